What follows belongs to an exercise in optimizing a design on an open flow for small area; a production flow would make more cautious choices. In this exercise RTL edits were held to simulation tests only and were not proved equivalent to the original. Order is by start time. A run may have started before the one above it ended, and the first run may already hold edits. Not every run is shown, and edits may drop behaviour that the tests do not exercise.

===== design/flow/run.sh =====
#!/bin/bash
# synth_recipe.tcl (not shown) runs the flow's synth.tcl, then flattens the netlist and writes it again
# the make line also repeats each setting of config.mk as NAME=value (left out here)
make -C /OpenROAD-flow-scripts/flow DESIGN_CONFIG=/design/flow/config.mk WORK_HOME=/design/flow/orfs CLKGATE_MAP_FILE= SYNTH_SCRIPT=/design/flow/synth_recipe.tcl finish

===== design/flow/config.mk =====
export PLATFORM = sky130hd
export DESIGN_NAME = Full_datapath
export DESIGN_NICKNAME = Full_datapath
export VERILOG_FILES = /design/flow/design.v
export SDC_FILE = /design/flow/constraint.sdc
export NUM_CORES = 4
export LEC_CHECK = 0
export CAP_MARGIN = 20
export CORE_MARGIN = 2
export CORE_UTILIZATION = 30
export PLACE_DENSITY = 0.45
export SLEW_MARGIN = 20

===== design/flow/constraint.sdc =====
create_clock -name core_clock -period 15.0 [get_ports {clk}]
set_input_delay 3.0000 -clock core_clock [delete_from_list [all_inputs] [get_ports {clk}]]
set_output_delay 3.0000 -clock core_clock [all_outputs]
set_load 0.01 [all_outputs]

===== design/flow/design.v =====
`timescale 1ns / 1ps
module DFlipFlop (input clk, input rst, input D, output reg Q);
 always @ (posedge clk or posedge rst)
 if (rst) begin
 Q <= 1'b0;
 end else begin
 Q <= D;
 end
endmodule
module mux(input selector, input a, input b, output y);
assign y=selector?b:a;
endmodule
module multiplexer #(parameter n=32) (input [n-1:0]a ,input [n-1:0]b, input s, output [n-1:0]c );
  genvar i;
  generate
    for (i = 0; i < n; i = i + 1)
    begin : gen
             mux m (s,a[i],b[i],c[i]);
    end
  endgenerate
endmodule
module nbitreg # (parameter n=32) (input clk, input reset,input load, input [n-1:0] d, output [n-1:0] q);
wire [n-1:0] new_d;
genvar i;
generate
for (i=0;i<n;i=i+1)
begin : bits
DFlipFlop f(clk,reset,new_d[i],q[i]);
mux m (load,q[i],d [i],new_d[i]);
end
endgenerate
endmodule
module Full_Adder(a,b,cin, sum, cout);
input wire a, b, cin;
output wire sum, cout;
assign {cout,sum} = a+b+cin;
endmodule
module ripple#( parameter n=32)   (input [n-1:0] a, input [n-1:0] b, output [n-1:0] out);
genvar i;
wire [n:0]carry;
assign carry[0] = 1'b0;
generate
for (i=0; i<n; i=i+1)
begin : fa
Full_Adder inst( .a(a[i]), .b(b[i]), .cin(carry[i]), .sum(out[i]), .cout(carry[i+1]));
end
endgenerate
endmodule
module RegFile #(parameter n=32)(input clk, input rst,input [4:0] rr1, input [4:0]rr2, input [4:0]wr, input [n-1:0] wd,
 input regwrite, output [n-1:0] rd1, output [n-1:0] rd2 );
    reg [31:0]load;
    wire [n-1:0]q[31:0];
    genvar i;
    generate
    for (i=0;i<32;i=i+1)
    begin : regs
        nbitreg  #(.n(n)) registers(clk,rst, load[i],wd,q[i]);
    end
    endgenerate
    assign rd1 = q[rr1];
    assign rd2 = q[rr2];
    integer j;
    always@(*)begin
        for(j = 0; j<32; j = j+1)
            load[j] = regwrite && (wr != 0) && (j == wr);
    end
endmodule
module mux4x1(input [31:0] a, input [31:0] b, input [31:0] c, input [31:0] d, input [1:0] s, output reg [31:0] y);
always @(*)
case (s)
 2'b00: y = a;
 2'b01: y = b;
 2'b10: y = c;
 default: y = d;
endcase
endmodule
module RFMux(input [31:0] sum, input [31:0] PCsum, input [31:0] muxout, input jump, input auipc, output [31:0] out);
assign out = jump ? PCsum : (auipc ? sum : muxout);
endmodule
module rv32_ImmGen (input [31:0] IR, output reg [31:0] Imm);
always @(*) begin
	case (IR[6:2])
		5'b00100 : Imm = { {21{IR[31]}}, IR[30:25], IR[24:21], IR[20] };           
		5'b01000 : Imm = { {21{IR[31]}}, IR[30:25], IR[11:8], IR[7] };             
		5'b01101 : Imm = { IR[31], IR[30:20], IR[19:12], 12'b0 };                  
		5'b00101 : Imm = { IR[31], IR[30:20], IR[19:12], 12'b0 };                  
		5'b11011 : Imm = { {12{IR[31]}}, IR[19:12], IR[20], IR[30:25], IR[24:21], 1'b0 };  
		5'b11001 : Imm = { {21{IR[31]}}, IR[30:25], IR[24:21], IR[20] };           
		5'b11000 : Imm = { {20{IR[31]}}, IR[7], IR[30:25], IR[11:8], 1'b0};        
		default  : Imm = { {21{IR[31]}}, IR[30:25], IR[24:21], IR[20] };           
	endcase
end
endmodule
module ALUcontrolunit(input [3:0] inst, input [1:0] ALUOp, input ALUSrc, output reg [3:0] ALUsel);
always @(*) begin
 if (ALUOp == 2'b00) ALUsel = 4'b0000;
 else if (ALUOp == 2'b01) ALUsel = 4'b0001;
 else case (inst[2:0])
  3'b000: ALUsel = (inst[3] && !ALUSrc) ? 4'b0001 : 4'b0000;  
  3'b001: ALUsel = 4'b1001;                                   
  3'b010: ALUsel = 4'b1101;                                   
  3'b011: ALUsel = 4'b1111;                                   
  3'b100: ALUsel = 4'b0111;                                   
  3'b101: ALUsel = inst[3] ? 4'b1010 : 4'b1000;               
  3'b110: ALUsel = 4'b0100;                                   
  default: ALUsel = 4'b0101;                                  
 endcase
end
endmodule
module branchControl(input cf, input zf, input sf, input vf, input branch, input jump, input isjalr,
 input [2:0] funct3, output reg [1:0] sel);
reg taken;
always @(*) begin
 case (funct3)
  3'b000: taken = zf;           
  3'b001: taken = ~zf;          
  3'b100: taken = (sf != vf);   
  3'b101: taken = (sf == vf);   
  3'b110: taken = ~cf;          
  3'b111: taken = cf;           
  default: taken = 1'b0;
 endcase
 if (jump) sel = isjalr ? 2'b11 : 2'b01;
 else if (branch && taken) sel = 2'b01;
 else sel = 2'b00;
end
endmodule
`timescale 1ns / 1ps
module shifter( input [31:0]a,  input [4:0] shamt, input [1:0] sh_type, output reg [31:0] r);
 always@ (*)
 begin  
 case (sh_type)
2'b00: r = a >> shamt;  
2'b01: r = a << shamt;  
2'b10: r = $signed(a) >>> shamt;  
default: r = a;
 endcase
end
endmodule
module prv32_ALU(
	input   wire [31:0] a, b,
	input   wire [4:0]  shamt,
	output  reg  [31:0] r,
	output  wire        cf, zf, vf, sf,
	input   wire [3:0]  alufn
);
    wire [31:0] add,  op_b;
    wire cfa, cfs;
    assign op_b = (~b);
    assign {cf, add} = alufn[0] ? (a + op_b + 1'b1) : (a + b);
    assign zf = (add == 0);
    assign sf = add[31];
    assign vf = (a[31] ^ (op_b[31]) ^ add[31] ^ cf);
    wire[31:0] sh;
    shifter shifter0(.a(a), .shamt(shamt), .sh_type(alufn[1:0]),  .r(sh));
    always @ * begin
        r = 0;
        (* parallel_case *)
        case (alufn)
            4'b00_00 : r = add;
            4'b00_01 : r = add;
            4'b00_11 : r = b;
            4'b01_00:  r = a | b;
            4'b01_01:  r = a & b;
            4'b01_11:  r = a ^ b;
            4'b10_00:  r=sh;  
            4'b10_01:  r=sh;  
            4'b10_10:  r=sh;  
            4'b11_01:  r = {31'b0,(sf != vf)}; 
            4'b11_11:  r = {31'b0,(~cf)};  
            default: r = 0;          	
        endcase
    end
endmodule
`timescale 1ns / 1ps
module PC(input [31:0] PCsum, input [31:0] sum, input [31:0] ALUresult, input[1:0] branchcontrolsignal, output reg [31:0] PCin);
always@(*)
begin
case(branchcontrolsignal)
2'b00:    PCin= PCsum;
2'b01:    PCin= sum; 
2'b11:    PCin= ALUresult;
default: PCin= PCsum;
endcase
end
endmodule
module controlunit(input [31:0] instruction, output reg[9:0] out );
always@(*)
begin
if (instruction[6:2] == 5'b01100) 
begin  out=10'b0000010001;
end
else if (instruction[6:2] == 5'b00100) 
begin  out=10'b0000010011;
end
else if (instruction[6:2]==5'b00000) 
begin  out=10'b0001100011;
end
else if (instruction[6:2]==5'b01000) 
begin  out=10'b0000000110;
end
else if (instruction[6:2]==5'b11000) 
begin  out=10'b0010001000;
end
else if (instruction[6:2]==5'b11011) 
begin  out=10'b1010000011;   
end
else if (instruction[6:2]==5'b11001) 
begin  out=10'b1010010011;   
end
else if (instruction[6:2]==5'b00101) 
begin  out=10'b0100000011;
end
else out=10'd0;
end
endmodule
`timescale 1ns / 1ps
module forwarding_unit(input[4:0] rs1, input [4:0]rs2, input[4:0] memrd,input [4:0] wbrd, input regwritemem,
 input regwritewb, output reg [1:0] forwardA, output reg [1:0] forwardB);
always@ (*)
begin 
if ((memrd!=0) && (memrd==rs1) && (regwritemem==1))
    forwardA=2'b10;
    else if ((regwritewb==1) && (wbrd!=0) &&(wbrd==rs1))
                forwardA=2'b01; 
                    else forwardA=2'b00;
if ((regwritemem==1) && (memrd!=0) && (memrd==rs2))
                        forwardB=2'b10;   
else if( (regwritewb==1) && (wbrd!=0) &&(wbrd==rs2))
             forwardB=2'b01; 
           else 
             forwardB=2'b00; 
end
endmodule
`timescale 1ns / 1ps
module Full_datapath( input clk, input rst,
 output [11:0] mem_addr, output [2:0] mem_func, output mem_re, output mem_we,
 output [31:0] mem_wdata, input [31:0] mem_rdata,
 output wb_we, output [4:0] wb_rd, output [31:0] wb_data);
wire [31:0] inst;
wire [4:0] readreg1, readreg2, writereg;
wire  branch, memRead, memtoReg;
wire  [1:0] ALUOp;
wire   memWrite, ALUSrc, regWrite;
wire [31:0] PCsum ;
wire [31:0] PCin ;
wire [31:0] PC;
wire [31:0] ALUresult;
wire zero;
wire [31:0] data_out,data_out_1;
wire jalr, AUIPC;
wire [31:0] gen_out;
wire [31:0]sum;
wire [31:0] muxout1;
wire [3:0] ALUsel;
wire [31:0] muxout2;
wire [31:0] readdata1, readdata2;
wire [31:0] IF_ID_PC, IF_ID_Inst;
wire [31:0] outIF_ID_PC, outIF_ID_Inst;
wire stall;
wire [11:0] mem_in;
wire sclk;
wire [3:0] EX_MEM_Func_out; 
wire cf_out,zf_out,vf_out,sf_out;
wire [4:0] EX_MEM_RS2;
wire EX_MEM_AUIPC_out;
wire EX_MEM_Jalr_out;
wire EX_MEM_IsJalr_out;
wire branch1;
wire [31:0] EX_MEM_BranchAddOut;
wire [31:0] EX_MEM_ALU_out;
wire [31:0] EX_MEM_RegR2;
wire [4:0] EX_MEM_Ctrl;
wire [4:0] EX_MEM_Rd;
wire EX_MEM_Zero;
wire [1:0] forwardA;
wire [1:0] forwardB;
wire [31:0] aluinput1;
wire [31:0] aluinput2;
wire [1:0] ALUop1;
wire ALUSrc1;
wire [31:0] ID_EX_PC, ID_EX_RegR1, ID_EX_RegR2, ID_EX_Imm;
wire [9:0] ID_EX_Ctrl;
wire [3:0] ID_EX_Func;
wire [4:0] ID_EX_Rs1, ID_EX_Rs2;
wire [4:0] ID_EX_lastInst;
wire [4:0] out_ID_EX_lastInst;
wire [31:0] ID_EX_PC_out, ID_EX_RegR1_out, ID_EX_RegR2_out, ID_EX_Imm_out;
wire [9:0] ID_EX_Ctrl_out;
wire [3:0] ID_EX_Func_out;
wire [4:0] ID_EX_Rs1_out, ID_EX_Rs2_out;
wire [4:0] ID_EX_shamt;
wire [4:0] ID_EX_shamt_out;
wire [31:0] MEM_WB_sum; 
wire [31:0] MEM_WB_PCsum; 
wire  MEM_WB_AUIPC;
wire  MEM_WB_JALR; 
wire [31:0] EX_MEM_in;
wire [4:0] MEM_WB_Rd;
wire memread1, memwrite1;
wire flush;
nbitreg #(1) clk1 (clk, rst, 1'b1, ~sclk, sclk);
wire [2:0] func;
assign mem_in = (sclk) ? EX_MEM_ALU_out[11:0] : PC[11:0];
assign func = (sclk) ?EX_MEM_Func_out[2:0] : 3'b010 ;
assign mem_addr = mem_in;
assign mem_func = func;
assign mem_re = memread1;
assign mem_we = memwrite1;
assign mem_wdata = EX_MEM_in;
assign data_out = mem_rdata;
assign IF_ID_PC=PC;
assign IF_ID_Inst=(sclk) ? 32'b0000000_00000_00000_000_00000_0110011 : data_out;
wire [1:0] branchcontrolsignal;
PC PCmux(PCsum, EX_MEM_BranchAddOut, EX_MEM_ALU_out, branchcontrolsignal,  PCin);
nbitreg #(32) Pcc (clk, rst, sclk ,PCin,PC);
ripple adderr(32'd4, PC, PCsum);
wire [31:0] out_IF_ID_PCsum;
wire [31:0] rfin;
assign flush = (branchcontrolsignal != 2'b00);
wire[95:0] IF_IDin= (flush) ? 32'b0000000_00000_00000_000_00000_0110011 :
 {IF_ID_PC, IF_ID_Inst, PCsum};  
 nbitreg #(96) IF_ID (clk,rst,1'b1,
 {IF_IDin},
 {outIF_ID_PC, outIF_ID_Inst, out_IF_ID_PCsum}
  );    
RFMux rfmuxx ( MEM_WB_sum, MEM_WB_PCsum,muxout2, MEM_WB_JALR, MEM_WB_AUIPC, rfin);
RegFile RF(clk, rst, readreg1, readreg2,writereg ,rfin, MEM_WB_Ctrl[0] , readdata1, readdata2 );
rv32_ImmGen imminstr ( outIF_ID_Inst, gen_out  );
controlunit CUI (outIF_ID_Inst , {jalr, AUIPC, branch, memRead, memtoReg,  ALUOp,   memWrite, ALUSrc, regWrite} );
assign ID_EX_Ctrl={jalr, AUIPC, branch, memRead, memtoReg,  ALUOp,   memWrite, ALUSrc, regWrite};
assign ID_EX_PC=outIF_ID_PC;
assign ID_EX_Rs1=readreg1;
assign ID_EX_Rs2=readreg2;
assign ID_EX_RegR1=readdata1;
assign ID_EX_RegR2=readdata2;
assign ID_EX_Imm=gen_out;
assign ID_EX_Func={outIF_ID_Inst[30], outIF_ID_Inst[14:12]};
assign ID_EX_lastInst=outIF_ID_Inst[11:7];  
assign ID_EX_shamt = outIF_ID_Inst[24:20];
wire [31:0] ID_EX_PCsum; 
wire[193:0] ID_EXin= (flush) ? 32'b0000000_00000_00000_000_00000_0110011 :
 {ID_EX_Ctrl,ID_EX_PC,ID_EX_RegR1,ID_EX_RegR2,
    ID_EX_Imm, ID_EX_Func,ID_EX_Rs1,ID_EX_Rs2,ID_EX_lastInst,ID_EX_shamt,out_IF_ID_PCsum};  
 nbitreg #(194) ID_EX (clk,rst,1'b1,
 {ID_EXin},
{ID_EX_Ctrl_out,ID_EX_PC_out,ID_EX_RegR1_out,ID_EX_RegR2_out,
    ID_EX_Imm_out, ID_EX_Func_out,ID_EX_Rs1_out,ID_EX_Rs2_out, out_ID_EX_lastInst,
    ID_EX_shamt_out, ID_EX_PCsum});
assign ALUop1=ID_EX_Ctrl_out[4:3];
assign ALUSrc1=ID_EX_Ctrl_out[1];  
wire cf,zf,vf,sf;
wire [4:0] alu_shamt = ALUSrc1 ? ID_EX_shamt_out : aluinput2[4:0];
ripple  add2(ID_EX_Imm_out,ID_EX_PC_out, sum); 
multiplexer muxx1(aluinput2, ID_EX_Imm_out, ALUSrc1,muxout1);
ALUcontrolunit acu(ID_EX_Func_out, ALUop1, ALUSrc1, ALUsel);
prv32_ALU aluu1(aluinput1,muxout1,alu_shamt, ALUresult,cf,zf,vf,sf, ALUsel );
forwarding_unit f1(ID_EX_Rs1_out, ID_EX_Rs2_out, EX_MEM_Rd, MEM_WB_Rd, 
  EX_MEM_Ctrl[0], MEM_WB_Ctrl[0], forwardA,  forwardB);
mux4x1 m1 (ID_EX_RegR1_out, rfin, EX_MEM_ALU_out,32'd0, forwardA, aluinput1);
mux4x1 m2 (ID_EX_RegR2_out, rfin, EX_MEM_ALU_out,32'd0, forwardB, aluinput2);
wire EX_MEM_Jalr = ID_EX_Ctrl_out[9];
wire EX_MEM_AUIPC = ID_EX_Ctrl_out[8];
wire EX_MEM_IsJalr = ID_EX_Ctrl_out[9] & ID_EX_Ctrl_out[4];
wire [4:0]control_new= {ID_EX_Ctrl_out[7:5], ID_EX_Ctrl_out[2], ID_EX_Ctrl_out[0]};
wire [31:0] EX_MEM_PCsum; 
wire[185:0] EX_MEMin= (flush) ? 32'b0000000_00000_00000_000_00000_0110011 :
 {control_new, sum, ALUresult,ID_EX_RegR2_out,out_ID_EX_lastInst,
 ID_EX_Func_out,cf,zf,vf,sf,ID_EX_Rs2_out,EX_MEM_Jalr,EX_MEM_AUIPC, EX_MEM_IsJalr, ID_EX_PCsum,aluinput2};  
 nbitreg #(186) EX_MEM (clk,rst,1'b1,
 {EX_MEMin},
 {EX_MEM_Ctrl, EX_MEM_BranchAddOut,
 EX_MEM_ALU_out, EX_MEM_RegR2, EX_MEM_Rd,EX_MEM_Func_out,cf_out,zf_out,vf_out,sf_out,
 EX_MEM_RS2,EX_MEM_Jalr_out,EX_MEM_AUIPC_out,EX_MEM_IsJalr_out,EX_MEM_PCsum,EX_MEM_in} );
assign branch1= EX_MEM_Ctrl[4];
assign memread1=EX_MEM_Ctrl[3];
assign memwrite1=EX_MEM_Ctrl[1];
branchControl bc(cf_out,zf_out,sf_out,vf_out, branch1,EX_MEM_Jalr_out, EX_MEM_IsJalr_out,
 EX_MEM_Func_out[2:0], branchcontrolsignal);
wire [31:0] MEM_WB_Mem_out, MEM_WB_ALU_out;
wire [1:0] MEM_WB_Ctrl;
 nbitreg #(137) MEM_WB (clk,rst,1'b1,
 {{EX_MEM_Ctrl[2], EX_MEM_Ctrl[0]}, data_out, EX_MEM_ALU_out,EX_MEM_Rd,
 EX_MEM_BranchAddOut,EX_MEM_PCsum,EX_MEM_AUIPC_out,EX_MEM_Jalr_out },
 {MEM_WB_Ctrl,MEM_WB_Mem_out, MEM_WB_ALU_out,
 MEM_WB_Rd, MEM_WB_sum,MEM_WB_PCsum,MEM_WB_AUIPC, MEM_WB_JALR} ); 
assign readreg1=outIF_ID_Inst[19:15];
assign readreg2=outIF_ID_Inst[24:20];
assign writereg= MEM_WB_Rd;
multiplexer muxx3( MEM_WB_ALU_out,MEM_WB_Mem_out , MEM_WB_Ctrl[1],muxout2);
assign wb_we = MEM_WB_Ctrl[0] && (MEM_WB_Rd != 5'd0);
assign wb_rd = MEM_WB_Rd;
assign wb_data = rfin;
endmodule

==> impl_metrics.yaml, run 1 <==
timing:
  finalHoldViolations: 0
  max_freq_mhz: 68.7
  setup_viol: 0
  post-route-worst-setup-slack_ns: 0.441
  worstMarginPinSlew_ns: 1.27
  rsz0062_at_grt: "false"
  drv_slew: 0
  fin_crit_sh: 0.971
  max_slew_margin: 0.151
  clock_skew_ns: 0.0694
  holdWs_ns: 0.338
  min_period_ns: 14.56
layout:
  mostFrequentLayoutCells: "dfrtp_1, nor2_1, a21oi_1, o21ai_0, nand2_1"
  fin_nets: 8390
  area_delta_synth_final_pct: 15.1
  final_common_cell: "dfrtp_1"
  layout-drive-gt1-share: 0.102
  register_area_mm2: 0.0406
  multi_input_area_mm2: 0.0366
  n_fill_cell: 26800
placed_design:
  hpwl_um: 261000
  io_buffer_count: 120
  place.gp.congestion: 0.973
  place_ws_ns: -0.513
detailed_routing:
  post_drt_via_cell_ratio: 6.10
  route.vias.total: 72600
  wl_per_cell_um: 35.6
  ant_nets: 0
  drtIter0Drc: 10500
  wl_um: 424000
  drc: 0
  firstDrtPassIters: 8
critical_path:
  cpMaxStageDelayCell: "fa_2"
  end_kind: "flop"
  cp-start-kind: "flop"
  cp_common_cell: "fa_1"
  rr_endpoint: "EX_MEM.bits[180].f.Q"
  crit_type: "reg -> reg"
  rrSetupSlack_ns: 0.44
  slowest_delay_ns: 0.50
  critical_path.max_fanout: 2
  cp.required_ns: 15.70
  worstPathArrival_ns: 15.26
  startpoint: "ID_EX.bits[56].f.Q"
  crit_end: "EX_MEM.bits[180].f.Q"
  r2r_start: "ID_EX.bits[56].f.Q"
  r2r_cells: 35
hold_path:
  min_path_type: "reg -> reg"
  min_delay_path_depth: 0
synth:
  synth_ff_type: "dfrtp_1"
  synth.avg_cell_area_um2: 9.49
  ys_seq_area_frac: 0.506
  synth-xor-area-share: 0.00448
  synth_fa_ha_area_frac: 0.0275
  synth_area_mm2: 0.0802
  synth.area.top_cells: "dfrtp_1, a21oi_1, o21ai_0"
  synth_mux_area_frac: 0.0380
  async_flop_share: 1.00
  synth_compound_gate_area_share: 0.237
  synth_top_family_by_area: "compound AO/OA/AOI/OAI gates"
  synth_top_area_frac: 0.506
  synth_area_leader_cell: "dfrtp_1"
  syn_inst: 8455
  synth_edf_count: 0
  synth_simple_gate_area_frac: 0.135
  ys_ff_latch: 1623
  netlist-cell-type-count: 90
  ys_warn_count: 11
run_status:
  outcome: "complete, no violations"
global_routing:
  antenna_found_initial: 22
  grt_pass1_vias: 69600
  grt.overflow.total: 0
  grt_start_max_net_pins: 170
  grt_pass1_wl_um: 583000
  grt.total_usage: 0.305
clock_tree:
  numCtsBuffers: 187
  cts_setup_buffers: 0
  clock_latency_ns: 0.89
  root_buffer: "clkbuf_16"
  cts.clk_slew.worst_paths_ns: 0.06
  ctsLongestPathBuffers: 3
  tritoncts: "built"
  clock_sinks: 1623
  htreeDepth: 4
floorplan:
  dieArea_mm2: 0.272
  dieHeight_um: 521
  ios: 121
  coreArea_mm2: 0.266
  rows: 189
  die_x_um: 521
  start_util: 0.302
run:
  maxCapViolCount: 0
[flip-flops by register name, indices dropped and copies added (netlist names)]
name and cells:
RF.regs.registers.bits.f.Q 1024, clk1.bits.f.Q 1, EX_MEM.bits.f.Q 147, IF_ID.bits.f.Q 94, ID_EX.bits.f.Q 188, Pcc.bits.f.Q 32, MEM_WB.bits.f.Q 137
[layout make-up]
cell class / instances / share of cell area
antenna: 9 / 0.000244
clock buffer: 280 / 0.0605
clock inverter: 71 / 0.0102
inverter: 201 / 0.00823
multi-input combinational: 5798 / 0.396
sequential: 1623 / 0.440
tap: 3533 / 0.0479
timing repair buffer: 388 / 0.0367
[critical path: cells and delay by family, from the launching register on]
| kind | cells | cell delay [ns] |
|---|---|---|
| xor+xnor | 2 | 0.32 |
| fa+ha+maj | 31 | 13.58 |
| buf+inv | 1 | 0.08 |
| flops | 1 | 0.36 |
| simple gates | 1 | 0.05 |
[cell usage after synthesis, types with 23 or more instances]
| cell | instances |
|---|---|
| nor3_1 | 111 |
| a22oi_1 | 400 |
| nand3_1 | 136 |
| nand2_1 | 701 |
| a31oi_1 | 25 |
| nor2_1 | 905 |
| a221oi_1 | 300 |
| fa_1 | 32 |
| inv_1 | 198 |
| and2_1 | 226 |
| buf_2 | 31 |
| nand2b_1 | 29 |
| o21bai_1 | 38 |
| a21oi_1 | 793 |
| a221o_1 | 24 |
| a22o_1 | 297 |
| ha_1 | 125 |
| nor4_1 | 31 |
| o22ai_1 | 31 |
| buf_1 | 49 |
| clkbuf_1 | 678 |
| dfrtp_1 | 1623 |
| a211oi_1 | 36 |
| nand4_1 | 131 |
| a21o_1 | 23 |
| and3_1 | 55 |
| mux2i_1 | 230 |
| o21ai_0 | 715 |
| o211ai_1 | 44 |
| mux2_2 | 59 |
| xnor2_1 | 23 |
| buf_4 | 71 |
[timing repair]
item | 4_1_cts | 5_1_grt
hold buffers | 0 | 0
setup endpoints to repair | 2 | 1
pin swaps | 3 | 3
resized for setup | 5 | 8
[cell families after synthesis]
kind of cell,count (synthesis)
xor+xnor,41
mux,294
simple gates,2408
buf+inv,1034
fa+ha+maj,157
flops,1623
compound gates,2898
[worst min path at each step]
stage / startpoint / to / slack, ns
final: EX_MEM.bits[45].f.Q / MEM_WB.bits[15].f.Q / 0.34
after global routing: EX_MEM.bits[39].f.Q / MEM_WB.bits[9].f.Q / 0.35
after CTS: EX_MEM.bits[38].f.Q / MEM_WB.bits[8].f.Q / 0.34
after detailed placement: EX_MEM.bits[42].f.Q / MEM_WB.bits[12].f.Q / 0.33
after global placement: EX_MEM.bits[51].f.Q / MEM_WB.bits[21].f.Q / 0.33
after floorplan: EX_MEM.bits[40].f.Q / MEM_WB.bits[10].f.Q / 0.33
[per-layer routing]
metal,GRT usage,part of all wire,vias to the layer above
met5,0.00386,0.00036,-
met4,0.155,0.063,13
met3,0.0809,0.10,1298
met2,0.438,0.41,4824
met1,0.420,0.42,36600
li1,-,-,29900
[stage by stage]
stage	utilization	instances	TNS (ns)	area, um^2
final	0.348	11900	0	92300
after global routing	0.348	11900	0	92300
after CTS	0.347	11900	0	92200
after detailed placement	0.323	11500	-0.760	85700
after global placement	0.322	11500	-0.761	85600
after floorplan	-	8455	-	80200
Power of run 1 is not shown: the default activity estimate is doubtful for this run.
==> inputs of run 2 (changes only) <==
==> design/flow/design.v (replaced) <==
`timescale 1ns / 1ps
module Full_datapath( input clk, input rst,
 output [11:0] mem_addr, output [2:0] mem_func, output mem_re, output mem_we,
 output [31:0] mem_wdata, input [31:0] mem_rdata,
 output wb_we, output [4:0] wb_rd, output [31:0] wb_data);
reg        ph;
reg        rdr;
reg        pl;       
reg        wbwe;
reg [31:0] pc;       
reg [31:2] ir1;      
reg [31:2] ir;       
reg [4:0]  wrd;
reg [31:0] r;        
reg [31:1] vld;      
always @(posedge clk or posedge rst)
 if (rst) begin
  ph <= 1'b0; rdr <= 1'b1; pl <= 1'b0; wbwe <= 1'b0; pc <= 32'd0; vld <= 31'd0;
 end else begin
  ph <= ~ph;
  pl <= rdr & ph;
  wbwe <= ph & wen;
  if (ph) begin
   rdr <= taken;
   pc <= pc_next;
   if (wen) vld[ir[11:7]] <= 1'b1;
  end
 end
always @(posedge clk) begin
 ir1 <= mem_rdata[31:2];
 if (ph) ir <= ir1;
 wrd <= ir[11:7];
 r <= ph ? res : rp;
end
wire [4:0] op = ir[6:2];
wire [2:0] f3 = ir[14:12];
wire is_op   = op == 5'b01100;
wire is_opi  = op == 5'b00100;
wire is_ld   = op == 5'b00000;
wire is_st   = op == 5'b01000;
wire is_br   = op == 5'b11000;
wire is_jal  = op == 5'b11011;
wire is_jalr = op == 5'b11001;
wire is_aui  = op == 5'b00101;
wire ok = ph & ~rdr;
wire [4:0] ra = ph ? ir[19:15] : ir[24:20];
wire [30:0] rs;
genvar g, k;
generate for (g = 1; g < 32; g = g + 1) begin : x
 reg [31:0] q;
 always @(posedge clk) if (wen && ir[11:7] == g) q <= res;
 assign rs[g-1] = ra == g && vld[g];
end endgenerate
wire [31:0] rp;
generate for (k = 0; k < 32; k = k + 1) begin : rdb
 wire [30:0] col;
 for (g = 1; g < 32; g = g + 1) begin : c
  assign col[g-1] = x[g].q[k];
 end
 rdbit m(col, rs, rp[k]);
end endgenerate
wire [31:0] imm_i = {{21{ir[31]}}, ir[30:20]};
wire [31:0] imm_s = {{21{ir[31]}}, ir[30:25], ir[11:7]};
wire [31:0] imm_b = {{20{ir[31]}}, ir[7], ir[30:25], ir[11:8], 1'b0};
wire [31:0] imm_j = {{12{ir[31]}}, ir[19:12], ir[20], ir[30:21], 1'b0};
wire [31:0] imm_u = {ir[31:12], 12'b0};
wire alu_f = is_op | is_opi | is_jalr;    
wire [31:0] a = rp;
wire [31:0] b = (is_op | is_br) ? r : (is_st ? imm_s : imm_i);
wire sub = is_br | (alu_f & (f3 == 3'b010 || f3 == 3'b011 || (f3 == 3'b000 && ir[30] && is_op)));
wire [31:0] alu;
wire cf, zf, lt;
alu_unit alu0(.a(a), .b(b), .sub(sub), .alu_f(alu_f), .f3(f3), .i30(ir[30]), .y(alu), .cf(cf), .zf(zf), .lt(lt));
reg cond;
always @*
 case (f3)
  3'b000: cond = zf;
  3'b001: cond = ~zf;
  3'b100: cond = lt;
  3'b101: cond = ~lt;
  3'b110: cond = ~cf;
  3'b111: cond = cf;
  default: cond = 1'b0;
 endcase
wire taken = ok & (is_jal | is_jalr | (is_br & cond));
wire [31:0] pc4 = pc + 32'd4;
wire [31:0] tgt = pc + (is_aui ? imm_u : (is_jal ? imm_j : imm_b));
wire [31:0] pc_next = taken ? (is_jalr ? alu : tgt) : (rdr ? pc : pc4);
wire [31:0] res = (is_jal | is_jalr) ? pc4 : is_aui ? tgt : is_ld ? mem_rdata : alu;
wire wen = ok & (is_op | is_opi | is_ld | is_jal | is_jalr | is_aui) & (ir[11:7] != 5'd0);
assign mem_addr = ph ? alu[11:0] : (rdr ? pc[11:0] : pc4[11:0]);
assign mem_func = ph ? f3 : 3'b010;
assign mem_re = ph ? ok & is_ld : pl;
assign mem_we = ok & is_st;
assign mem_wdata = r;
assign wb_we = wbwe;
assign wb_rd = wrd;
assign wb_data = r;
endmodule
module aoi222(input a1, input a2, input b1, input b2, input c1, input c2, output y);
assign y = ~((a1 & a2) | (b1 & b2) | (c1 & c2));
endmodule
module rdbit(input [30:0] d, input [30:0] s, output y);
wire [10:0] n;
genvar k;
generate for (k = 0; k < 10; k = k + 1) begin : g
 aoi222 c(d[3*k], s[3*k], d[3*k+1], s[3*k+1], d[3*k+2], s[3*k+2], n[k]);
end endgenerate
assign n[10] = ~(d[30] & s[30]);
assign y = ~&n;
endmodule
module alu_unit(input [31:0] a, input [31:0] b, input sub, input alu_f, input [2:0] f3, input i30,
 output reg [31:0] y, output cf, output zf, output lt);
wire [32:0] sum = {1'b0, a} + {1'b0, b ^ {32{sub}}} + {32'd0, sub};
assign cf = sum[32];
assign zf = sum[31:0] == 32'd0;
wire vf = a[31] ^ ~b[31] ^ sum[31] ^ cf;
assign lt = sum[31] ^ vf;
wire sl = f3 == 3'b001;
wire [31:0] sh_in, sh_l;
wire [31:0] sh_r = $signed({i30 & ~sl & a[31], sl ? sh_in : a}) >>> b[4:0];
genvar g;
generate for (g = 0; g < 32; g = g + 1) begin : rev
 assign sh_in[g] = a[31 - g];
 assign sh_l[g] = sh_r[31 - g];
end endgenerate
always @* begin
 if (!alu_f) y = sum[31:0];
 else case (f3)
  3'b000: y = sum[31:0];
  3'b001: y = sh_l;
  3'b010: y = {31'd0, lt};
  3'b011: y = {31'd0, ~cf};
  3'b100: y = a ^ b;
  3'b101: y = sh_r;
  3'b110: y = a | b;
  default: y = a & b;
 endcase
end
endmodule
--- a/design/flow/config.mk
+++ b/design/flow/config.mk
@@ -10,3 +10,5 @@
 export CORE_UTILIZATION = 30
 export PLACE_DENSITY = 0.45
 export SLEW_MARGIN = 20
+export SYNTH_HIERARCHICAL = 1
+export SYNTH_MINIMUM_KEEP_SIZE = 0
==> run 2 against run 1 <==
Still clean on timing, DRC and antenna; via count is 50% lower; worst hold slack better by 0.060 ns; first-iteration DRC count is 55% lower; synthesized area is 35% lower; flip-flop and latch count is 467 lower; core utilization is 0.50 points higher; design area is 34% lower; count of clock-buffer cells in the layout is 111 lower; clock skew is 0.017 ns lower; routed wire length is 54% lower; synthesized cell count is 56% lower; largest cell class unchanged.
==> impl_metrics.yaml, run 2 <==
timing:
  max_slew_margin: 0.262
  rsz0062_at_grt: "false"
  max_freq_mhz: 86.5
  setup_viol: 0
  finalHoldViolations: 0
  fin_crit_sh: 0.771
  min_period_ns: 11.56
  worstMarginPinSlew_ns: 1.09
  tns_ns: 0
  clock_skew_ns: 0.0522
  drv_slew: 0
layout:
  fin_nets: 4117
  final_common_cell: "edfxtp_1"
  n_fill_cell: 16900
  layout-drive-gt1-share: 0.122
  mostFrequentLayoutCells: "edfxtp_1, a222oi_1, nand2_1, nor2_1, a21oi_1"
  final_core_util: 0.353
  regMostFlops: "x.q"
  area_delta_synth_final_pct: 17.0
  top_regs: "x.q: 992 flops, pc: 32 flops, r: 32 flops"
  largest_register_ffs: 992
synth:
  synth_edf_count: 1022
  synth_common_cells: "edfxtp_1, a222oi_1, nand2_1, nor2_1, a21oi_1"
  netlist-cell-type-count: 101
  yosysMostFrequentCell: "edfxtp_1"
  async_flop_share: 0.0580
  ys_warn_count: 8
  synth_area_mm2: 0.0523
  ys_ff_latch: 1156
  synth.avg_cell_area_um2: 13.9
  synth_top_area_frac: 0.587
  synth.area.top_cells: "edfxtp_1, a222oi_1, ha_1"
  synth_area_leader_cell: "edfxtp_1"
  syn_inst: 3749
  synth_ff_type: "edfxtp_1"
  ys_seq_area_frac: 0.645
clock_tree:
  tritoncts: "built"
  postCtsHoldBufs: 0
  cts.clk_slew.worst_paths_ns: 0.06
  clock_sinks: 1156
  ctsLongestPathBuffers: 3
  root_buffer: "clkbuf_16"
  cts_resized: 0
  htreeDepth: 4
  clock_latency_ns: 0.79
  cts_setup_buffers: 0
  numCtsBuffers: 133
placed_design:
  place.gp.congestion: 0.937
  io_buffer_count: 120
  hpwl_um: 130000
global_routing:
  grt_pass1_vias: 35500
  antenna_found_initial: 11
  grt_pass1_wl_um: 275000
  grt_start_max_net_pins: 60
  grt.total_usage: 0.214
  grt.overflow.total: 0
critical_path:
  rrSetupSlack_ns: 5.47
  critical_path.max_fanout: 59
  cp.required_ns: 12.00
  crit_type: "reg -> out"
  cp-start-kind: "flop"
  end_kind: "output port"
  worstPathArrival_ns: 8.56
detailed_routing:
  drc: 0
  route.vias.total: 36400
  dr_wl_met3_um: 12000
  routed.top_layer: "met4"
  wl_per_cell_um: 30.6
  drtIter0Drc: 4661
  ant_nets: 0
  post_drt_via_cell_ratio: 5.71
  firstDrtPassIters: 9
  drt-met1-wl_um: 85600
  met2_length_um: 88400
  wl_um: 195000
floorplan:
  ios: 121
  start_util: 0.301
  die_x_um: 421
  dieArea_mm2: 0.178
  rows: 153
  coreArea_mm2: 0.173
  dieHeight_um: 421
run:
  maxCapViolCount: 0
hold_path:
  min_path_type: "reg -> reg"
run_status:
  outcome: "complete, no violations"
[run 2: changes by cell type in the layout (fill, tap and decap cells not counted), moves of 84 or more]
cell / previous run / this run
o21ai_0: 713 / 124
buf_4: 255 / 108
and2_1: 223 / 22
edfxtp_1: 0 / 1022
nor2_1: 827 / 175
a222oi_1: 12 / 322
mux2i_1: 203 / 93
a22oi_1: 400 / 16
a221oi_1: 300 / 17
nand2_1: 690 / 256
dfrtp_1: 1619 / 65
a22o_1: 297 / 10
inv_1: 197 / 113
a21oi_1: 788 / 147
[run 2: worst paths after layout]
kind                          from          end  depth (start not counted)
max in group asynchronous      rst           ph                          3
setup / recovery                ph  mem_addr[0]                         23
min in group asynchronous      rst       pc[22]                          2
hold / removal             ir1[22]       ir[22]                          0
setup reg to reg                ph       pc[22]                         28
hold reg to reg            ir1[22]       ir[22]                          0
[run 2: critical path: stages, from the launching register on]
cell and delay (ns):
dfrtp_4 0.91, inv_1 0.20, buf_4 0.29, nand2_1 0.13
o32ai_1 0.10, buf_4 0.19, and3_2 0.47, a222oi_1 0.45
nand4_1 0.24, a2111o_1 0.61, mux2i_2 0.37, inv_1 0.10
fa_1 0.41, a21o_1 0.20, a22oi_1 0.42, a211oi_1 0.19
nand3b_1 0.24, a221o_1 0.41, a221o_1 0.41, xnor2_1 0.19
a31oi_1 0.10, a21oi_1 0.27, mux2_2 0.25, clkdlybuf4s50_1 0.55
[run 2: per-layer routing]
metal | GRT usage | vias to the layer above
met5 | 0 | -
li1 | - | 15800
met1 | 0.298 | 18900
met2 | 0.331 | 1529
met4 | 0.0962 | 0
met3 | 0.0291 | 274
[run 2: kinds of logic after synthesis]
| kind of cell | Yosys count | share of synthesized area |
|---|---|---|
| DFF | 1156 | 0.645 |
| xor gates and xnor gates | 132 | 0.0221 |
| adders and majority gates | 140 | 0.0338 |
| AOI/OAI and AO/OA | 1029 | 0.155 |
| and+or+nand+nor | 834 | 0.0785 |
| muxes | 165 | 0.0413 |
| buffers and inverters | 293 | 0.0241 |
[run 2: layout make-up]
cell class              count  area [um^2]  area share
multi-input cells        2300        17600       0.288
flip-flops and latches   1156        33700       0.551
clock inverters            68          853      0.0140
clock buffers             169         3500      0.0573
inverters                 121          454     0.00743
well taps                2325         2910      0.0476
diodes                      7         17.5    0.000286
repair buffers            231         2070      0.0339
[run 2: Yosys stat by module (local to each module, per instance)]
module | cells inside | area [um^2] | times used | flops+latches
Full_datapath | 2310 | 41100 | 1 | 1156
rdbit | 4 | 27.5 | 32 | 0
aoi222 | 1 | 10.0 | 320 | 0
alu_unit | 991 | 7120 | 1 | 0
[run 2: through the flow]
stage	instances	hold WS [ns]	area (um^2)	setup WS (ns)
3_5_place_dp	6133	0.389	56800	4.18
2_1_floorplan	3749	0.346	52300	5.97
3_3_place_gp	6130	0.386	56700	4.27
6_report	6377	0.398	61200	3.44
4_1_cts	6370	0.398	61100	3.30
5_1_grt	6370	0.405	61100	3.01
Power of run 2 is not shown: the default activity estimate is doubtful for this run.
==> inputs of run 3 (changes only) <==
--- a/design/flow/config.mk
+++ b/design/flow/config.mk
@@ -7,8 +7,8 @@
 export LEC_CHECK = 0
 export CAP_MARGIN = 20
 export CORE_MARGIN = 2
-export CORE_UTILIZATION = 30
-export PLACE_DENSITY = 0.45
+export CORE_UTILIZATION = 55
+export PLACE_DENSITY = 0.65
 export SLEW_MARGIN = 20
 export SYNTH_HIERARCHICAL = 1
 export SYNTH_MINIMUM_KEEP_SIZE = 0
==> run 3 against run 2 <==
Still clean; final cell count shrank 17%; worst setup slack lost 0.80 ns; flip-flop and latch count is the same.
==> impl_metrics.yaml, run 3 <==
detailed_routing:
  firstDrtPassIters: 10
  ant_nets: 0
  drc: 0
  route.vias.total: 37600
  drtIter0Drc: 6962
  wl_um: 183000
  post_drt_via_cell_ratio: 7.12
  wl_per_cell_um: 34.6
synth:
  synth.area.top_cells: "edfxtp_1, a222oi_1, ha_1"
  synth_ff_type: "edfxtp_1"
  yosysMostFrequentCell: "edfxtp_1"
  ys_seq_area_frac: 0.645
  syn_inst: 3749
  ys_warn_count: 8
  synth_area_leader_cell: "edfxtp_1"
  synth_edf_count: 1022
  ys_ff_latch: 1156
  netlist-cell-type-count: 101
  async_flop_share: 0.0580
  synth_common_cells: "edfxtp_1, a222oi_1, nand2_1, nor2_1, a21oi_1"
  synth.avg_cell_area_um2: 13.9
  synth_top_area_frac: 0.587
  synth_area_mm2: 0.0523
clock_tree:
  root_buffer: "clkbuf_16"
  cts_resized: 0
  numCtsBuffers: 112
  clock_sinks: 1156
  cts_setup_buffers: 0
  tritoncts: "built"
  ctsLongestPathBuffers: 3
  clock_latency_ns: 0.72
  postCtsHoldBufs: 0
  htreeDepth: 3
  cts.clk_slew.worst_paths_ns: 0.06
run_status:
  outcome: "complete, no violations"
timing:
  finalHoldViolations: 0
  clock_skew_ns: 0.0379
  rsz0062_at_grt: "false"
  setup_viol: 0
  min_period_ns: 12.37
  max_freq_mhz: 80.9
  drv_slew: 0
  tns_ns: 0
  worstMarginPinSlew_ns: 1.21
  max_slew_margin: 0.186
  fin_crit_sh: 0.824
floorplan:
  start_util: 0.553
  coreArea_mm2: 0.0946
  dieArea_mm2: 0.0975
  die_x_um: 312
  ios: 121
  rows: 113
  dieHeight_um: 312
layout:
  regMostFlops: "x.q"
  fin_cells: 5281
  layout-drive-gt1-share: 0.111
  top_regs: "x.q: 992 flops, pc: 32 flops, r: 32 flops"
  largest_register_ffs: 992
  area_delta_synth_final_pct: 12.9
  fin_nets: 4094
  final_common_cell: "edfxtp_1"
  mostFrequentLayoutCells: "edfxtp_1, a222oi_1, nand2_1, nor2_1, a21oi_1"
global_routing:
  grt.total_usage: 0.368
  antenna_found_initial: 8
  grt.overflow.total: 0
  grt_pass1_wl_um: 258000
  grt_start_max_net_pins: 65
  grt_pass1_vias: 35700
critical_path:
  crit_type: "reg -> out"
  cp-start-kind: "flop"
  rrSetupSlack_ns: 4.68
  worstPathArrival_ns: 9.37
  critical_path.max_fanout: 64
  cp.required_ns: 12.00
  end_kind: "output port"
placed_design:
  hpwl_um: 118000
  place.gp.congestion: 1.05
  dp.cells: 5067
  io_buffer_count: 120
hold_path:
  min_path_type: "reg -> reg"
run:
  maxCapViolCount: 0
-- run 3: cell count changes in the layout (fill, tap and decap cells not counted), sizes merged, moves of 2 or more --
cell,change
buf,-2
clkinvlp,+2
clkbuf,-25
clkinv,-5
diode,-3
bufinv,-2
-- run 3: worst paths after layout --
check | end | cells after the start | startpoint
max in group asynchronous | ph | 3 | rst
worst min register to register | ir[6] | 0 | ir1[6]
worst min-delay path | ir[6] | 0 | ir1[6]
min in group asynchronous | wbwe | 2 | rst
worst max register to register | pc[20] | 26 | ph
worst max-delay path | mem_addr[0] | 18 | ph
-- run 3: through the flow --
step | setup slack (ns) | hold WS [ns] | util | instance area, um^2
after floorplan | 5.97 | 0.346 | - | 52300
after global placement | 3.83 | 0.386 | 0.585 | 55300
after detailed placement | 3.74 | 0.389 | 0.585 | 55300
after CTS | 2.98 | 0.403 | 0.622 | 58900
after global routing | 2.54 | 0.404 | 0.624 | 59000
final | 2.63 | 0.404 | 0.624 | 59000
-- run 3: Yosys stat by module, one instance, submodules excluded --
module / area [um^2] / times used / flops+latches
rdbit: 27.5 / 32 / 0
alu_unit: 7120 / 1 / 0
Full_datapath: 41100 / 1 / 1156
aoi222: 10.0 / 320 / 0
-- run 3: cell families after synthesis --
| logic type | synth area share |
|---|---|
| XOR/XNOR | 0.0221 |
| flip-flops | 0.645 |
| AND/OR/NAND/NOR | 0.0785 |
| adder cells (fa/ha/maj) | 0.0338 |
| AO/OA/AOI/OAI | 0.155 |
| buffers and inverters | 0.0241 |
| multiplexers | 0.0413 |
-- run 3: worst max-delay path: stages, from the launching register on --
cell,delay (ns)
dfrtp_4,0.92
inv_1,0.64
o32ai_1,1.06
and3_2,1.03
a222oi_1,0.17
nand4_1,0.23
a2111o_1,0.39
ha_1,0.39
a21o_1,0.21
a22oi_1,0.52
a211oi_1,0.15
nand3b_1,0.23
a221o_1,0.45
a221o_1,0.44
xnor2_1,0.19
a31oi_1,0.14
a21oi_1,0.63
mux2_2,0.29
clkdlybuf4s50_1,0.54
-- run 3: layout make-up --
cell class              count  area [um^2]
repair buffers            229         2130
diodes                      4         10.0
multi-input cells        2300        17600
inverters                 121          454
clock inverters            62          576
well taps                1265         1580
flip-flops and latches   1156        33700
clock buffers             144         2940
fillers                  7043        35600
-- run 3: per-layer routing --
| layer | wire length [um] | vias to the layer above | track usage |
|---|---|---|---|
| li1 | - | 15700 | - |
| met1 | 72000 | 19000 | 0.534 |
| met2 | 79500 | 2583 | 0.534 |
| met3 | 23900 | 357 | 0.0979 |
| met4 | 7380 | 6 | 0.140 |
| met5 | 53 | - | 0 |
Power of run 3 is not shown: the default activity estimate is doubtful for this run.
==> inputs of run 4 (changes only) <==
==> design/flow/design.v (replaced) <==
`timescale 1ns / 1ps
module Full_datapath( input clk, input rst,
 output [11:0] mem_addr, output [2:0] mem_func, output mem_re, output mem_we,
 output [31:0] mem_wdata, input [31:0] mem_rdata,
 output wb_we, output [4:0] wb_rd, output [31:0] wb_data);
reg        ph;
reg        rdr;
reg        pl;
reg        wbwe;
reg [31:0] pc;       
reg [31:2] ir1;      
reg [31:2] ir;       
reg [4:0]  wrd;
reg [31:0] r;        
reg [31:1] vld;      
wire [4:0] op = ir[6:2];
wire [2:0] f3 = ir[14:12];
wire [4:0] rd = ir[11:7];
wire is_op   = op == 5'b01100;
wire is_opi  = op == 5'b00100;
wire is_ld   = op == 5'b00000;
wire is_st   = op == 5'b01000;
wire is_br   = op == 5'b11000;
wire is_jal  = op == 5'b11011;
wire is_jalr = op == 5'b11001;
wire is_aui  = op == 5'b00101;
wire jump    = is_jal | is_jalr;
wire ok      = ph & ~rdr;
wire wen     = ok & (is_op | is_opi | is_ld | jump | is_aui) & (rd != 5'd0);
wire [31:0] w;        
wire [4:0] ra = ph ? ir[19:15] : ir[24:20];
wire [31:1] wsel;
wire [30:0] rsel;
genvar g, k;
generate for (g = 1; g < 32; g = g + 1) begin : x
 reg [31:0] q;
 assign wsel[g] = wen && rd == g;
 assign rsel[g-1] = ra == g && vld[g];
 always @(posedge clk) if (wsel[g]) q <= w;
end endgenerate
wire [31:0] rp;
generate for (k = 0; k < 32; k = k + 1) begin : rdb
 wire [30:0] col;
 for (g = 1; g < 32; g = g + 1) begin : c
  assign col[g-1] = x[g].q[k];
 end
 rdbit m(col, rsel, rp[k]);
end endgenerate
wire use_r = is_op | is_br;
wire alu_f = is_op | is_opi | is_jalr;    
wire sub = is_br | (alu_f & (f3 == 3'b010 || f3 == 3'b011 || (f3 == 3'b000 && ir[30] && is_op)));
wire [31:0] imm = {{21{ir[31]}}, ir[30:25], is_st ? ir[11:7] : ir[24:20]};
wire [31:0] bx;       
generate for (k = 0; k < 32; k = k + 1) begin : bs
 mxx m(imm[k], r[k], use_r, sub, bx[k]);
end endgenerate
wire [31:0] sum;
wire [16:0] cl;
wire [32:16] c0, c1;
wire [31:16] s0, s1;
assign cl[0] = sub;
assign c0[16] = 1'b0;
assign c1[16] = 1'b1;
generate for (k = 0; k < 16; k = k + 1) begin : al
 fa m(rp[k], bx[k], cl[k], sum[k], cl[k+1]);
end
for (k = 16; k < 32; k = k + 1) begin : ah
 fa m0(rp[k], bx[k], c0[k], s0[k], c0[k+1]);
 fa m1(rp[k], bx[k], c1[k], s1[k], c1[k+1]);
 mx2 m(s0[k], s1[k], cl[16], sum[k]);
end endgenerate
wire cf;
mx2 mc(c0[32], c1[32], cl[16], cf);
wire zf = sum == 32'd0;
wire lt = rp[31] ^ bx[31] ^ cf;
wire sl = f3 == 3'b001;
wire fill = ir[30] & ~sl & rp[31];
wire [31:0] s_0, s_1, s_2, s_3, s_4, s_5;
generate for (k = 0; k < 32; k = k + 1) begin : sh
 mx2i m0(rp[k], rp[31-k], sl, s_0[k]);
 mx2i m1(s_0[k], (k + 1 < 32) ? s_0[(k + 1) % 32] : ~fill, bx[0], s_1[k]);
 mx2i m2(s_1[k], (k + 2 < 32) ? s_1[(k + 2) % 32] : fill, bx[1], s_2[k]);
 mx2i m3(s_2[k], (k + 4 < 32) ? s_2[(k + 4) % 32] : ~fill, bx[2], s_3[k]);
 mx2i m4(s_3[k], (k + 8 < 32) ? s_3[(k + 8) % 32] : fill, bx[3], s_4[k]);
 mx2i m5(s_4[k], (k + 16 < 32) ? s_4[(k + 16) % 32] : ~fill, bx[4], s_5[k]);
end endgenerate
wire s_sum = ~alu_f | f3 == 3'b000;
wire s_shr = alu_f & f3 == 3'b101;
wire s_shl = alu_f & sl;
wire k_xo  = alu_f & (f3 == 3'b100 || f3 == 3'b110);
wire k_ao  = alu_f & (f3 == 3'b110 || f3 == 3'b111);
wire s_lt  = alu_f & f3 == 3'b010;
wire s_ltu = alu_f & f3 == 3'b011;
wire [31:0] alu, alu_l;
generate for (k = 0; k < 32; k = k + 1) begin : ao
 alubit m(sum[k], s_sum, s_5[k], s_shr, s_5[31-k], s_shl, rp[k], bx[k], k_xo, k_ao, alu_l[k]);
end endgenerate
assign alu = {alu_l[31:1], alu_l[0] | (s_lt & lt) | (s_ltu & ~cf)};
reg cond;
always @*
 case (f3)
  3'b000: cond = zf;
  3'b001: cond = ~zf;
  3'b100: cond = lt;
  3'b101: cond = ~lt;
  3'b110: cond = ~cf;
  3'b111: cond = cf;
  default: cond = 1'b0;
 endcase
wire taken = ok & (jump | (is_br & cond));
wire [31:0] pinc;
wire [32:2] ci;
assign ci[2] = ~rdr;
assign pinc[1:0] = pc[1:0];
generate for (k = 2; k < 32; k = k + 1) begin : inc
 ha m(pc[k], ci[k], pinc[k], ci[k+1]);
end endgenerate
wire [31:0] timm;
assign timm[0] = 1'b0;
assign timm[4:1] = is_aui ? 4'd0 : is_jal ? ir[24:21] : ir[11:8];
assign timm[10:5] = is_aui ? 6'd0 : ir[30:25];
assign timm[11] = is_aui ? 1'b0 : is_jal ? ir[20] : ir[7];
assign timm[19:12] = (is_aui | is_jal) ? ir[19:12] : {8{ir[31]}};
assign timm[31:20] = is_aui ? ir[31:20] : {12{ir[31]}};
wire [31:0] tgt;
wire [32:1] ct;
assign tgt[0] = pc[0];
assign ct[1] = 1'b0;
generate for (k = 1; k < 32; k = k + 1) begin : ta
 fa m(pc[k], timm[k], ct[k], tgt[k], ct[k+1]);
end endgenerate
wire p_hold = ~ph;
wire p_inc  = ph & ~taken;
wire p_tgt  = taken & ~is_jalr;
wire p_alu  = taken & is_jalr;
wire [31:0] pc_next;
generate for (k = 0; k < 32; k = k + 1) begin : pn
 ao4 m(pc[k], p_hold, pinc[k], p_inc, tgt[k], p_tgt, alu[k], p_alu, pc_next[k]);
end endgenerate
wire w_j   = ph & jump;
wire w_au  = ph & is_aui;
wire w_ld  = ph & is_ld;
wire w_alu = ph & ~(jump | is_aui | is_ld);
generate for (k = 0; k < 32; k = k + 1) begin : wm
 ao5 m(pinc[k], w_j, tgt[k], w_au, mem_rdata[k], w_ld, alu[k], w_alu, rp[k], ~ph, w[k]);
end endgenerate
always @(posedge clk or posedge rst)
 if (rst) begin
  ph <= 1'b0; rdr <= 1'b1; pl <= 1'b0; wbwe <= 1'b0; pc <= 32'd0; vld <= 31'd0;
 end else begin
  ph <= ~ph;
  pl <= rdr & ph;
  wbwe <= wen;
  rdr <= ph ? taken : rdr;
  pc <= pc_next;
  vld <= vld | wsel;
 end
always @(posedge clk) begin
 ir1 <= mem_rdata[31:2];
 if (ph) ir <= ir1;
 wrd <= rd;
 r <= w;
end
generate for (k = 0; k < 12; k = k + 1) begin : ma
 mx2 m(pinc[k], alu[k], ph, mem_addr[k]);
end endgenerate
assign mem_func = ph ? f3 : 3'b010;
assign mem_re = ph ? ok & is_ld : pl;
assign mem_we = ok & is_st;
assign mem_wdata = r;
assign wb_we = wbwe;
assign wb_rd = wrd;
assign wb_data = r;
endmodule
module fa(input a, input b, input ci, output s, output co);
assign {co, s} = a + b + ci;
endmodule
module ha(input a, input b, output s, output co);
assign {co, s} = a + b;
endmodule
module mx2(input a0, input a1, input s, output y);
assign y = s ? a1 : a0;
endmodule
module mx2i(input a0, input a1, input s, output y);
assign y = ~(s ? a1 : a0);
endmodule
module mxx(input a0, input a1, input s, input x, output y);
assign y = (s ? a1 : a0) ^ x;
endmodule
module aoi222(input a1, input a2, input b1, input b2, input c1, input c2, output y);
assign y = ~((a1 & a2) | (b1 & b2) | (c1 & c2));
endmodule
module aoi22(input a1, input a2, input b1, input b2, output y);
assign y = ~((a1 & a2) | (b1 & b2));
endmodule
module ao4(input a1, input a2, input b1, input b2, input c1, input c2, input d1, input d2, output y);
assign y = (a1 & a2) | (b1 & b2) | (c1 & c2) | (d1 & d2);
endmodule
module ao5(input a1, input a2, input b1, input b2, input c1, input c2, input d1, input d2,
 input e1, input e2, output y);
assign y = (a1 & a2) | (b1 & b2) | (c1 & c2) | (d1 & d2) | (e1 & e2);
endmodule
module alubit(input sum, input s_sum, input shr, input s_shr, input shl, input s_shl,
 input a, input b, input k_xo, input k_ao, output y);
assign y = (sum & s_sum) | (shr & s_shr) | (shl & s_shl) | ((a ^ b) & k_xo) | (a & b & k_ao);
endmodule
module lgc(input a, input b, input k_xo, input k_ao, output y);
wire x = a ^ b;
assign y = ~((x & k_xo) | (a & b & k_ao));
endmodule
module rdbit(input [30:0] d, input [30:0] s, output y);
wire [10:0] n;
genvar k;
generate for (k = 0; k < 10; k = k + 1) begin : g
 aoi222 c(d[3*k], s[3*k], d[3*k+1], s[3*k+1], d[3*k+2], s[3*k+2], n[k]);
end endgenerate
assign n[10] = ~(d[30] & s[30]);
assign y = ~&n;
endmodule
--- a/design/flow/config.mk
+++ b/design/flow/config.mk
@@ -8,6 +8,7 @@
 export CAP_MARGIN = 20
 export CORE_MARGIN = 2
 export CORE_UTILIZATION = 55
+export CTS_BUF_LIST = sky130_fd_sc_hd__clkbuf_8
 export PLACE_DENSITY = 0.65
 export SLEW_MARGIN = 20
 export SYNTH_HIERARCHICAL = 1
==> run 4 against run 3 <==
Synthesized cell count down 29%; design area down 7.5%; die area down 9.5%; core utilization up 1.7 points; count of clock-buffer cells in the layout up 47; highest routed layer unchanged.
==> impl_metrics.yaml, run 4 <==
layout:
  largest_register_ffs: 992
  multi_input_area_mm2: 0.0135
  layout-drive-gt1-share: 0.161
  top_regs: "x.q: 992 flops, pc: 32 flops, r: 32 flops"
  final_core_util: 0.641
  mostFrequentLayoutCells: "edfxtp_1, a222oi_1, mux2i_1, clkbuf_8, buf_4"
  final_common_cell: "edfxtp_1"
  n_fill_cell: 6032
  area_delta_synth_final_pct: 15.4
  fin_nets: 3234
  register_area_mm2: 0.0337
  regMostFlops: "x.q"
timing:
  setup_viol: 0
  max_slew_margin: 0.264
  max_freq_mhz: 68.0
  tns_ns: 0
  fin_crit_sh: 0.980
  clock_skew_ns: 0.0512
  worstMarginPinSlew_ns: 1.10
  finalHoldViolations: 0
  drv_slew: 0
  rsz0062_at_grt: "false"
  min_period_ns: 14.70
  holdWs_ns: 0.401
detailed_routing:
  firstDrtPassIters: 13
  wl_per_cell_um: 35.0
  post_drt_via_cell_ratio: 7.06
  drc: 0
  drtIter0Drc: 5728
  route.vias.total: 30800
  wl_um: 153000
  ant_nets: 0
synth:
  ys_warn_count: 7
  netlist-cell-type-count: 61
  synth_ff_type: "edfxtp_1"
  ys_seq_area_frac: 0.713
  synth_area_mm2: 0.0473
  yosysMostFrequentCell: "edfxtp_1"
  synth_edf_count: 1022
  synth_area_leader_cell: "edfxtp_1"
  synth.area.top_cells: "edfxtp_1, a222oi_1, mux2i_1"
  syn_inst: 2664
  synth_top_area_frac: 0.649
  synth.avg_cell_area_um2: 17.7
  synth_common_cells: "edfxtp_1, a222oi_1, mux2i_1, nand2_1, a22oi_1"
  ys_ff_latch: 1156
  async_flop_share: 0.0580
critical_path:
  cp-start-kind: "flop"
  cp.required_ns: 12.00
  startpoint: "ir[24]"
  critPathBufInv: 2
  slowest_delay_ns: 0.65
  cp_common_cell: "fa_1"
  r2r_start: "ir[4]"
  critical_path.max_fanout: 17
  end_kind: "output port"
  worstPathArrival_ns: 11.70
  crit_type: "reg -> out"
  cpMaxStageDelayCell: "a2111o_2"
  cp_top_family: "adder cells"
clock_tree:
  ctsLongestPathBuffers: 3
  numCtsBuffers: 179
  htreeDepth: 4
  postCtsHoldBufs: 0
  tritoncts: "built"
  root_buffer: "clkbuf_8"
  cts.clk_slew.worst_paths_ns: 0.06
  clock_latency_ns: 0.86
  clock_sinks: 1156
hold_path:
  min_path_type: "reg -> reg"
  hp-start: "ir1[3]"
run:
  maxCapViolCount: 0
placed_design:
  place.gp.congestion: 0.942
  hpwl_um: 97200
  io_buffer_count: 120
global_routing:
  grt_pass1_wl_um: 215000
  grt.total_usage: 0.341
  grt_start_max_net_pins: 68
  grt.overflow.total: 0
  antenna_found_initial: 8
  grt_pass1_vias: 30000
floorplan:
  start_util: 0.555
  die_x_um: 297
  dieArea_mm2: 0.0883
  rows: 107
  coreArea_mm2: 0.0851
  ios: 121
  dieHeight_um: 297
run_status:
  outcome: "complete, no violations"
-- run 4: metal layers --
metal,vias up,track usage,routed length [um]
li1,12500,-,-
met1,15600,0.459,56900
met2,2282,0.515,69300
met3,375,0.0719,16700
met4,2,0.203,9690
met5,-,0,16
-- run 4: final timing paths --
check,to,slack [ns],depth (start not counted)
setup / recovery,mem_addr[0],0.30,29
hold / removal,ir[3],0.40,0
setup reg to reg,x[17].q[31],0.47,38
hold reg to reg,ir[3],0.40,0
max in group asynchronous,ph,11.86,4
min in group asynchronous,pc[2],2.52,3
-- run 4: per-stage QoR --
stage | instance area, um^2 | setup slack, ns | std cells
after floorplan | 47300 | 0.455 | 2665
after global placement | 50800 | 0.464 | 4006
after detailed placement | 50900 | 0.254 | 4007
after CTS | 54300 | 0.134 | 4336
after global routing | 54500 | 0.0170 | 4352
final | 54600 | 0.301 | 4357
-- run 4: cell families after synthesis --
logic type | count (synthesis) | share of synthesized area
other cells | 2 | 0.000159
fa+ha+maj | 142 | 0.0501
flops | 1156 | 0.713
mux | 263 | 0.0589
buf+inv | 80 | 0.00980
compound gates | 620 | 0.122
xor+xnor | 37 | 0.00686
simple gates | 364 | 0.0387
-- run 4: area by class of cell --
cell class / instances / area share
diodes: 6 / 0.000275
clock buffers: 191 / 0.0482
clock inverters: 138 / 0.0149
inverters: 16 / 0.00115
multi-input cells: 1429 / 0.247
flip-flops and latches: 1156 / 0.618
well taps: 1144 / 0.0262
repair buffers: 277 / 0.0444
-- run 4: timing repair --
action / CTS / global route
endpoints found under the setup margin: 0 / 65
gates resized for setup: 0 / 23
buffers inserted: 0 / 14
endpoints found under the hold margin: 0 / 0
-- run 4: worst register-to-register path: cells and delay by family, from the launching register on --
family                   cells  cell delay, ns
adder cells (fa/ha/maj)     31           12.42
AND/OR/NAND/NOR              4            0.72
flip-flops                   1            0.45
buffers and inverters        1            0.26
multiplexers                 1            0.22
AO/OA/AOI/OAI                1            0.18
-- run 4: modules after synthesis, one instance, submodules excluded --
| module | copies in the design | cells inside | area (um^2) |
|---|---|---|---|
| mx2 | 29 | 1 | 15.0 |
| Full_datapath | 1 | 1502 | 35900 |
| aoi222 | 320 | 1 | 10.0 |
| mxx | 32 | 2 | 18.8 |
| mx2i | 192 | 1 | 10.0 |
| ao4 | 32 | 3 | 18.8 |
| ao5 | 32 | 3 | 21.3 |
| rdbit | 32 | 4 | 27.5 |
| fa | 79 | 1 | 20.0 |
| alubit | 32 | 4 | 33.8 |
| ha | 30 | 1 | 12.5 |
Power of run 4 is not shown: the default activity estimate is doubtful for this run.
==> inputs of run 5 (changes only) <==
--- a/design/flow/config.mk
+++ b/design/flow/config.mk
@@ -8,7 +8,7 @@
 export CAP_MARGIN = 20
 export CORE_MARGIN = 2
 export CORE_UTILIZATION = 55
-export CTS_BUF_LIST = sky130_fd_sc_hd__clkbuf_8
+export CTS_BUF_LIST = sky130_fd_sc_hd__clkbuf_4
 export PLACE_DENSITY = 0.65
 export SLEW_MARGIN = 20
 export SYNTH_HIERARCHICAL = 1
==> run 5 against run 4 <==
Non-clock buffer count grew 12; largest cell class unchanged; count of clock-buffer cells in the layout grew 257; via count grew 3.1%; synthesized cell count is the same; still clean; register-to-register slack is essentially flat; flip-flop and latch count is the same.
==> impl_metrics.yaml, run 5 <==
critical_path:
  worstPathArrival_ns: 11.81
  end_kind: "output port"
  cp-start-kind: "flop"
  rrSetupSlack_ns: 0.47
  critical_path.max_fanout: 5
  crit_type: "reg -> out"
  cp_common_cell: "fa_1"
  slowest_delay_ns: 0.59
  cp.required_ns: 12.00
  cpMaxStageDelayCell: "a2111o_2"
placed_design:
  place.gp.congestion: 0.942
  hpwl_um: 97200
  io_buffer_count: 120
  dp.cells: 4007
detailed_routing:
  ant_nets: 0
  route.vias.total: 31700
  firstDrtPassIters: 15
  post_drt_via_cell_ratio: 6.98
  wl_per_cell_um: 33.9
  drtIter0Drc: 5832
  drc: 0
  wl_um: 154000
layout:
  largest_register_ffs: 992
  fin_cells: 4540
  top_regs: "x.q: 992 flops, pc: 32 flops, r: 32 flops"
  mostFrequentLayoutCells: "edfxtp_1, clkbuf_4, a222oi_1, mux2i_1, buf_4"
  regMostFlops: "x.q"
  final_common_cell: "edfxtp_1"
  fin_nets: 3374
  n_fill_cell: 6102
  layout-drive-gt1-share: 0.230
  area_delta_synth_final_pct: 16.3
floorplan:
  start_util: 0.555
  coreArea_mm2: 0.0851
  ios: 121
  rows: 107
  dieArea_mm2: 0.0883
  die_x_um: 297
  dieHeight_um: 297
synth:
  synth_common_cells: "edfxtp_1, a222oi_1, mux2i_1, nand2_1, a22oi_1"
  synth_ff_type: "edfxtp_1"
  ys_warn_count: 7
  synth_edf_count: 1022
  netlist-cell-type-count: 61
  ys_seq_area_frac: 0.713
  synth_area_mm2: 0.0473
  syn_inst: 2664
  synth_top_area_frac: 0.649
  yosysMostFrequentCell: "edfxtp_1"
  synth.avg_cell_area_um2: 17.7
  synth.area.top_cells: "edfxtp_1, a222oi_1, mux2i_1"
  synth_area_leader_cell: "edfxtp_1"
  async_flop_share: 0.0580
  ys_ff_latch: 1156
global_routing:
  grt_start_max_net_pins: 68
  antenna_found_initial: 12
  grt.total_usage: 0.345
  grt_pass1_wl_um: 218000
  grt_pass1_vias: 31100
  grt.overflow.total: 0
clock_tree:
  clock_sinks: 1156
  tritoncts: "built"
  root_buffer: "clkbuf_4"
  cts.clk_slew.worst_paths_ns: 0.06
  clock_latency_ns: 1.25
  ctsLongestPathBuffers: 4
  numCtsBuffers: 307
  htreeDepth: 5
hold_path:
  min_path_type: "reg -> reg"
timing:
  min_period_ns: 14.81
  max_freq_mhz: 67.5
  fin_crit_sh: 0.987
  worstMarginPinSlew_ns: 1.10
  setup_viol: 0
  drv_slew: 0
  clock_skew_ns: 0.155
  max_slew_margin: 0.264
  finalHoldViolations: 0
run_status:
  outcome: "complete, no violations"
run:
  maxCapViolCount: 0
run 5: changes by cell type in the layout (fill, tap and decap cells not counted), sizes merged:
cell,previous run,this run
clkbuf,191,449
inv,81,19
clkinv,64,41
buf,157,168
bufinv,7,4
diode,6,9
clkinvlp,2,1
run 5: cell families (layout without fill, tap and decap cells):
family,count (synthesis),in the layout,share of synthesized area
simple gates,364,364,0.0387
flops,1156,1156,0.713
fa+ha+maj,142,142,0.0501
other cells,2,12,0.000159
buf+inv,80,802,0.00980
xor+xnor,37,37,0.00686
compound gates,620,620,0.122
mux,263,263,0.0589
run 5: modules after synthesis, one instance, submodules excluded:
module,times used,cells
rdbit,32,4
ao5,32,3
alubit,32,4
fa,79,1
ha,30,1
ao4,32,3
aoi222,320,1
mx2,29,1
Full_datapath,1,1502
mx2i,192,1
mxx,32,2
run 5: cell type report:
| type | count | area [um^2] | share of cell area |
|---|---|---|---|
| Tap cell | 1144 | 1430 | 0.0260 |
| Sequential cell | 1156 | 33700 | 0.613 |
| Clock buffer | 448 | 3360 | 0.0612 |
| Multi-Input combinational cell | 1429 | 13500 | 0.246 |
| Inverter | 16 | 62.6 | 0.00114 |
| Timing Repair Buffer | 289 | 2530 | 0.0461 |
| Clock inverter | 49 | 298 | 0.00542 |
| Antenna cell | 9 | 22.5 | 0.000410 |
run 5: path summary, 6_finish.rpt:
kind / from / end / cells past startpoint
max: ir[24] / mem_addr[0] / 28
min: ir1[3] / ir[3] / 0
max reg2reg: ir[4] / x[8].q[31] / 38
min reg2reg: ir1[3] / ir[3] / 0
max in group asynchronous: rst / vld[31] / 4
min in group asynchronous: rst / pl / 3
run 5: per-layer routing:
layer,global-route usage,share of wire,vias up
li1,-,-,12900
met1,0.456,0.36,15900
met2,0.519,0.46,2451
met3,0.0846,0.12,450
met4,0.210,0.063,6
met5,0,0.00026,-
run 5: worst max-delay path, delay by kind of cell (launching register included):
| kind | cells | cell delay [ns] |
|---|---|---|
| multiplexers | 2 | 0.58 |
| flip-flops | 1 | 0.49 |
| XOR/XNOR | 1 | 0.15 |
| AO/OA/AOI/OAI | 4 | 1.55 |
| adder cells (fa/ha/maj) | 16 | 6.35 |
| AND/OR/NAND/NOR | 3 | 0.77 |
| buffers and inverters | 2 | 0.66 |
run 5: what timing repair did:
action | in CTS | in global routing
endpoints found under the setup margin | 1 | 65
pin swaps | 6 | 12
buffers inserted | 8 | 17
resized for setup | 10 | 39
hold buffers | 0 | 0
run 5: through the flow:
step	util	worst slack [ns]	TNS, ns	hold WS (ns)	area [um^2]
finish	0.645	0.194	0	0.312	55000
global route	0.645	-0.00357	-0.00587	0.304	54900
CTS	0.641	0.00275	0	0.300	54600
detailed placement	0.597	0.254	0	0.389	50900
global placement	0.597	0.464	0	0.386	50800
floorplan	-	0.455	0	0.346	47300
Power of run 5 is not shown: the default activity estimate is doubtful for this run.
==> inputs of run 6 (changes only) <==
--- a/design/flow/design.v
+++ b/design/flow/design.v
@@ -21,9 +21,9 @@
 wire is_ld   = op == 5'b00000;
 wire is_st   = op == 5'b01000;
 wire is_br   = op == 5'b11000;
-wire is_jal  = op == 5'b11011;
 wire is_jalr = op == 5'b11001;
-wire is_aui  = op == 5'b00101;
+reg  is_aui;    
+reg  is_jal;
 wire jump    = is_jal | is_jalr;
 wire ok      = ph & ~rdr;
 wire wen     = ok & (is_op | is_opi | is_ld | jump | is_aui) & (rd != 5'd0);
@@ -157,12 +157,16 @@
  end
 always @(posedge clk) begin
  ir1 <= mem_rdata[31:2];
- if (ph) ir <= ir1;
+ if (ph) begin
+  ir <= ir1;
+  is_aui <= ir1[6:2] == 5'b00101;
+  is_jal <= ir1[6:2] == 5'b11011;
+ end
  wrd <= rd;
  r <= w;
 end
 generate for (k = 0; k < 12; k = k + 1) begin : ma
- mx2 m(pinc[k], alu[k], ph, mem_addr[k]);
+ mx2 m(pinc[k], sum[k], ph, mem_addr[k]);
 end endgenerate
 assign mem_func = ph ? f3 : 3'b010;
 assign mem_re = ph ? ok & is_ld : pl;
--- a/design/flow/config.mk
+++ b/design/flow/config.mk
@@ -8,7 +8,9 @@
 export CAP_MARGIN = 20
 export CORE_MARGIN = 2
 export CORE_UTILIZATION = 55
-export CTS_BUF_LIST = sky130_fd_sc_hd__clkbuf_4
+export CTS_BUF_LIST = sky130_fd_sc_hd__clkbuf_8
+export CTS_CLUSTER_DIAMETER = 60
+export CTS_CLUSTER_SIZE = 14
 export PLACE_DENSITY = 0.65
 export SLEW_MARGIN = 20
 export SYNTH_HIERARCHICAL = 1
==> run 6 against run 5 <==
Still clean on timing, DRC and antenna; synthesized area is 0.19% lower; maximum frequency is 1.8% higher; via count is 4.9% lower; worst setup slack better by 0.27 ns; core utilization is 2.7 points lower; worst hold slack better by 0.096 ns; critical path type is now reg -> reg; critical endpoint is now x[16].q[31]; highest routed layer is now met4.
==> impl_metrics.yaml, run 6 <==
run_status:
  outcome: "complete, no violations"
placed_design:
  io_buffer_count: 120
  place.gp.congestion: 0.922
  hpwl_um: 98200
timing:
  rsz0062_at_grt: "false"
  max_slew_margin: 0.180
  fin_crit_sh: 0.969
  drv_slew: 0
  worstMarginPinSlew_ns: 1.23
  tns_ns: 0
  clock_skew_ns: 0.0814
  min_period_ns: 14.54
  max_freq_mhz: 68.8
  finalHoldViolations: 0
  setup_viol: 0
layout:
  mostFrequentLayoutCells: "edfxtp_1, a222oi_1, mux2i_1, nand2_1, a22oi_1"
  n_fill_cell: 6167
  final_core_util: 0.618
  regMostFlops: "x.q"
  fin_nets: 3126
  largest_register_ffs: 992
  final_common_cell: "edfxtp_1"
  register_area_mm2: 0.0338
  top_regs: "x.q: 992 flops, pc: 32 flops, r: 32 flops"
  multi_input_area_mm2: 0.0133
  area_delta_synth_final_pct: 11.5
  layout-drive-gt1-share: 0.127
critical_path:
  critical_path.max_fanout: 32
  end_kind: "flop"
  cp.required_ns: 15.25
  crit_type: "reg -> reg"
  cp-start-kind: "flop"
  slowest_delay_ns: 0.59
  cp_top_family: "adder cells"
  cp_common_cell: "fa_1"
  worstPathArrival_ns: 14.79
  cpMaxStageDelayCell: "nand2_1"
  critPathBufInv: 0
synth:
  async_flop_share: 0.0579
  syn_inst: 2653
  ys_warn_count: 7
  yosysMostFrequentCell: "edfxtp_1"
  synth.avg_cell_area_um2: 17.8
  synth_edf_count: 1024
  synth_top_area_frac: 0.652
  synth.area.top_cells: "edfxtp_1, a222oi_1, mux2i_1"
  ys_seq_area_frac: 0.716
  synth_ff_type: "edfxtp_1"
  synth_area_mm2: 0.0472
  synth_common_cells: "edfxtp_1, a222oi_1, mux2i_1, nand2_1, a22oi_1"
  ys_ff_latch: 1158
  synth_area_leader_cell: "edfxtp_1"
  netlist-cell-type-count: 60
global_routing:
  antenna_found_initial: 3
  grt.total_usage: 0.349
  grt_start_max_net_pins: 68
  grt_pass1_vias: 29500
  grt_pass1_wl_um: 218000
  grt.overflow.total: 0
clock_tree:
  cts_resized: 0
  clock_latency_ns: 0.79
  htreeDepth: 3
  clock_sinks: 1158
  cts.clk_slew.worst_paths_ns: 0.09
  cts_setup_buffers: 0
  tritoncts: "built"
  numCtsBuffers: 100
  root_buffer: "clkbuf_8"
  postCtsHoldBufs: 0
  ctsLongestPathBuffers: 3
detailed_routing:
  wl_per_cell_um: 37.6
  route.vias.total: 30200
  post_drt_via_cell_ratio: 7.26
  drc: 0
  wl_um: 156000
  ant_nets: 0
  firstDrtPassIters: 13
  drtIter0Drc: 5545
floorplan:
  ios: 121
  dieArea_mm2: 0.0881
  die_x_um: 297
  rows: 107
  start_util: 0.555
  dieHeight_um: 297
  coreArea_mm2: 0.0850
hold_path:
  min_path_type: "reg -> reg"
run:
  maxCapViolCount: 0
## run 6: cell count changes after synthesis, moves of 5 or more
cell and delta:
buf_2 -7, or2_2 +15, nand2_1 +29, or2_1 +12, a31o_2 -15, nor3_1 -9
or3_1 +5, a41o_1 -9, o21ai_0 +7, a21o_1 -18
## run 6: layer usage
metal  routed length [um]  vias to the layer above  track usage
met3                19500                      382       0.0794
met2                72300                     2321        0.541
met4                 8920                        0        0.187
met1                55500                    15300        0.461
met5                    0                        -            0
li1                     -                    12100            -
## run 6: cell families (layout without fill, tap and decap cells)
kind of cell | count (synthesis) | after routing | synth area share
AOI/OAI and AO/OA | 577 | 577 | 0.115
xor gates and xnor gates | 35 | 35 | 0.00650
adders and majority gates | 141 | 141 | 0.0500
buffers and inverters | 62 | 417 | 0.00822
DFF | 1158 | 1158 | 0.716
muxes | 265 | 265 | 0.0595
other | 2 | 4 | 0.000159
and+or+nand+nor | 413 | 413 | 0.0449
## run 6: area by class of cell
class / instances / share of cell area
repair buffers: 246 / 0.0417
well taps: 1144 / 0.0272
flip-flops and latches: 1158 / 0.642
multi-input cells: 1434 / 0.253
diodes: 1 / 0.0000476
clock buffers: 104 / 0.0272
inverters: 11 / 0.000785
clock inverters: 56 / 0.00724
## run 6: final timing paths
path | start | to | slack [ns] | depth (start not counted)
hold / removal | ir1[25] | ir[25] | 0.41 | 0
setup reg to reg | ir[21] | x[16].q[31] | 0.46 | 35
max in group asynchronous | rst | rdr | 11.79 | 4
hold reg to reg | ir1[25] | ir[25] | 0.41 | 0
min in group asynchronous | rst | ph | 2.57 | 3
setup / recovery | ir[21] | x[16].q[31] | 0.46 | 35
## run 6: modules after synthesis, one instance, submodules excluded
module         flip-flops and latches  times used  cells
Full_datapath                    1158           1   1491
alubit                              0          32      4
ao4                                 0          32      3
ao5                                 0          32      3
aoi222                              0         320      1
fa                                  0          79      1
ha                                  0          30      1
mx2                                 0          29      1
mx2i                                0         192      1
mxx                                 0          32      2
rdbit                               0          32      4
## run 6: per-stage QoR
step                      area, um^2  cells  hold slack [ns]  setup slack [ns]
after global placement         50700   3992            0.386             0.874
final                          52600   4154            0.409             0.462
after CTS                      52500   4152            0.408             0.561
after floorplan                47200   2654            0.386             0.399
after detailed placement       50700   3992            0.389             0.627
after global routing           52600   4154            0.414             0.180
## run 6: worst register-to-register path, delay by kind of cell (launching register included)
family	cells	cell delay (ns)
AO/OA/AOI/OAI	1	0.20
adder cells (fa/ha/maj)	31	12.40
flip-flops	1	0.50
multiplexers	1	0.22
AND/OR/NAND/NOR	2	0.68
Power of run 6 is not shown: the default activity estimate is doubtful for this run.
==> inputs of run 7 (changes only) <==
--- a/design/flow/config.mk
+++ b/design/flow/config.mk
@@ -8,9 +8,9 @@
 export CAP_MARGIN = 20
 export CORE_MARGIN = 2
 export CORE_UTILIZATION = 55
-export CTS_BUF_LIST = sky130_fd_sc_hd__clkbuf_8
+export CTS_BUF_LIST = sky130_fd_sc_hd__clkbuf_16
 export CTS_CLUSTER_DIAMETER = 60
-export CTS_CLUSTER_SIZE = 14
+export CTS_CLUSTER_SIZE = 20
 export PLACE_DENSITY = 0.65
 export SLEW_MARGIN = 20
 export SYNTH_HIERARCHICAL = 1
==> run 7 against run 6 <==
Still clean on timing, DRC and antenna; final cell count decreased by 0.12%; sequential share of layout area down 1.3 points; maximum frequency rose by 0.44%; non-clock buffer count is the same; via count about the same; worst setup slack gained 0.064 ns; clock skew down 0.034 ns; core utilization increased by 1.3 points; synthesized cell count did not move; first-iteration DRC count increased by 9.1%; global-route usage rose by 0.077 points; largest cell class unchanged.
==> impl_metrics.yaml, run 7 <==
critical_path:
  crit_type: "reg -> reg"
  cp.required_ns: 15.18
  critical_path.max_fanout: 32
  cp_top_family: "adder cells"
  worstPathArrival_ns: 14.66
  slowest_delay_ns: 0.56
  critPathBufInv: 0
  rr_endpoint: "x[21].q[31]"
  rrSetupSlack_ns: 0.53
  cp-start-kind: "flop"
  cp_common_cell: "fa_1"
  cpMaxStageDelayCell: "nand2_1"
  r2r_cells: 35
  end_kind: "flop"
  cp_num_cells: 35
  r2r_start: "ir[8]"
synth:
  synth.avg_cell_area_um2: 17.8
  synth_edf_count: 1024
  ys_ff_latch: 1158
  synth_ff_type: "edfxtp_1"
  synth_top_area_frac: 0.652
  yosysMostFrequentCell: "edfxtp_1"
  synth_area_leader_cell: "edfxtp_1"
  syn_inst: 2653
  synth_area_mm2: 0.0472
  async_flop_share: 0.0579
  synth.area.top_cells: "edfxtp_1, a222oi_1, mux2i_1"
  ys_warn_count: 7
  synth_common_cells: "edfxtp_1, a222oi_1, mux2i_1, nand2_1, a22oi_1"
  netlist-cell-type-count: 60
  ys_seq_area_frac: 0.716
global_routing:
  grt_pass1_wl_um: 218000
  antenna_found_initial: 2
  grt.total_usage: 0.350
  grt.overflow.total: 0
  grt_pass1_vias: 29500
  grt_start_max_net_pins: 68
timing:
  drv_slew: 0
  clock_skew_ns: 0.0473
  max_slew_margin: 0.233
  min_period_ns: 14.47
  holdWs_ns: 0.405
  setup_viol: 0
  max_freq_mhz: 69.1
  finalHoldViolations: 0
  rsz0062_at_grt: "false"
  fin_crit_sh: 0.965
  tns_ns: 0
  worstMarginPinSlew_ns: 1.15
placed_design:
  hpwl_um: 98200
  io_buffer_count: 120
  place.gp.congestion: 0.922
clock_tree:
  numCtsBuffers: 86
  clock_latency_ns: 0.69
  clock_sinks: 1158
  postCtsHoldBufs: 0
  cts.clk_slew.worst_paths_ns: 0.07
  ctsLongestPathBuffers: 3
  cts_setup_buffers: 0
  root_buffer: "clkbuf_16"
  cts_resized: 0
  htreeDepth: 3
  tritoncts: "built"
detailed_routing:
  drtIter0Drc: 6049
  ant_nets: 0
  wl_um: 157000
  wl_per_cell_um: 37.7
  firstDrtPassIters: 14
  post_drt_via_cell_ratio: 7.27
  route.vias.total: 30200
  drc: 0
floorplan:
  die_x_um: 297
  rows: 107
  coreArea_mm2: 0.0850
  start_util: 0.555
  dieHeight_um: 297
  ios: 121
  dieArea_mm2: 0.0881
layout:
  mostFrequentLayoutCells: "edfxtp_1, a222oi_1, mux2i_1, nand2_1, a22oi_1"
  final_common_cell: "edfxtp_1"
  regMostFlops: "x.q"
  largest_register_ffs: 992
  layout-drive-gt1-share: 0.132
  top_regs: "x.q: 992 flops, pc: 32 flops, r: 32 flops"
  area_delta_synth_final_pct: 13.8
  fin_nets: 3112
hold_path:
  min_path_type: "reg -> reg"
  min_to: "ir[25]"
  hp-start: "ir1[25]"
  min_delay_path_depth: 0
run:
  maxCapViolCount: 0
run_status:
  outcome: "complete, no violations"
[run 7: cell counts after synthesis]
No cell type changed its count.
[run 7: worst max path at each step]
stage                      start           to  slack (ns)
after floorplan               ph        pc[0]        0.40
after global routing       ir[8]  x[15].q[31]        0.20
after global placement    ir[21]  x[28].q[31]        0.87
after detailed placement   ir[8]  x[30].q[31]        0.63
after CTS                  ir[8]  x[24].q[31]        0.59
final                      ir[8]  x[21].q[31]        0.53
[run 7: cell families (layout without fill, tap and decap cells)]
kind of cell,count (synthesis),in the layout,share of synthesized area
AO/OA/AOI/OAI,577,577,0.115
adder cells (fa/ha/maj),141,141,0.0500
AND/OR/NAND/NOR,413,413,0.0449
multiplexers,265,265,0.0595
other,2,7,0.000159
flip-flops,1158,1158,0.716
buffers and inverters,62,409,0.00822
XOR/XNOR,35,35,0.00650
[run 7: layout make-up]
class / instances / area (um^2)
clock inverters: 66 / 742
fillers: 6015 / 31300
clock buffers: 86 / 2150
inverters: 11 / 41.3
flip-flops and latches: 1158 / 33800
repair buffers: 246 / 2190
well taps: 1144 / 1430
multi-input cells: 1434 / 13300
diodes: 4 / 10.0
[run 7: per-layer routing]
layer | wire [um] | vias up | GRT usage
li1 | - | 12200 | -
met1 | 56200 | 15300 | 0.464
met2 | 71800 | 2302 | 0.538
met3 | 19000 | 396 | 0.0795
met4 | 9540 | 2 | 0.195
met5 | 8 | - | 0
[run 7: metrics by stage]
step	setup slack (ns)	std cells	area [um^2]	util
final	0.526	4149	53700	0.631
after detailed placement	0.627	3992	50700	0.596
after global routing	0.198	4145	53700	0.631
after floorplan	0.399	2654	47200	-
after global placement	0.874	3992	50700	0.596
after CTS	0.586	4144	53600	0.630
[run 7: modules after synthesis, one instance, submodules excluded, excerpt]
module | cell area (um^2) | flip-flops and latches | times used
Full_datapath | 35800 | 1158 | 1
ao4 | 18.8 | 0 | 32
ao5 | 21.3 | 0 | 32
ha | 12.5 | 0 | 30
mx2 | 15.0 | 0 | 29
mx2i | 10.0 | 0 | 192
mxx | 18.8 | 0 | 32
rdbit | 27.5 | 0 | 32
Power of run 7 is not shown: the default activity estimate is doubtful for this run.
==> inputs of run 8 (changes only) <==
==> design/flow/flow/run.sh (new file) <==
#!/bin/bash
# The standard layout, with single-drive buffers on the ports and
# power recovery (downsizing of gates off the critical paths) after
# global routing. Synthesis is the standard one, unchanged.
set -euo pipefail
bash standard.sh synth > synth.log 2>&1
bash standard.sh 'BUFFER_PORTS_ARGS=-buffer_cell sky130_fd_sc_hd__buf_1' RECOVER_POWER=100 finish > layout.log 2>&1
==> design/flow/standard.sh (new file) <==
#!/bin/bash
# synth_recipe.tcl (not shown) runs the flow's synth.tcl, then flattens the netlist and writes it again
# the make line also repeats each setting of config.mk as NAME=value (left out here)
make -C /OpenROAD-flow-scripts/flow DESIGN_CONFIG=/design/flow/config.mk WORK_HOME=/design/flow/orfs CLKGATE_MAP_FILE= SYNTH_SCRIPT=/design/flow/synth_recipe.tcl "${@:-finish}"
--- a/design/flow/config.mk
+++ b/design/flow/config.mk
@@ -8,9 +8,9 @@
 export CAP_MARGIN = 20
 export CORE_MARGIN = 2
 export CORE_UTILIZATION = 55
-export CTS_BUF_LIST = sky130_fd_sc_hd__clkbuf_16
+export CTS_BUF_LIST = sky130_fd_sc_hd__clkbuf_8
 export CTS_CLUSTER_DIAMETER = 60
-export CTS_CLUSTER_SIZE = 20
+export CTS_CLUSTER_SIZE = 14
 export PLACE_DENSITY = 0.65
 export SLEW_MARGIN = 20
 export SYNTH_HIERARCHICAL = 1
removed: design/flow/run.sh
==> run 8 against run 7 <==
The layout now fails its checks (max-capacitance violations, max-slew violations); clock skew rose by 0.015 ns; core utilization fell by 2.9 points; sequential share of layout area rose by 3.0 points; maximum frequency rose by 0.12%; critical path depth did not move; design area fell by 4.5%; routed wire length rose by 0.57%; first-iteration DRC count rose by 2.8%; flip-flop and latch count did not move; critical path type unchanged; largest cell class unchanged.
==> impl_metrics.yaml, run 8 <==
clock_tree:
  postCtsHoldBufs: 0
  cts_resized: 0
  root_buffer: "clkbuf_8"
  ctsLongestPathBuffers: 3
  numCtsBuffers: 99
  cts_setup_buffers: 0
  clock_latency_ns: 0.79
  cts.clk_slew.worst_paths_ns: 0.09
  tritoncts: "built"
  clock_sinks: 1158
  htreeDepth: 3
placed_design:
  post_dp_cell_area_mm2: 0.0499
  hpwl_um: 97300
  io_buffer_count: 120
  place.gp.congestion: 0.922
synth:
  ys_ff_latch: 1158
  yosysMostFrequentCell: "edfxtp_1"
  synth.avg_cell_area_um2: 17.8
  synth.area.top_cells: "edfxtp_1, a222oi_1, mux2i_1"
  synth_ff_type: "edfxtp_1"
  synth_top_area_frac: 0.652
  synth_common_cells: "edfxtp_1, a222oi_1, mux2i_1, nand2_1, a22oi_1"
  synth_edf_count: 1024
  ys_seq_area_frac: 0.716
  synth_area_mm2: 0.0472
  ys_warn_count: 7
  netlist-cell-type-count: 60
  syn_inst: 2653
  async_flop_share: 0.0579
  synth_area_leader_cell: "edfxtp_1"
critical_path:
  end_kind: "flop"
  cpMaxStageDelayCell: "nand2_1"
  critical_path.max_fanout: 32
  worstPathArrival_ns: 14.75
  slowest_delay_ns: 0.57
  crit_type: "reg -> reg"
  cp-start-kind: "flop"
  cp_top_family: "adder cells"
  cp.required_ns: 15.30
  critPathBufInv: 0
  cp_common_cell: "fa_1"
detailed_routing:
  drc: 0
  firstDrtPassIters: 14
  wl_per_cell_um: 38.0
  wl_um: 157000
  ant_nets: 0
  drtIter0Drc: 6220
  route.vias.total: 30200
  post_drt_via_cell_ratio: 7.28
floorplan:
  ios: 121
  die_x_um: 297
  dieArea_mm2: 0.0881
  start_util: 0.555
  dieHeight_um: 297
  coreArea_mm2: 0.0850
  rows: 107
layout:
  layout-drive-gt1-share: 0.0881
  area_delta_synth_final_pct: 8.63
  final_common_cell: "edfxtp_1"
  mostFrequentLayoutCells: "edfxtp_1, a222oi_1, mux2i_1, nand2_1, a22oi_1"
  finalInstanceArea_mm2: 0.0512
  register_area_mm2: 0.0338
  largest_register_ffs: 992
  fin_nets: 3126
  multi_input_area_mm2: 0.0131
  n_fill_cell: 6347
  top_regs: "x.q: 992 flops, pc: 32 flops, r: 32 flops"
  regMostFlops: "x.q"
timing:
  clock_skew_ns: 0.0622
  rsz0062_at_grt: "false"
  finalHoldViolations: 0
  holdWs_ns: 0.407
  worstMarginPinSlew_ns: 4.23
  min_period_ns: 14.46
  drv_slew: 1572
  max_freq_mhz: 69.2
  setup_viol: 0
  tns_ns: 0
  fin_crit_sh: 0.964
  max_slew_margin: -1.82
global_routing:
  grt_pass1_wl_um: 218000
  grt_pass1_vias: 29500
  antenna_found_initial: 3
  grt_start_max_net_pins: 70
  grt.overflow.total: 0
  grt.total_usage: 0.351
run_status:
  outcome: "finished with violations"
  check-failures: "max-capacitance violations, max-slew violations"
hold_path:
  min_path_type: "reg -> reg"
run:
  maxCapViolCount: 45
==> run 8: cell counts after synthesis <==
Identical to the previous run, type by type.
==> run 8: kinds of logic (layout without fill, tap and decap cells) <==
logic type / count (synthesis) / count (layout) / synth area share
mux: 265 / 265 / 0.0595
compound gates: 577 / 577 / 0.115
buf+inv: 62 / 405 / 0.00822
xor+xnor: 35 / 35 / 0.00650
flops: 1158 / 1158 / 0.716
other cells: 2 / 4 / 0.000159
simple gates: 413 / 413 / 0.0449
fa+ha+maj: 141 / 141 / 0.0500
==> run 8: area by class of cell <==
class                      instances  share of cell area
antenna                            1           0.0000488
clock buffer                     103              0.0277
clock inverter                    44             0.00527
inverter                          11            0.000806
multi-input combinational       1434               0.255
sequential                      1158               0.659
tap                             1144              0.0279
timing repair buffer             247              0.0240
==> run 8: path summary, 6_finish.rpt <==
kind / from / end / slack (ns) / cells past startpoint
setup / recovery: ir[8] / x[23].q[31] / 0.54 / 35
hold / removal: ir1[14] / ir[14] / 0.41 / 0
setup reg to reg: ir[8] / x[23].q[31] / 0.54 / 35
hold reg to reg: ir1[14] / ir[14] / 0.41 / 0
max in group asynchronous: rst / pc[26] / 8.79 / 3
min in group asynchronous: rst / pc[1] / 3.85 / 3
==> run 8: Yosys stat by module (local to each module, per instance), excerpt <==
module,flip-flops and latches,copies in the design,cells
alubit,0,32,4
ha,0,30,1
ao4,0,32,3
fa,0,79,1
mx2i,0,192,1
mxx,0,32,2
==> run 8: worst reg2reg max path: cells and delay by family, from the launching register on <==
family,cells,cell delay [ns]
AO/OA/AOI/OAI,1,0.18
AND/OR/NAND/NOR,2,0.66
flip-flops,1,0.51
multiplexers,1,0.25
adder cells (fa/ha/maj),31,12.36
==> run 8: per-layer routing <==
| metal | track usage | wire length [um] | vias up |
|---|---|---|---|
| li1 | - | - | 12100 |
| met1 | 0.456 | 54500 | 15200 |
| met2 | 0.545 | 72100 | 2391 |
| met3 | 0.0828 | 20300 | 452 |
| met4 | 0.205 | 10600 | 0 |
| met5 | 0 | 0 | - |
==> run 8: through the flow <==
stage | setup WS [ns] | std cells | utilization
floorplan | 0.399 | 2654 | -
global placement | 0.806 | 3993 | 0.587
detailed placement | 0.656 | 3994 | 0.587
CTS | 0.635 | 4141 | 0.607
global route | 0.160 | 4142 | 0.603
finish | 0.543 | 4142 | 0.603
Power of run 8 is not shown: the default activity estimate is doubtful for this run.
==> inputs of run 9 (changes only) <==
==> design/flow/flow/run.sh (replaced) <==
#!/bin/bash
# The standard layout, with single-drive buffers (buf_1) on the ports.
# Synthesis is the standard one, unchanged.
set -euo pipefail
bash standard.sh synth > synth.log 2>&1
bash standard.sh 'BUFFER_PORTS_ARGS=-buffer_cell sky130_fd_sc_hd__buf_1' finish > layout.log 2>&1
==> run 9 against run 8 <==
Now clean on timing, DRC and antenna; worst setup slack better by 0.026 ns; flip-flop and latch count stayed put; maximum frequency is 0.18% higher; design area is 0.79% higher; register-to-register slack better by 0.03 ns; routed wire length hardly changed; via count is 0.99% higher; global-route usage stayed put; synthesized area stayed put; worst hold slack hardly changed; sequential share of layout area is 0.51 points lower; synthesized cell count stayed put; largest cell class unchanged.
==> impl_metrics.yaml, run 9 <==
synth:
  synth_common_cells: "edfxtp_1, a222oi_1, mux2i_1, nand2_1, a22oi_1"
  ys_warn_count: 7
  synth_area_mm2: 0.0472
  synth_ff_type: "edfxtp_1"
  synth.avg_cell_area_um2: 17.8
  ys_ff_latch: 1158
  synth_edf_count: 1024
  synth_area_leader_cell: "edfxtp_1"
  syn_inst: 2653
  synth.area.top_cells: "edfxtp_1, a222oi_1, mux2i_1"
  yosysMostFrequentCell: "edfxtp_1"
  synth_top_area_frac: 0.652
  async_flop_share: 0.0579
  netlist-cell-type-count: 60
  ys_seq_area_frac: 0.716
critical_path:
  r2r_start: "ir[8]"
  slowest_delay_ns: 0.57
  cp-start-kind: "flop"
  critical_path.max_fanout: 32
  r2r_cells: 35
  rrSetupSlack_ns: 0.57
  cp_common_cell: "fa_1"
  end_kind: "flop"
  cp.required_ns: 15.31
  cpMaxStageDelayCell: "nand2_1"
  rr_endpoint: "x[21].q[31]"
  crit_type: "reg -> reg"
  worstPathArrival_ns: 14.74
global_routing:
  grt.overflow.total: 0
  grt_pass1_wl_um: 218000
  grt.total_usage: 0.351
  antenna_found_initial: 3
  grt_pass1_vias: 29500
  grt_start_max_net_pins: 70
floorplan:
  die_x_um: 297
  dieArea_mm2: 0.0881
  start_util: 0.555
  rows: 107
  ios: 121
  dieHeight_um: 297
  coreArea_mm2: 0.0850
timing:
  min_period_ns: 14.43
  tns_ns: 0
  drv_slew: 0
  rsz0062_at_grt: "false"
  worstMarginPinSlew_ns: 1.19
  max_freq_mhz: 69.3
  fin_crit_sh: 0.962
  max_slew_margin: 0.205
  clock_skew_ns: 0.0591
  finalHoldViolations: 0
  setup_viol: 0
hold_path:
  min_delay_path_depth: 0
  hp-start: "ir1[11]"
  min_path_type: "reg -> reg"
  min_to: "ir[11]"
layout:
  layout-drive-gt1-share: 0.124
  top_regs: "x.q: 992 flops, pc: 32 flops, r: 32 flops"
  multi_input_area_mm2: 0.0133
  n_fill_cell: 6240
  regMostFlops: "x.q"
  final_common_cell: "edfxtp_1"
  register_area_mm2: 0.0338
  mostFrequentLayoutCells: "edfxtp_1, a222oi_1, mux2i_1, nand2_1, a22oi_1"
  area_delta_synth_final_pct: 9.49
  fin_nets: 3126
  largest_register_ffs: 992
clock_tree:
  clock_sinks: 1158
  ctsLongestPathBuffers: 3
  numCtsBuffers: 99
  cts.clk_slew.worst_paths_ns: 0.10
  clock_latency_ns: 0.79
  root_buffer: "clkbuf_8"
  cts_setup_buffers: 0
  cts_resized: 0
  postCtsHoldBufs: 0
  htreeDepth: 3
  tritoncts: "built"
detailed_routing:
  post_drt_via_cell_ratio: 7.35
  firstDrtPassIters: 13
  wl_um: 157000
  ant_nets: 0
  drc: 0
  drtIter0Drc: 6220
  wl_per_cell_um: 38.0
  route.vias.total: 30500
run:
  maxCapViolCount: 0
placed_design:
  io_buffer_count: 120
  hpwl_um: 97300
  place.gp.congestion: 0.922
run_status:
  outcome: "complete, no violations"
-- run 9: changes by cell type in the layout (fill, tap and decap cells not counted), moves of 7 or more --
cell	previous run	this run
mux2_4	4	29
nor4_2	0	8
nand2_1	169	153
clkbuf_1	54	0
nor4_1	18	10
buf_1	113	120
mux2_1	25	0
buf_4	80	126
nand2_2	2	18
-- run 9: Yosys stat by module, one instance, submodules excluded --
| module | cell area, um^2 | flip-flops and latches |
|---|---|---|
| Full_datapath | 35800 | 1158 |
| ao4 | 18.8 | 0 |
| ao5 | 21.3 | 0 |
| aoi222 | 10.0 | 0 |
| mxx | 18.8 | 0 |
| mx2i | 10.0 | 0 |
| rdbit | 27.5 | 0 |
| ha | 12.5 | 0 |
| fa | 20.0 | 0 |
| mx2 | 15.0 | 0 |
| alubit | 33.8 | 0 |
-- run 9: per-stage QoR --
stage	cells	setup WS (ns)	hold slack, ns	util	cell area, um^2
2_1_floorplan	2654	0.399	0.386	-	47200
3_3_place_gp	3993	0.806	0.387	0.587	49900
3_5_place_dp	3994	0.656	0.389	0.587	49900
4_1_cts	4141	0.635	0.408	0.607	51600
5_1_grt	4142	0.163	0.415	0.607	51600
6_report	4144	0.569	0.408	0.607	51600
-- run 9: cell families (layout without fill, tap and decap cells) --
family	count (synthesis)	count (layout)	share of synthesized area
buf+inv	62	405	0.00822
xor+xnor	35	35	0.00650
simple gates	413	413	0.0449
mux	265	265	0.0595
fa+ha+maj	141	141	0.0500
flops	1158	1158	0.716
other cells	2	6	0.000159
compound gates	577	577	0.115
-- run 9: worst max path at each step --
stage / startpoint / to / slack [ns] / cells after the start
after floorplan: ph / pc[0] / 0.40 / 32
after global placement: ir[21] / x[28].q[31] / 0.81 / 35
after detailed placement: ir[8] / x[26].q[31] / 0.66 / 35
after CTS: ir[8] / x[6].q[31] / 0.64 / 35
after global routing: ir[8] / x[6].q[31] / 0.16 / 35
final: ir[8] / x[21].q[31] / 0.57 / 35
-- run 9: critical path, delay by kind of cell (launching register included) --
kind,cells,cell delay [ns]
compound gates,1,0.18
fa+ha+maj,31,12.32
flops,1,0.51
mux,1,0.25
simple gates,2,0.66
-- run 9: cell type report --
| type | instances | area share |
|---|---|---|
| Clock buffer | 103 | 0.0275 |
| Sequential cell | 1158 | 0.654 |
| Inverter | 11 | 0.000800 |
| Tap cell | 1144 | 0.0277 |
| Timing Repair Buffer | 247 | 0.0273 |
| Antenna cell | 3 | 0.000145 |
| Multi-Input combinational cell | 1434 | 0.257 |
| Clock inverter | 44 | 0.00523 |
-- run 9: per-layer routing --
layer  track usage  up-vias  part of all wire
li1              -    12100                 -
met1         0.456    15400              0.34
met2         0.545     2491              0.46
met3        0.0828      473              0.13
met4         0.205        0             0.067
met5             0        -                 0
Power of run 9 is not shown: the default activity estimate is doubtful for this run.
==> inputs of run 10 (changes only) <==
==> design/flow/run.sh (new file) <==
#!/bin/bash
# synth_recipe.tcl (not shown) runs the flow's synth.tcl, then flattens the netlist and writes it again
# the make line also repeats each setting of config.mk as NAME=value (left out here)
make -C /OpenROAD-flow-scripts/flow DESIGN_CONFIG=/design/flow/config.mk WORK_HOME=/design/flow/orfs CLKGATE_MAP_FILE= SYNTH_SCRIPT=/design/flow/synth_recipe.tcl finish
--- a/design/flow/config.mk
+++ b/design/flow/config.mk
@@ -7,11 +7,11 @@
 export LEC_CHECK = 0
 export CAP_MARGIN = 20
 export CORE_MARGIN = 2
-export CORE_UTILIZATION = 55
+export CORE_UTILIZATION = 70
 export CTS_BUF_LIST = sky130_fd_sc_hd__clkbuf_8
 export CTS_CLUSTER_DIAMETER = 60
 export CTS_CLUSTER_SIZE = 14
-export PLACE_DENSITY = 0.65
+export PLACE_DENSITY = 0.8
 export SLEW_MARGIN = 20
 export SYNTH_HIERARCHICAL = 1
 export SYNTH_MINIMUM_KEEP_SIZE = 0
removed: design/flow/flow/run.sh
removed: design/flow/standard.sh
==> run 10 against run 9 <==
Synthesized cell count unchanged; global-route usage up 9.6 points; still clean; first-iteration DRC count up 26%; die area down 21%; non-clock buffer count down 1; critical endpoint is now x[5].q[31]; critical path depth unchanged; worst setup slack worse by 0.068 ns; count of clock-buffer cells in the layout down 5; maximum frequency down 0.47%; synthesized area unchanged.
==> impl_metrics.yaml, run 10 <==
clock_tree:
  tritoncts: "built"
  cts.clk_slew.worst_paths_ns: 0.10
  cts_setup_buffers: 0
  ctsLongestPathBuffers: 3
  numCtsBuffers: 96
  clock_sinks: 1158
  root_buffer: "clkbuf_8"
  postCtsHoldBufs: 0
  clock_latency_ns: 0.77
  cts_resized: 0
  htreeDepth: 3
critical_path:
  cp-start-kind: "flop"
  crit_type: "reg -> reg"
  rrSetupSlack_ns: 0.50
  slowest_delay_ns: 0.60
  end_kind: "flop"
  cp_common_cell: "fa_1"
  critical_path.max_fanout: 32
  cp.required_ns: 15.25
  cpMaxStageDelayCell: "nand2_1"
  worstPathArrival_ns: 14.75
placed_design:
  place_ws_ns: 0.713
  place.gp.congestion: 0.993
  hpwl_um: 94700
  io_buffer_count: 120
synth:
  synth.area.top_cells: "edfxtp_1, a222oi_1, mux2i_1"
  synth_mux_area_frac: 0.0595
  ys_warn_count: 7
  syn_inst: 2653
  synth_edf_count: 1024
  synth_top_family_by_area: "compound AO/OA/AOI/OAI gates"
  synth_compound_gate_area_share: 0.115
  synth_fa_ha_area_frac: 0.0500
  synth_area_mm2: 0.0472
  synth_area_leader_cell: "edfxtp_1"
  synth_common_cells: "edfxtp_1, a222oi_1, mux2i_1, nand2_1, a22oi_1"
  synth-xor-area-share: 0.00650
  ys_ff_latch: 1158
  synth_ff_type: "edfxtp_1"
  synth_top_area_frac: 0.652
  async_flop_share: 0.0579
  synth.avg_cell_area_um2: 17.8
  yosysMostFrequentCell: "edfxtp_1"
  ys_seq_area_frac: 0.716
  netlist-cell-type-count: 60
  synth_simple_gate_area_frac: 0.0449
layout:
  fin_nets: 3122
  area_delta_synth_final_pct: 10.3
  largest_register_ffs: 992
  layout-drive-gt1-share: 0.123
  final_common_cell: "edfxtp_1"
  top_regs: "x.q: 992 flops, pc: 32 flops, r: 32 flops"
  regMostFlops: "x.q"
  mostFrequentLayoutCells: "edfxtp_1, a222oi_1, mux2i_1, nand2_1, a22oi_1"
  n_fill_cell: 3610
timing:
  fin_crit_sh: 0.967
  clock_skew_ns: 0.0383
  post-route-worst-setup-slack_ns: 0.501
  max_slew_margin: 0.202
  max_freq_mhz: 69.0
  tns_ns: 0
  drv_slew: 0
  rsz0062_at_grt: "false"
  worstMarginPinSlew_ns: 1.19
  min_period_ns: 14.50
  setup_viol: 0
  finalHoldViolations: 0
floorplan:
  ios: 121
  dieHeight_um: 264
  dieArea_mm2: 0.0695
  coreArea_mm2: 0.0669
  die_x_um: 264
  start_util: 0.705
  rows: 95
detailed_routing:
  post_drt_via_cell_ratio: 8.17
  drc: 0
  drtIter0Drc: 7826
  route.vias.total: 31500
  wl_um: 155000
  wl_per_cell_um: 40.3
  firstDrtPassIters: 14
  ant_nets: 0
hold_path:
  min_path_type: "reg -> reg"
global_routing:
  grt_pass1_wl_um: 218000
  antenna_found_initial: 5
  grt.overflow.total: 0
  grt_pass1_vias: 30600
  grt_start_max_net_pins: 68
  grt.total_usage: 0.447
run_status:
  outcome: "complete, no violations"
run:
  maxCapViolCount: 0
-- run 10: cell counts after synthesis --
Identical to the previous run, type by type.
-- run 10: critical path, delay by kind of cell (launching register included) --
kind	cells	cell delay, ns
AND/OR/NAND/NOR	2	0.69
AO/OA/AOI/OAI	1	0.18
multiplexers	1	0.26
flip-flops	1	0.51
adder cells (fa/ha/maj)	31	12.38
-- run 10: final cells by class --
cell class | count | area [um^2] | area share
antenna | 4 | 10.0 | 0.000192
clock buffer | 98 | 1350 | 0.0259
clock inverter | 35 | 285 | 0.00549
timing repair buffer | 246 | 2150 | 0.0414
inverter | 11 | 41.3 | 0.000794
multi-input combinational | 1434 | 13300 | 0.256
tap | 873 | 1090 | 0.0210
sequential | 1158 | 33800 | 0.649
-- run 10: path summary, 6_finish.rpt --
| check | from | endpoint | cells after the start |
|---|---|---|---|
| worst max-delay path | ir[21] | x[5].q[31] | 35 |
| worst min register to register | ir1[21] | ir[21] | 0 |
| worst max register to register | ir[21] | x[5].q[31] | 35 |
| worst min-delay path | ir1[21] | ir[21] | 0 |
| min in group asynchronous | rst | pl | 3 |
| max in group asynchronous | rst | ph | 3 |
-- run 10: cell families after synthesis --
kind of cell               after synthesis
DFF                                   1158
buffers and inverters                   62
other                                    2
xor gates and xnor gates                35
adders and majority gates              141
and+or+nand+nor                        413
muxes                                  265
AOI/OAI and AO/OA                      577
-- run 10: metal layers --
layer	vias up	global-route usage	routed length [um]
li1	12100	-	-
met1	15200	0.578	49000
met2	3499	0.656	68200
met3	681	0.148	25600
met4	4	0.293	12600
met5	-	0	26
-- run 10: stage by stage --
stage | hold slack (ns) | instances | area (um^2) | utilization
final | 0.404 | 3859 | 52000 | 0.777
after global routing | 0.411 | 3858 | 52000 | 0.777
after CTS | 0.406 | 3854 | 51900 | 0.776
after detailed placement | 0.389 | 3721 | 50300 | 0.752
after global placement | 0.387 | 3721 | 50300 | 0.751
after floorplan | 0.386 | 2654 | 47200 | -
-- run 10: modules after synthesis (local to each module, per instance) --
module / copies in the design / cells / flops+latches
mx2i: 192 / 1 / 0
fa: 79 / 1 / 0
Full_datapath: 1 / 1491 / 1158
mx2: 29 / 1 / 0
ha: 30 / 1 / 0
ao5: 32 / 3 / 0
alubit: 32 / 4 / 0
rdbit: 32 / 4 / 0
mxx: 32 / 2 / 0
aoi222: 320 / 1 / 0
ao4: 32 / 3 / 0
Power of run 10 is not shown: the default activity estimate is doubtful for this run.
==> inputs of run 11 (changes only) <==
--- a/design/flow/design.v
+++ b/design/flow/design.v
@@ -165,9 +165,7 @@
  wrd <= rd;
  r <= w;
 end
-generate for (k = 0; k < 12; k = k + 1) begin : ma
- mx2 m(pinc[k], sum[k], ph, mem_addr[k]);
-end endgenerate
+assign mem_addr = ph ? sum[11:0] : pinc[11:0];
 assign mem_func = ph ? f3 : 3'b010;
 assign mem_re = ph ? ok & is_ld : pl;
 assign mem_we = ok & is_st;
--- a/design/flow/config.mk
+++ b/design/flow/config.mk
@@ -5,13 +5,13 @@
 export SDC_FILE = /design/flow/constraint.sdc
 export NUM_CORES = 4
 export LEC_CHECK = 0
-export CAP_MARGIN = 20
+export CAP_MARGIN = 0
 export CORE_MARGIN = 2
 export CORE_UTILIZATION = 70
 export CTS_BUF_LIST = sky130_fd_sc_hd__clkbuf_8
 export CTS_CLUSTER_DIAMETER = 60
 export CTS_CLUSTER_SIZE = 14
 export PLACE_DENSITY = 0.8
-export SLEW_MARGIN = 20
+export SLEW_MARGIN = 0
 export SYNTH_HIERARCHICAL = 1
 export SYNTH_MINIMUM_KEEP_SIZE = 0
==> run 11 against run 10 <==
Design area shrank 0.13%; critical endpoint is now x[30].q[31]; routed wire length shrank 6.1%; still clean; critical path depth grew 1; clock skew grew 0.013 ns; core utilization shrank 0.10 points; synthesized area shrank 0.11%.
==> impl_metrics.yaml, run 11 <==
placed_design:
  io_buffer_count: 120
  hpwl_um: 93000
  post_dp_cell_area_mm2: 0.0502
  place.gp.congestion: 0.991
critical_path:
  crit_type: "reg -> reg"
  cp.required_ns: 15.45
  cpMaxStageDelayCell: "edfxtp_1"
  critical_path.max_fanout: 32
  worstPathArrival_ns: 14.77
  cp-start-kind: "flop"
  slowest_delay_ns: 0.71
  end_kind: "flop"
  cp_common_cell: "fa_1"
synth:
  netlist-cell-type-count: 62
  synth_area_mm2: 0.0471
  synth_common_cells: "edfxtp_1, a222oi_1, mux2i_1, nand2_1, a22oi_1"
  synth_area_leader_cell: "edfxtp_1"
  synth_ff_type: "edfxtp_1"
  async_flop_share: 0.0579
  synth_top_area_frac: 0.653
  yosysMostFrequentCell: "edfxtp_1"
  synth.area.top_cells: "edfxtp_1, a222oi_1, mux2i_1"
  ys_seq_area_frac: 0.717
  synth.avg_cell_area_um2: 17.8
  ys_warn_count: 7
  synth_edf_count: 1024
  ys_ff_latch: 1158
  syn_inst: 2652
global_routing:
  antenna_found_initial: 12
  grt.overflow.total: 0
  grt_pass1_wl_um: 206000
  grt.total_usage: 0.420
  grt_pass1_vias: 29400
  grt_start_max_net_pins: 68
timing:
  drv_slew: 0
  worstMarginPinSlew_ns: 1.42
  clock_skew_ns: 0.0518
  finalHoldViolations: 0
  fin_crit_sh: 0.955
  rsz0062_at_grt: "false"
  min_period_ns: 14.32
  holdWs_ns: 0.412
  setup_viol: 0
  max_slew_margin: 0.0535
  max_freq_mhz: 69.8
  tns_ns: 0
detailed_routing:
  dr_wl_met3_um: 21700
  met2_length_um: 65100
  post_drt_via_cell_ratio: 7.86
  route.vias.total: 30600
  drc: 0
  routed.top_layer: "met5"
  ant_nets: 0
  firstDrtPassIters: 15
  drt-met1-wl_um: 49400
  wl_per_cell_um: 37.5
  wl_um: 146000
  drtIter0Drc: 7379
floorplan:
  start_util: 0.704
  die_x_um: 263
  dieHeight_um: 263
  coreArea_mm2: 0.0669
  dieArea_mm2: 0.0694
  ios: 121
  rows: 95
layout:
  finalInstanceArea_mm2: 0.0519
  mostFrequentLayoutCells: "edfxtp_1, a222oi_1, mux2i_1, nand2_1, a22oi_1"
  top_regs: "x.q: 992 flops, pc: 32 flops, r: 32 flops"
  regMostFlops: "x.q"
  final_common_cell: "edfxtp_1"
  largest_register_ffs: 992
  layout-drive-gt1-share: 0.111
  area_delta_synth_final_pct: 10.2
  fin_nets: 3116
run:
  maxCapViolCount: 0
clock_tree:
  htreeDepth: 3
  cts_setup_buffers: 0
  ctsLongestPathBuffers: 3
  postCtsHoldBufs: 0
  tritoncts: "built"
  root_buffer: "clkbuf_8"
  cts_resized: 0
  clock_sinks: 1158
  clock_latency_ns: 0.75
  numCtsBuffers: 95
  cts.clk_slew.worst_paths_ns: 0.10
run_status:
  outcome: "complete, no violations"
hold_path:
  min_path_type: "reg -> reg"
run 11: cell count changes after synthesis, moves of 3 or more:
cell,previous run,this run
buf_2,6,3
mux2_4,29,17
or2_1,12,16
mux2_2,6,18
buf_1,1,5
or2_2,18,14
run 11: critical path, delay by kind of cell (launching register included):
| kind | cells | cell delay, ns |
|---|---|---|
| flip-flops | 1 | 0.71 |
| adder cells (fa/ha/maj) | 31 | 12.34 |
| AO/OA/AOI/OAI | 1 | 0.20 |
| buffers and inverters | 1 | 0.26 |
| AND/OR/NAND/NOR | 2 | 0.22 |
| multiplexers | 1 | 0.27 |
run 11: logic make-up after synthesis:
family	synth area share
other	0.000159
buffers and inverters	0.00807
adder cells (fa/ha/maj)	0.0500
flip-flops	0.717
multiplexers	0.0586
AO/OA/AOI/OAI	0.115
AND/OR/NAND/NOR	0.0454
XOR/XNOR	0.00651
run 11: area by class of cell:
cell class	count	area, um^2
Inverter	12	45.0
Sequential cell	1158	33800
Tap cell	873	1090
Timing Repair Buffer	242	2140
Clock inverter	71	350
Antenna cell	8	20.0
Multi-Input combinational cell	1432	13200
Fill cell	3682	15000
Clock buffer	96	1320
run 11: final timing paths:
path                               end  slack (ns)  cells past startpoint  startpoint
max reg2reg                x[30].q[31]        0.68                     36      is_jal
max                        x[30].q[31]        0.68                     36      is_jal
min in group asynchronous        pc[9]        2.88                      3         rst
min                             ir[12]        0.41                      0     ir1[12]
min reg2reg                     ir[12]        0.41                      0     ir1[12]
max in group asynchronous           ph       11.44                      3         rst
run 11: per-module statistics from Yosys, one instance, submodules excluded:
module	times used	flip-flops and latches	cells inside	cell area, um^2
mxx	32	0	2	18.8
Full_datapath	1	1158	1502	35900
rdbit	32	0	4	27.5
alubit	32	0	4	33.8
mx2i	192	0	1	10.0
mx2	17	0	1	15.0
ha	30	0	1	12.5
fa	79	0	1	20.0
ao4	32	0	3	18.8
aoi222	320	0	1	10.0
ao5	32	0	3	21.3
run 11: per-stage QoR:
step / cells / setup slack [ns] / util
global placement: 3716 / 1.00 / 0.750
floorplan: 2653 / 0.885 / -
finish: 3892 / 0.680 / 0.776
CTS: 3883 / 0.799 / 0.775
detailed placement: 3716 / 0.851 / 0.750
global route: 3885 / 0.292 / 0.776
run 11: metal layers:
layer,global-route usage,vias up
li1,-,12100
met1,0.573,15000
met2,0.615,2965
met3,0.113,473
met4,0.252,4
met5,0,-
Power of run 11 is not shown: the default activity estimate is doubtful for this run.
==> inputs of run 12 (changes only) <==
==> design/flow/flow/run.sh (new file) <==
#!/bin/bash
# The standard layout, with single-drive buffers (buf_1) on the ports.
# Synthesis is the standard one, unchanged.
set -euo pipefail
bash standard.sh synth > synth.log 2>&1
bash standard.sh 'BUFFER_PORTS_ARGS=-buffer_cell sky130_fd_sc_hd__buf_1' finish > layout.log 2>&1
==> design/flow/standard.sh (new file) <==
#!/bin/bash
# synth_recipe.tcl (not shown) runs the flow's synth.tcl, then flattens the netlist and writes it again
# the make line also repeats each setting of config.mk as NAME=value (left out here)
make -C /OpenROAD-flow-scripts/flow DESIGN_CONFIG=/design/flow/config.mk WORK_HOME=/design/flow/orfs CLKGATE_MAP_FILE= SYNTH_SCRIPT=/design/flow/synth_recipe.tcl "${@:-finish}"
--- a/design/flow/config.mk
+++ b/design/flow/config.mk
@@ -5,13 +5,13 @@
 export SDC_FILE = /design/flow/constraint.sdc
 export NUM_CORES = 4
 export LEC_CHECK = 0
-export CAP_MARGIN = 0
+export CAP_MARGIN = 20
 export CORE_MARGIN = 2
 export CORE_UTILIZATION = 70
 export CTS_BUF_LIST = sky130_fd_sc_hd__clkbuf_8
 export CTS_CLUSTER_DIAMETER = 60
 export CTS_CLUSTER_SIZE = 14
 export PLACE_DENSITY = 0.8
-export SLEW_MARGIN = 0
+export SLEW_MARGIN = 20
 export SYNTH_HIERARCHICAL = 1
 export SYNTH_MINIMUM_KEEP_SIZE = 0
removed: design/flow/run.sh
==> run 12 against run 11 <==
Worst hold slack got worse by 0.011 ns; via count up 0.34%; non-clock buffer count grew 8; core utilization decreased by 1.1 points; final cell count decreased by 0.59%; worst setup slack better by 0.11 ns; count of clock-buffer cells in the layout is 1 lower; routed wire length fell by 1.6%; register-to-register slack gained 0.11 ns; design area down 1.4%; maximum frequency grew 0.78%; global-route usage decreased by 0.63 points; largest cell class unchanged; highest routed layer unchanged.
==> impl_metrics.yaml, run 12 <==
run_status:
  outcome: "complete, no violations"
hold_path:
  min_to: "ir[22]"
  min_delay_path_depth: 0
  min_path_type: "reg -> reg"
  hp-start: "ir1[22]"
global_routing:
  grt.total_usage: 0.414
  grt_pass1_vias: 29600
  antenna_found_initial: 8
  grt_start_max_net_pins: 68
  grt_pass1_wl_um: 204000
  grt.overflow.total: 0
critical_path:
  slowest_delay_ns: 0.52
  r2r_start: "ir[21]"
  rrSetupSlack_ns: 0.79
  cp-start-kind: "flop"
  cpMaxStageDelayCell: "edfxtp_1"
  cp_common_cell: "fa_1"
  crit_type: "reg -> reg"
  end_kind: "flop"
  r2r_cells: 35
  worstPathArrival_ns: 14.57
  cp.required_ns: 15.36
  rr_endpoint: "x[18].q[31]"
  critical_path.max_fanout: 32
detailed_routing:
  route.vias.total: 30700
  wl_per_cell_um: 37.1
  drc: 0
  wl_um: 144000
  firstDrtPassIters: 11
  ant_nets: 0
  drtIter0Drc: 6941
  post_drt_via_cell_ratio: 7.94
floorplan:
  coreArea_mm2: 0.0669
  ios: 121
  dieHeight_um: 263
  dieArea_mm2: 0.0694
  die_x_um: 263
  start_util: 0.704
  rows: 95
layout:
  fin_nets: 3123
  register_area_mm2: 0.0338
  area_delta_synth_final_pct: 8.68
  layout-drive-gt1-share: 0.118
  top_regs: "x.q: 992 flops, pc: 32 flops, r: 32 flops"
  mostFrequentLayoutCells: "edfxtp_1, a222oi_1, mux2i_1, nand2_1, a22oi_1"
  n_fill_cell: 3770
  largest_register_ffs: 992
  multi_input_area_mm2: 0.0132
  regMostFlops: "x.q"
  final_common_cell: "edfxtp_1"
clock_tree:
  cts_setup_buffers: 0
  htreeDepth: 3
  numCtsBuffers: 94
  clock_latency_ns: 0.77
  postCtsHoldBufs: 0
  tritoncts: "built"
  cts.clk_slew.worst_paths_ns: 0.09
  ctsLongestPathBuffers: 3
  clock_sinks: 1158
  cts_resized: 0
  root_buffer: "clkbuf_8"
placed_design:
  io_buffer_count: 120
  hpwl_um: 90700
  place.gp.congestion: 1.02
timing:
  drv_slew: 0
  clock_skew_ns: 0.0448
  min_period_ns: 14.21
  finalHoldViolations: 0
  tns_ns: 0
  max_freq_mhz: 70.4
  max_slew_margin: 0.210
  setup_viol: 0
  fin_crit_sh: 0.947
  worstMarginPinSlew_ns: 1.18
  rsz0062_at_grt: "false"
run:
  maxCapViolCount: 0
synth:
  synth_top_area_frac: 0.653
  yosysMostFrequentCell: "edfxtp_1"
  ys_seq_area_frac: 0.717
  synth_area_leader_cell: "edfxtp_1"
  syn_inst: 2652
  synth.avg_cell_area_um2: 17.8
  synth_ff_type: "edfxtp_1"
  synth.area.top_cells: "edfxtp_1, a222oi_1, mux2i_1"
  ys_ff_latch: 1158
  netlist-cell-type-count: 62
  synth_common_cells: "edfxtp_1, a222oi_1, mux2i_1, nand2_1, a22oi_1"
  synth_area_mm2: 0.0471
  async_flop_share: 0.0579
  synth_edf_count: 1024
  ys_warn_count: 7
[run 12: cell counts after synthesis]
Identical to the previous run, type by type.
[run 12: per-module statistics from Yosys (local to each module, per instance)]
module         flip-flops and latches  copies in the design  cell area, um^2
alubit                              0                    32             33.8
aoi222                              0                   320             10.0
Full_datapath                    1158                     1            35900
ao5                                 0                    32             21.3
fa                                  0                    79             20.0
ao4                                 0                    32             18.8
rdbit                               0                    32             27.5
ha                                  0                    30             12.5
mx2                                 0                    17             15.0
mx2i                                0                   192             10.0
mxx                                 0                    32             18.8
[run 12: how the worst max path moves through the flow]
stage | slack, ns | depth (start not counted) | to | startpoint
after floorplan | 0.88 | 31 | pc[0] | ph
after global placement | 0.89 | 35 | x[16].q[31] | ir[21]
after detailed placement | 0.70 | 35 | x[16].q[31] | ir[21]
after CTS | 0.63 | 35 | x[14].q[31] | ir[21]
after global routing | 0.24 | 35 | x[3].q[31] | ir[21]
final | 0.79 | 35 | x[18].q[31] | ir[21]
[run 12: cell type report]
class                           instances  area share
Tap cell                              873      0.0213
Clock inverter                         45     0.00511
Sequential cell                      1158       0.659
Timing Repair Buffer                  250      0.0289
Inverter                               12    0.000880
Antenna cell                            4    0.000195
Multi-Input combinational cell       1432       0.259
Clock buffer                           95      0.0255
[run 12: metal layers]
metal | track usage | wire (um) | share of wire
met4 | 0.257 | 10600 | 0.074
met1 | 0.557 | 47500 | 0.33
met2 | 0.600 | 62400 | 0.43
met3 | 0.124 | 23100 | 0.16
met5 | 0 | 36 | 0.00025
[run 12: worst max-delay path, delay by kind of cell, from the launching register on]
family	cells	cell delay [ns]
flip-flops	1	0.52
AND/OR/NAND/NOR	2	0.47
multiplexers	1	0.23
adder cells (fa/ha/maj)	31	12.29
AO/OA/AOI/OAI	1	0.26
[run 12: cells by family (layout without fill, tap and decap cells)]
logic type	Yosys count	after routing	synth area share
XOR/XNOR	35	35	0.00651
adder cells (fa/ha/maj)	141	141	0.0500
other	2	7	0.000159
AO/OA/AOI/OAI	575	575	0.115
flip-flops	1158	1158	0.717
buffers and inverters	63	402	0.00807
multiplexers	265	265	0.0586
AND/OR/NAND/NOR	413	413	0.0454
[run 12: per-stage QoR]
stage                     std cells  utilization  setup slack, ns  hold slack [ns]  area (um^2)
after global placement         3723        0.740            0.886            0.386        49500
after floorplan                2653            -            0.885            0.343        47100
after detailed placement       3725        0.741            0.698            0.389        49600
final                          3869        0.765            0.791            0.401        51200
after global routing           3866        0.765            0.240            0.400        51200
after CTS                      3865        0.764            0.627            0.385        51200
Power of run 12 is not shown: the default activity estimate is doubtful for this run.
==> inputs of run 13 (changes only) <==
--- a/design/flow/config.mk
+++ b/design/flow/config.mk
@@ -9,8 +9,8 @@
 export CORE_MARGIN = 2
 export CORE_UTILIZATION = 70
 export CTS_BUF_LIST = sky130_fd_sc_hd__clkbuf_8
-export CTS_CLUSTER_DIAMETER = 60
-export CTS_CLUSTER_SIZE = 14
+export CTS_CLUSTER_DIAMETER = 80
+export CTS_CLUSTER_SIZE = 16
 export PLACE_DENSITY = 0.8
 export SLEW_MARGIN = 20
 export SYNTH_HIERARCHICAL = 1
==> run 13 against run 12 <==
Worst setup slack worse by 0.031 ns; highest routed layer unchanged; worst hold slack better by 0.0031 ns; still clean; critical endpoint is now pc[22]; clock skew is 0.0062 ns higher.
==> impl_metrics.yaml, run 13 <==
synth:
  synth_edf_count: 1024
  async_flop_share: 0.0579
  synth_common_cells: "edfxtp_1, a222oi_1, mux2i_1, nand2_1, a22oi_1"
  synth_top_area_frac: 0.653
  ys_seq_area_frac: 0.717
  synth.avg_cell_area_um2: 17.8
  synth_area_leader_cell: "edfxtp_1"
  synth_ff_type: "edfxtp_1"
  synth.area.top_cells: "edfxtp_1, a222oi_1, mux2i_1"
  yosysMostFrequentCell: "edfxtp_1"
  syn_inst: 2652
  ys_warn_count: 7
  synth_area_mm2: 0.0471
  ys_ff_latch: 1158
  netlist-cell-type-count: 62
critical_path:
  critPathBufInv: 4
  end_kind: "flop"
  worstPathArrival_ns: 14.92
  cpMaxStageDelayCell: "a21o_1"
  cp_top_family: "adder cells"
  cp.required_ns: 15.67
  cp-start-kind: "flop"
  cp_common_cell: "fa_1"
  slowest_delay_ns: 0.94
  crit_type: "reg -> reg"
  critical_path.max_fanout: 48
run:
  maxCapViolCount: 0
timing:
  min_period_ns: 14.24
  rsz0062_at_grt: "false"
  tns_ns: 0
  finalHoldViolations: 0
  worstMarginPinSlew_ns: 1.13
  setup_viol: 0
  max_slew_margin: 0.245
  max_freq_mhz: 70.2
  drv_slew: 0
  clock_skew_ns: 0.0511
  fin_crit_sh: 0.949
global_routing:
  grt_pass1_vias: 29600
  grt.overflow.total: 0
  grt.total_usage: 0.414
  grt_start_max_net_pins: 68
  antenna_found_initial: 7
  grt_pass1_wl_um: 205000
floorplan:
  dieArea_mm2: 0.0694
  dieHeight_um: 263
  start_util: 0.704
  ios: 121
  die_x_um: 263
  coreArea_mm2: 0.0669
  rows: 95
layout:
  mostFrequentLayoutCells: "edfxtp_1, a222oi_1, mux2i_1, nand2_1, a22oi_1"
  final_common_cell: "edfxtp_1"
  largest_register_ffs: 992
  regMostFlops: "x.q"
  top_regs: "x.q: 992 flops, pc: 32 flops, r: 32 flops"
  fin_nets: 3112
  n_fill_cell: 3774
  area_delta_synth_final_pct: 8.27
  layout-drive-gt1-share: 0.114
detailed_routing:
  ant_nets: 0
  route.vias.total: 30500
  firstDrtPassIters: 14
  drtIter0Drc: 7119
  wl_per_cell_um: 37.2
  wl_um: 143000
  post_drt_via_cell_ratio: 7.93
  drc: 0
placed_design:
  hpwl_um: 90700
  io_buffer_count: 120
  place.gp.congestion: 1.02
clock_tree:
  tritoncts: "built"
  clock_latency_ns: 0.75
  clock_sinks: 1158
  ctsLongestPathBuffers: 3
  numCtsBuffers: 82
  root_buffer: "clkbuf_8"
  cts.clk_slew.worst_paths_ns: 0.11
  cts_setup_buffers: 0
  htreeDepth: 3
hold_path:
  min_path_type: "reg -> reg"
run_status:
  outcome: "complete, no violations"
==> run 13: cell counts after synthesis <==
Identical to the previous run, type by type.
==> run 13: cell type report <==
class / count / area (um^2) / area share
Antenna cell: 2 / 5.00 / 0.0000981
Clock buffer: 83 / 1140 / 0.0224
Clock inverter: 39 / 211 / 0.00415
Inverter: 12 / 45.0 / 0.000883
Multi-Input combinational cell: 1432 / 13300 / 0.260
Sequential cell: 1158 / 33800 / 0.662
Tap cell: 873 / 1090 / 0.0214
Timing Repair Buffer: 251 / 1490 / 0.0293
==> run 13: logic make-up (layout without fill, tap and decap cells) <==
kind of cell               after synthesis  after routing  share of synthesized area
other                                    2              5                   0.000159
muxes                                  265            265                     0.0586
AOI/OAI and AO/OA                      575            575                      0.115
buffers and inverters                   63            385                    0.00807
DFF                                   1158           1158                      0.717
adders and majority gates              141            141                     0.0500
and+or+nand+nor                        413            413                     0.0454
xor gates and xnor gates                35             35                    0.00651
==> run 13: repair_timing <==
item | 4_1_cts | 5_1_grt
hold buffers | 0 | 0
setup endpoints to repair | 0 | 31
gates resized for setup | 0 | 1
==> run 13: metrics by stage <==
stage | hold slack (ns) | area [um^2] | worst slack [ns] | util | cells
finish | 0.404 | 51000 | 0.759 | 0.762 | 3850
global route | 0.404 | 51000 | 0.265 | 0.762 | 3849
CTS | 0.399 | 50900 | 0.662 | 0.761 | 3847
detailed placement | 0.389 | 49600 | 0.698 | 0.741 | 3725
global placement | 0.386 | 49500 | 0.886 | 0.740 | 3723
floorplan | 0.343 | 47100 | 0.885 | - | 2653
==> run 13: Yosys stat by module, one instance, submodules excluded <==
module | cells | flip-flops and latches | cell area (um^2)
aoi222 | 1 | 0 | 10.0
mxx | 2 | 0 | 18.8
ao4 | 3 | 0 | 18.8
ha | 1 | 0 | 12.5
mx2i | 1 | 0 | 10.0
fa | 1 | 0 | 20.0
Full_datapath | 1502 | 1158 | 35900
alubit | 4 | 0 | 33.8
mx2 | 1 | 0 | 15.0
rdbit | 4 | 0 | 27.5
ao5 | 3 | 0 | 21.3
==> run 13: worst reg2reg max path, delay by kind of cell (launching register included) <==
| family | cells | cell delay (ns) |
|---|---|---|
| muxes | 1 | 0.48 |
| and+or+nand+nor | 7 | 2.10 |
| DFF | 1 | 0.72 |
| AOI/OAI and AO/OA | 6 | 2.72 |
| buffers and inverters | 4 | 1.22 |
| adders and majority gates | 16 | 6.98 |
==> run 13: final timing paths <==
path | from | end | slack, ns | cells after the start
min in group asynchronous | rst | pc[12] | 2.57 | 3
hold reg to reg | ir1[22] | ir[22] | 0.40 | 0
setup / recovery | ph | pc[22] | 0.76 | 34
hold / removal | ir1[22] | ir[22] | 0.40 | 0
max in group asynchronous | rst | ph | 11.76 | 3
setup reg to reg | ph | pc[22] | 0.76 | 34
==> run 13: metal layers <==
metal	global-route usage	wire (um)	vias up
li1	-	-	12100
met1	0.556	46800	14900
met2	0.596	62300	2997
met3	0.128	23400	483
met4	0.265	10800	6
met5	0	39	-
Power of run 13 is not shown: the default activity estimate is doubtful for this run.
==> inputs of run 14 (changes only) <==
--- a/design/flow/config.mk
+++ b/design/flow/config.mk
@@ -9,8 +9,8 @@
 export CORE_MARGIN = 2
 export CORE_UTILIZATION = 70
 export CTS_BUF_LIST = sky130_fd_sc_hd__clkbuf_8
-export CTS_CLUSTER_DIAMETER = 80
-export CTS_CLUSTER_SIZE = 16
+export CTS_CLUSTER_DIAMETER = 70
+export CTS_CLUSTER_SIZE = 15
 export PLACE_DENSITY = 0.8
 export SLEW_MARGIN = 20
 export SYNTH_HIERARCHICAL = 1
==> run 14 against run 13 <==
Flip-flop and latch count did not move; final cell count rose by 0.39%; synthesized cell count did not move; highest routed layer unchanged; worst hold slack got worse by 0.0083 ns; routed wire length rose by 0.11%; synthesized area did not move; register-to-register slack got worse by 0.02 ns; worst setup slack got worse by 0.018 ns.
==> impl_metrics.yaml, run 14 <==
critical_path:
  startpoint: "ir[21]"
  crit_type: "reg -> reg"
  cp-start-kind: "flop"
  cpMaxStageDelayCell: "edfxtp_1"
  crit_end: "x[16].q[31]"
  slowest_delay_ns: 0.52
  critical_path.max_fanout: 32
  cp.required_ns: 15.34
  cp_common_cell: "fa_1"
  rrSetupSlack_ns: 0.74
  r2r_cells: 35
  r2r_start: "ir[21]"
  end_kind: "flop"
  rr_endpoint: "x[16].q[31]"
  worstPathArrival_ns: 14.60
floorplan:
  die_x_um: 263
  start_util: 0.704
  coreArea_mm2: 0.0669
  ios: 121
  dieArea_mm2: 0.0694
  dieHeight_um: 263
  rows: 95
clock_tree:
  htreeDepth: 3
  cts.clk_slew.worst_paths_ns: 0.12
  root_buffer: "clkbuf_8"
  clock_latency_ns: 0.76
  clock_sinks: 1158
  numCtsBuffers: 88
  cts_setup_buffers: 0
  tritoncts: "built"
  ctsLongestPathBuffers: 3
synth:
  synth_edf_count: 1024
  synth_area_leader_cell: "edfxtp_1"
  yosysMostFrequentCell: "edfxtp_1"
  synth_top_family_by_area: "compound AO/OA/AOI/OAI gates"
  synth-xor-area-share: 0.00651
  ys_warn_count: 7
  ys_ff_latch: 1158
  synth_mux_area_frac: 0.0586
  synth.area.top_cells: "edfxtp_1, a222oi_1, mux2i_1"
  synth_top_area_frac: 0.653
  async_flop_share: 0.0579
  synth_compound_gate_area_share: 0.115
  synth_simple_gate_area_frac: 0.0454
  synth_fa_ha_area_frac: 0.0500
  netlist-cell-type-count: 62
  syn_inst: 2652
  synth.avg_cell_area_um2: 17.8
  synth_area_mm2: 0.0471
  synth_ff_type: "edfxtp_1"
  ys_seq_area_frac: 0.717
  synth_common_cells: "edfxtp_1, a222oi_1, mux2i_1, nand2_1, a22oi_1"
layout:
  final_core_util: 0.764
  top_regs: "x.q: 992 flops, pc: 32 flops, r: 32 flops"
  final_common_cell: "edfxtp_1"
  fin_nets: 3117
  regMostFlops: "x.q"
  mostFrequentLayoutCells: "edfxtp_1, a222oi_1, mux2i_1, nand2_1, a22oi_1"
  layout-drive-gt1-share: 0.115
  area_delta_synth_final_pct: 8.47
  largest_register_ffs: 992
detailed_routing:
  wl_per_cell_um: 37.1
  drc: 0
  ant_nets: 0
  firstDrtPassIters: 14
  drtIter0Drc: 7188
  route.vias.total: 30700
  wl_um: 143000
  post_drt_via_cell_ratio: 7.95
hold_path:
  min_path_type: "reg -> reg"
timing:
  fin_crit_sh: 0.951
  post-route-worst-setup-slack_ns: 0.741
  rsz0062_at_grt: "false"
  max_slew_margin: 0.158
  finalHoldViolations: 0
  worstMarginPinSlew_ns: 1.26
  tns_ns: 0
  setup_viol: 0
  drv_slew: 0
  min_period_ns: 14.26
  max_freq_mhz: 70.1
  clock_skew_ns: 0.0529
run_status:
  outcome: "complete, no violations"
global_routing:
  antenna_found_initial: 10
  grt_pass1_vias: 29500
  grt_pass1_wl_um: 204000
  grt.total_usage: 0.414
  grt_start_max_net_pins: 68
  grt.overflow.total: 0
run:
  maxCapViolCount: 0
placed_design:
  place_ws_ns: 0.698
  io_buffer_count: 120
  place.gp.congestion: 1.02
  hpwl_um: 90700
[run 14: cell counts after synthesis]
No cell type changed its count.
[run 14: routing by layer]
layer	up-vias	GRT usage	share of wire	wire [um]
li1	12100	-	-	-
met1	15100	0.564	0.34	48200
met2	3055	0.603	0.44	63000
met3	488	0.121	0.16	22700
met4	6	0.246	0.066	9530
met5	-	0	0.00025	36
[run 14: kinds of logic after synthesis]
family / Yosys count
mux: 265
xor+xnor: 35
simple gates: 413
compound gates: 575
buf+inv: 63
flops: 1158
fa+ha+maj: 141
other cells: 2
[run 14: per-stage QoR]
stage                     std cells  instance area [um^2]  hold slack, ns
after floorplan                2653                 47100           0.343
after global placement         3723                 49500           0.386
after detailed placement       3725                 49600           0.389
after CTS                      3858                 51100           0.391
after global routing           3859                 51100           0.422
final                          3865                 51100           0.396
[run 14: layout make-up]
type | instances | area [um^2]
Antenna cell | 7 | 17.5
Clock buffer | 89 | 1220
Clock inverter | 44 | 240
Fill cell | 3758 | 15800
Inverter | 12 | 45.0
Multi-Input combinational cell | 1432 | 13200
Sequential cell | 1158 | 33800
Tap cell | 873 | 1090
Timing Repair Buffer | 250 | 1480
[run 14: what timing repair did]
action,CTS,global route
endpoints found under the setup margin,0,31
hold buffers,0,0
gates resized for setup,0,1
[run 14: critical path: cells and delay by family (launching register included)]
kind	cells	cell delay, ns
AND/OR/NAND/NOR	2	0.47
AO/OA/AOI/OAI	1	0.25
adder cells (fa/ha/maj)	31	12.36
multiplexers	1	0.23
flip-flops	1	0.52
[run 14: worst min-delay path by stage]
| stage | from | end | slack (ns) | cells past startpoint |
|---|---|---|---|---|
| detailed placement | ir1[25] | ir[25] | 0.39 | 0 |
| global placement | ir1[30] | ir[30] | 0.39 | 0 |
| global route | ir1[28] | ir[28] | 0.42 | 0 |
| floorplan | ir[11] | wrd[4] | 0.34 | 0 |
| finish | ir1[28] | ir[28] | 0.40 | 0 |
| CTS | ir1[28] | ir[28] | 0.39 | 0 |
[run 14: per-module statistics from Yosys (local to each module, per instance), excerpt]
module         flip-flops and latches  copies in the design  cells
Full_datapath                    1158                     1   1502
alubit                              0                    32      4
ao4                                 0                    32      3
ao5                                 0                    32      3
aoi222                              0                   320      1
fa                                  0                    79      1
ha                                  0                    30      1
mx2i                                0                   192      1
mxx                                 0                    32      2
rdbit                               0                    32      4
Power of run 14 is not shown: the default activity estimate is doubtful for this run.

[afterwards: timing with drivers on the ports]
Ports are ideal in the flow. The routed layouts listed here were re-timed in OpenROAD. Step 1: set_driving_cell puts a clkbuf_16 on clk and a buf_2 on each other input, an assumption about the parent block. Step 2 adds t to the input delays and takes it off the output delays; t is the mean of the earliest and latest rising clock arrival at the registers after step 1. Input paths then give back, and output paths get back, about the clock's delay inside the block. a / b / c = ideal / step 1 / step 2; a / b = the first two.
run	shift t [ns]	slack for setup (ns)	worst hold slack (ns)	worst setup path at the end	worst register clock-pin slew, ns
run 1	0.947	0.441 / 0.441 / 0.441	0.338 / 0.338 / 0.338	register to register	0.08 / 0.08
run 2	0.843	3.437 / 3.354 / 4.197	0.398 / 0.398 / 0.398	register to output	0.07 / 0.07
run 3	0.781	2.635 / 2.557 / 3.338	0.404 / 0.404 / 0.404	register to output	0.07 / 0.07
run 4	0.897	0.301 / 0.241 / 0.474	0.401 / 0.401 / 0.401	register to register	0.07 / 0.07
run 5	1.229	0.194 / 0.134 / 0.468	0.312 / 0.312 / 0.312	register to register	0.08 / 0.08
run 6	0.816	0.462 / 0.462 / 0.462	0.409 / 0.409 / 0.409	register to register	0.10 / 0.10
run 7	0.734	0.526 / 0.526 / 0.526	0.405 / 0.405 / 0.405	register to register	0.08 / 0.08
run 8	0.826	0.543 / 0.543 / 0.543	0.407 / 0.407 / 0.407	register to register	0.10 / 0.10
run 9	0.816	0.569 / 0.569 / 0.569	0.408 / 0.408 / 0.408	register to register	0.10 / 0.10
run 10	0.818	0.501 / 0.501 / 0.501	0.404 / 0.404 / 0.404	register to register	0.10 / 0.10
run 11	0.798	0.680 / 0.680 / 0.680	0.412 / 0.412 / 0.412	register to register	0.10 / 0.10
run 12	0.814	0.791 / 0.791 / 0.791	0.401 / 0.401 / 0.401	register to register	0.10 / 0.10
run 13	0.784	0.759 / 0.759 / 0.759	0.404 / 0.404 / 0.404	register to register	0.12 / 0.12
run 14	0.798	0.741 / 0.741 / 0.741	0.396 / 0.396 / 0.396	register to register	0.12 / 0.12
